What follows belongs to an exercise in optimizing a design on an open flow for small area and a short achievable clock period; a production flow would make more cautious choices. At most, simulation tests tie the RTL to the original design; equivalence was not proved. Runs are listed by start time; runs that overlapped did not see each other's results, and the first one shown may already differ from the original design. The series may have gaps, and a smaller design here may also do less where the tests do not look. The RTL of run 2 was laid out without a check of its function. Power is estimated from default activity; no workload was simulated.

==> flow/config.mk <==
export PLATFORM = sky130hd
export DESIGN_NAME = ysyx_23060286_top
export DESIGN_NICKNAME = ysyx_23060286_top
export VERILOG_FILES = /design/flow/design.v
export SDC_FILE = /design/flow/constraint.sdc
export NUM_CORES = 4
export LEC_CHECK = 0
export CAP_MARGIN = 20
export CORE_MARGIN = 2
export CORE_UTILIZATION = 40
export SETUP_SLACK_MARGIN = 0.3
export SLEW_MARGIN = 20
==> flow/constraint.sdc <==
create_clock -name core_clock -period 14.0 [get_ports {clk}]
set_input_delay 2.8000 -clock core_clock [delete_from_list [all_inputs] [get_ports {clk}]]
set_output_delay 2.8000 -clock core_clock [all_outputs]
set_load 0.01 [all_outputs]
==> flow/design.v <==
module ysyx_23060286_Alu(
  input [31:0] srca,
  input [31:0] srcb,
  input [3:0] alucontrol,
  input [2:0] f3,
  output zero,
  output reg [31:0] aluresult
);
  assign zero = (aluresult == 32'd0 & f3==3'b000) |(aluresult != 32'd0 & f3==3'b001)|($signed(srca) >= $signed(srcb) & f3==3'b101)|(srca<srcb & f3==3'b110)|(($signed(srca) < $signed(srcb) & f3==3'b100))|(srca>=srcb & f3==3'b111);
  always @(*) begin
    case (alucontrol)
      4'b0000:aluresult=srca+srcb;
      4'b0001:aluresult=srca-srcb;
      4'b0010:aluresult=srca&srcb;
      4'b0011:aluresult=srca|srcb;
      4'b0100:aluresult=$signed(srca)>>>srcb[4:0];  
      4'b0101:aluresult=($signed(srca)<$signed(srcb) ? 32'd1:32'd0);
      4'b0110:aluresult=srca>>srcb[4:0];  
      4'b0111:aluresult=srca<<srcb[4:0];
      4'b1000:aluresult=srca^srcb;
      4'b1001:aluresult=srcb;
      default: aluresult={{32{1'b1}}};
    endcase
  end
endmodule
module ysyx_23060286_Alumux (
    input [31:0] rs2data,
    input [31:0] immext,
    input alusrc,
    output [31:0] srcb
);
    assign srcb=(alusrc ? immext:rs2data);
endmodule
module ysyx_23060286_Dnpc (
    input [31:0] pc,
    input [31:0] immext,
    input [31:0] rs1data,
    input jalr,
    output [31:0] dnpc
);
    assign dnpc= jalr? rs1data+immext:pc+immext;
endmodule
module ysyx_23060286_Idu (
    input [6:0] op,
    input [2:0] f3,
    input f7,
    input zero,
    output jalr,
    output pcsrc,
    output reg [1:0] resultsrc,
    output [3:0] memwrite,
    output reg [3:0] alucontrol,
    output reg alusrc,
    output reg [1:0] immsrc,
    output reg regwrite,
    output reg auipc
);
    reg branch;
    reg [1:0] aluop;
    reg jump;
    assign jalr=(immsrc==2'b00)&jump;
    assign pcsrc=(zero&branch)|jump;
    reg mw0;
    reg [2:0] mwhi;
    assign memwrite={mwhi,mw0};
  always @(*) begin
    /*verilator lint_off CASEINCOMPLETE*/
    case (op)
        7'd3:begin regwrite=1;immsrc=2'b00;alusrc=1;mw0=0;resultsrc=2'b01;branch=0;aluop=2'b00;jump=0;auipc=0; end  
        7'd35:begin regwrite=0;immsrc=2'b01;alusrc=1;mw0=1;resultsrc=2'b01;branch=0;aluop=2'b00;jump=0; auipc=0;end  
        7'd51:begin regwrite=1;immsrc=2'b00;alusrc=0;mw0=0;resultsrc=2'b00;branch=0;aluop=2'b10;jump=0; auipc=0;end  
        7'd99:begin regwrite=0;immsrc=2'b10;alusrc=0;mw0=0;resultsrc=2'b01;branch=1;aluop=2'b01;jump=0; auipc=0;end  
        7'd19:begin regwrite=1;immsrc=2'b00;alusrc=1;mw0=0;resultsrc=2'b00;branch=0;aluop=2'b10;jump=0; auipc=0;end  
        7'd111:begin regwrite=1;immsrc=2'b11;alusrc=1;mw0=0;resultsrc=2'b10;branch=0;aluop=2'b00;jump=1; auipc=0;end  
        7'd103:begin regwrite=1;immsrc=2'b00;alusrc=1;mw0=0;resultsrc=2'b10;branch=0;aluop=2'b00;jump=1; auipc=0;end  
        7'd23:begin regwrite=1;immsrc=2'b00;alusrc=1;mw0=0;resultsrc=2'b00;branch=0;aluop=2'b11;jump=0; auipc=1;end  
        7'd55:begin regwrite=1;immsrc=2'b00;alusrc=1;mw0=0;resultsrc=2'b00;branch=0;aluop=2'b11;jump=0; auipc=1;end  
        7'd115:begin regwrite=1;immsrc=2'b00;alusrc=1;mw0=0;resultsrc=2'b10;branch=0;aluop=2'b00;jump=1;auipc=1;end  
        default:begin regwrite=1;immsrc=2'b00;alusrc=1;mw0=0;resultsrc=2'b10;branch=0;aluop=2'b00;jump=1;auipc=1;end  
    endcase
    /*verilator lint_off CASEINCOMPLETE*/
  end
  always @(*) begin
    mwhi=3'b000;
    /*verilator lint_off CASEINCOMPLETE*/
    case (aluop)
        2'b00:begin
                alucontrol=4'b0000;  
                /*verilator lint_off CASEINCOMPLETE*/
                case(f3)
                    3'b010:mwhi=3'b000;  
                    3'b100:mwhi=3'b001;  
                    3'b001:mwhi=3'b010;  
                    3'b101:mwhi=3'b011;  
                    3'b000:mwhi=3'b011;  
                endcase
                 /*verilator lint_off CASEINCOMPLETE*/
            end
        2'b01:alucontrol=4'b0001;     
        2'b10:begin
            /*verilator lint_off CASEINCOMPLETE*/
            case (f3)
                3'b111:alucontrol=4'b0010;    
                3'b110:alucontrol=4'b0011;    
                3'b010:alucontrol=4'b0101;    
                3'b011:alucontrol=4'b0101;    
                3'b001:alucontrol=4'b0111;    
                3'b100:alucontrol=4'b1000;    
                3'b101:begin if(f7==1'b1) alucontrol=4'b0100; else alucontrol=4'b0110; end  
                3'b000:begin 
                        if ({op[5],f7}==2'b11)
                            alucontrol=4'b0001;   
                        else
                            alucontrol=4'b0000;   
                    end
            endcase
            /*verilator lint_off CASEINCOMPLETE*/
        end
        2'b11:begin if(op[5]==0) alucontrol=4'b0000; else alucontrol=4'b1001; end 
    endcase
    /*verilator lint_off CASEINCOMPLETE*/
  end
endmodule
module ysyx_23060286_Imm (
    input [31:7] imm,
    input auipc,
    input [1:0] immsrc,
    output reg [31:0] immext  
);
    always @(*) begin
        case ({immsrc,auipc})
            3'b000: immext = {{20{imm[31]}}, imm[31:20]};  
            3'b010: immext = {{20{imm[31]}}, imm[31:25], imm[11:7]};  
            3'b100: immext = {{19{imm[31]}}, imm[31], imm[7], imm[30:25], imm[11:8], 1'b0};  
            3'b110: immext = {{12{imm[31]}}, imm[19:12], imm[20], imm[30:21], 1'b0};  
            3'b001: immext = {{imm[31:12]},{12{1'b0}}};  
            default: immext = {32{1'b1}};
        endcase
    end
endmodule
module ysyx_23060286_Pc (
    input clk,
    input rst,
    input [31:0] next_pc,
    output reg [31:0] pc
);
    always @(posedge clk ) begin
        if(rst)
            pc<=32'h80000000;
        else
            pc<=next_pc;
    end
endmodule
module ysyx_23060286_Pcmux (
    input [31:0] snpc,
    input [31:0] dnpc,
    input pcsrc,
    output [31:0] next_pc
);
    assign next_pc=(pcsrc ? dnpc:snpc);
endmodule
module ysyx_23060286_RegisterFile(
  input clk,
  input [31:0] rddata,
  input [4:0] waddr,
  input [4:0] r1addr,
  input [4:0] r2addr,
  input wen,
  output [31:0] rs1data,
  output [31:0] rs2data
);
    reg [31:0] rf [31:0];
    assign rs1data=rf[r1addr];
    assign rs2data=rf[r2addr];
    always @(posedge clk) begin
        if (wen) rf[waddr] <= rddata;
        rf[0]<=32'd0;
    end
endmodule
module ysyx_23060286_Resultmux (
    input [31:0] aluresult,
    input [31:0] readdata,
    input [31:0] snpc,
    input [1:0] resultsrc,
    output [31:0] result
);
     assign result=(resultsrc[1] ? snpc:(resultsrc[0] ? readdata:aluresult));
endmodule
module ysyx_23060286_Snpc (
    input [31:0] pc,
    output [31:0] snpc
);
    assign snpc=pc+32'd4;
endmodule
module ysyx_23060286_Srcamux (
    input [31:0] rs1data,
    input [31:0] pc,
    input auipc,
    output [31:0] srca
);
    assign srca=auipc? pc:rs1data;
endmodule
module ysyx_23060286_top (
  input clk,
  input rst,
  /*verilator lint_off UNDRIVEN*/
  input [31:0] inst_wire,
  /*verilator lint_off UNDRIVEN*/
  input [31:0] readdata_wire,
  output [31:0] npc_wire,pc_wire,snpc_wire,rs1data_wire,rs2data_wire,immext_wire,srcb_wire,aluresult_wire,dnpc_wire,result_wire,srca_wire,
  output pcsrc,alusrc,regwrite,zero,jalr,auipc,
  output [1:0] resultsrc,immsrc,
  output [3:0] memwrite,
  output [3:0] alucontrol
);
	ysyx_23060286_Alu ALU(srca_wire,srcb_wire,alucontrol,inst_wire[14:12],zero,aluresult_wire);
  ysyx_23060286_Srcamux SRCA(rs1data_wire,pc_wire,auipc,srca_wire);
  ysyx_23060286_Alumux ALUMUX(rs2data_wire,immext_wire,alusrc,srcb_wire);
  ysyx_23060286_Dnpc DNPC(pc_wire,immext_wire,rs1data_wire,jalr,dnpc_wire);
  ysyx_23060286_Idu IDU(inst_wire[6:0],inst_wire[14:12],inst_wire[30],zero,jalr,pcsrc,resultsrc,memwrite,alucontrol,alusrc,immsrc,regwrite,auipc);
  ysyx_23060286_Imm Imm(inst_wire[31:7],auipc,immsrc,immext_wire);
  ysyx_23060286_Pc PC(clk,rst,npc_wire,pc_wire);
  ysyx_23060286_Pcmux PCMUX(snpc_wire,dnpc_wire,pcsrc,npc_wire);
  ysyx_23060286_RegisterFile GRP(clk,result_wire,inst_wire[11:7],inst_wire[19:15],inst_wire[24:20],regwrite,rs1data_wire,rs2data_wire);
  ysyx_23060286_Resultmux RESMUX(aluresult_wire,readdata_wire,snpc_wire,resultsrc,result_wire);
  ysyx_23060286_Snpc SNPC(pc_wire,snpc_wire);
endmodule
==> flow/run.sh <==
#!/bin/bash
# synth_recipe.tcl (not shown) runs the flow's synth.tcl, then flattens the netlist and writes it again
# the make line also repeats each setting of config.mk as NAME=value (left out here)
make -C /OpenROAD-flow-scripts/flow DESIGN_CONFIG=/design/flow/config.mk WORK_HOME=/design/flow/orfs CLKGATE_MAP_FILE= SYNTH_SCRIPT=/design/flow/synth_recipe.tcl finish
==> results of run 1 <==
## stage by stage
| step | cells | setup WS [ns] | hold slack, ns | TNS [ns] |
|---|---|---|---|---|
| after global placement | 7408 | -0.6542 | 0.6005 | -19.17 |
| after global routing | 7647 | 0.3049 | 0.6677 | 0 |
| after CTS | 7620 | 0.1577 | 0.6093 | 0 |
| after floorplan | 4727 | 0.3106 | 0.5512 | 0 |
| after detailed placement | 7408 | -0.6500 | 0.6027 | -19.46 |
| final | 7657 | 0.3471 | 0.6293 | 0 |
## power by group
group | total (mW) | internal [mW] | switching, mW | leakage (nW)
clock | 2.91 | 1.61 | 1.30 | 1.73
sequential | 3.69 | 3.61 | 0.0772 | 9.34
combinational | 3.36 | 1.32 | 2.04 | 17.1
total | 9.96 | 6.54 | 3.42 | 28.2
## state kept, by name (all words and copies together) (netlist names)
register	flops
GRP.rf	992
PC.pc	32
## cell type report
class | count | area, µm² | share of cell area
clock inverter | 77 | 775.7 | 0.01013
clock buffer | 122 | 2776 | 0.03625
sequential | 1024 | 30430 | 0.3973
inverter | 229 | 865.8 | 0.01130
tap | 2030 | 2540 | 0.03316
timing repair buffer | 1040 | 9654 | 0.1260
multi-input combinational | 3121 | 29510 | 0.3854
antenna | 14 | 35.03 | 0.0004574
## layout by cell type, fill, tap and decap left out, types with 125 or more instances in the layout
| cell | count |
|---|---|
| edfxtp_1 | 992 |
| buf_4 | 545 |
| mux4_2 | 406 |
| clkdlybuf4s50_1 | 387 |
| mux2i_1 | 353 |
| nand2_1 | 320 |
| nor2_1 | 274 |
| inv_1 | 216 |
| a21oi_1 | 175 |
| a22oi_1 | 126 |
| o21ai_0 | 125 |
## kinds of logic (layout without fill, tap and decap cells)
group	count (synthesis)	after routing	synth area share
AO/OA/AOI/OAI	979	979	0.1122
XOR/XNOR	83	83	0.01182
adder cells (fa/ha/maj)	133	133	0.02743
buffers and inverters	582	1468	0.04249
flip-flops	1024	1024	0.4949
multiplexers	913	913	0.2345
other	1	15	0.00006099
AND/OR/NAND/NOR	1012	1012	0.07663
## worst max-delay path: cells and delay by family
kind | cells | cell delay, ns
compound gates | 10 | 2.28
fa+ha+maj | 1 | 0.36
buf+inv | 9 | 2.06
mux | 3 | 0.92
simple gates | 9 | 2.40
## routing by layer
metal	wire [µm]	vias up	track usage
met5	64	-	0
met4	21650	10	0.2300
met3	31670	749	0.08532
met2	136900	3430	0.5868
met1	108300	25770	0.4635
li1	-	20300	-
## worst paths after layout
check,to,slack [ns],start,cells after the start
max reg2reg,PC.pc[10],5.71,GRP.rf[14][1],30
min reg2reg,PC.pc[0],0.63,PC.pc[0],2
min,PC.pc[0],0.63,PC.pc[0],2
max,npc_wire[0],0.35,inst_wire[19],32
## timing repair
item	4_1_cts	5_1_grt
setup endpoints to repair	34	34
hold buffers	0	0
cloned	5	5
pin swaps	6	11
gates resized for setup	100	88
setup buffers	8	17
==> flow_metrics.tcl, run 1 <==
set metrics [dict create \
    run_status "complete, no violations" \
    fillCellCount 13090 \
    synth_fp_nets 4926 \
    clk_pin_slew_ns 0.07 \
    setup_violations 0 \
    max_freq_ghz 0.07324 \
    synth_warnings 5 \
    hold_class "register to register" \
    vdd_drop_max_v 0.00009971 \
    endpoint_kind "primary output" \
    io_pins 436 \
    place_hpwl_mm 213.7 \
    synth.most_common_cell "edfxtp_1" \
    critical_path_required_ns 11.20 \
    p_total_mw 9.958 \
    initial_core_util 0.4038 \
    syn_area_um2 61490 \
    nNetsFinal 5724 \
    hold_viol_final 0 \
    crit_type "input port to primary output" \
    dieWidth_um 396.1 \
    cts_max_path_buffers 3 \
    synth_edf_count 992 \
    clkLatencyLatePin_ns 0.76 \
    synth_seq_area_share 0.4949 \
    drive_gt1_frac 0.2701 \
    slew_headroom 0.2228 \
    min_period_over_period 0.9752 \
    netlist.area_leader.share 0.4845 \
    power_density_nw_per_um2 130.0 \
    path_common_cell "buf_4" \
    dr.pass1.iters 8 \
    slowest_stage "clkdlybuf4s15_1" \
    via_per_inst 6.564 \
    async_reset_ff_frac 0 \
    ys_types 102 \
    leakage_nw 28.16 \
    rows 143 \
    fin_area_um2 76590 \
    synthTopCellsByArea "edfxtp_1, mux4_2, mux2i_1" \
    start_kind "input port" \
    gp_congestion 1.051 \
    grt_overflow_total 0 \
    final_util 0.5030 \
    area_growth_pct 24.56 \
    synth_common_cells "edfxtp_1, mux4_2, mux2i_1, nand2_1, nor2_1" \
    ys.flop_type "edfxtp_1" \
    cts_root_buf "clkbuf_16" \
    slowest_delay_ns 0.46 \
    ant_nets 0 \
    vias 50260 \
    cts_tree "done" \
    rsz0062_at_grt "no" \
    grt_pass1_vias 48440 \
    syn_inst 4727 \
    skew_ns 0.04828 \
    fp.dieArea_um2 156900 \
    clock_sinks 1024 \
    synth-seq-cells 1024 \
    core_region_area_um2 152300 \
    tightest_slew_ns 1.166 \
    drcViolationCount 0 \
    max_cap_violations 0 \
    maxSlewViolCount 0 \
    critPathArrivalTime_ns 10.85 \
    syn_area_per_cell_um2 13.01 \
    dpl_cell_area_um2 71870 \
    htree_num_levels 3 \
    grt_max_degree 74 \
    wl_mm 298.6 \
    routedWlPerCell_um 38.99 \
    io_buffer_count 434 \
    crit_fanout 11 \
    drt_iter0_markers 6223 \
    grtUsageTotal 0.3717 \
    yosysTopAreaCell "edfxtp_1" \
    cts_buffers 109 \
    grt_pass1_wl_mm 402.8 \
    antenna_found_initial 19 \
    period_minus_slack_ns 13.65 \
    die_h_um 396.1 \
]
==> run 2, diff against run 1 <==
==> flow/design.v (replaced) <==
module ysyx_23060286_Alu_unused;
endmodule
module ysyx_23060286_Alumux_unused;
endmodule
module ysyx_23060286_Dnpc_unused;
endmodule
module ysyx_23060286_Idu_unused;
endmodule
module ysyx_23060286_Imm_unused;
endmodule
module ysyx_23060286_Pc_unused;
endmodule
module ysyx_23060286_Pcmux_unused;
endmodule
module ysyx_23060286_rdport (
  input  [31:1] sel,
  input  [32*31-1:0] d,       
  output [31:0] q
);
  genvar b, j;
  generate for (b = 0; b < 32; b = b + 1) begin : bt
    wire [9:0] t;
    for (j = 0; j < 10; j = j + 1) begin : grp
      ysyx_23060286_aoi222 u (.a1(sel[3*j+1]), .a2(d[(3*j)*32+b]),
                              .b1(sel[3*j+2]), .b2(d[(3*j+1)*32+b]),
                              .c1(sel[3*j+3]), .c2(d[(3*j+2)*32+b]), .y(t[j]));
    end
    wire t31;
    ysyx_23060286_nand2 u31 (.a(sel[31]), .b(d[30*32+b]), .y(t31));
    wire [2:0] o;
    ysyx_23060286_nand4 n0 (.a(t[0]), .b(t[1]), .c(t[2]), .d(t[3]), .y(o[0]));
    ysyx_23060286_nand4 n1 (.a(t[4]), .b(t[5]), .c(t[6]), .d(t[7]), .y(o[1]));
    ysyx_23060286_nand3 n2 (.a(t[8]), .b(t[9]), .c(t31), .y(o[2]));
    ysyx_23060286_or3 r (.a(o[0]), .b(o[1]), .c(o[2]), .y(q[b]));
  end endgenerate
endmodule
module ysyx_23060286_aoi222 (input a1, a2, b1, b2, c1, c2, output y);
  assign y = ~((a1 & a2) | (b1 & b2) | (c1 & c2));
endmodule
module ysyx_23060286_nand2 (input a, b, output y);
  assign y = ~(a & b);
endmodule
module ysyx_23060286_nand3 (input a, b, c, output y);
  assign y = ~(a & b & c);
endmodule
module ysyx_23060286_nand4 (input a, b, c, d, output y);
  assign y = ~(a & b & c & d);
endmodule
module ysyx_23060286_or3 (input a, b, c, output y);
  assign y = a | b | c;
endmodule
module ysyx_23060286_Resultmux_unused;
endmodule
module ysyx_23060286_Snpc_unused;
endmodule
module ysyx_23060286_Srcamux_unused;
endmodule
module ysyx_23060286_top (
  input clk,
  input rst,
  input [31:0] inst_wire,
  input [31:0] readdata_wire,
  output [31:0] npc_wire,pc_wire,snpc_wire,rs1data_wire,rs2data_wire,immext_wire,srcb_wire,aluresult_wire,dnpc_wire,result_wire,srca_wire,
  output pcsrc,alusrc,regwrite,zero,jalr,auipc,
  output [1:0] resultsrc,immsrc,
  output [3:0] memwrite,
  output [3:0] alucontrol
);
  wire [6:0] op = inst_wire[6:0];
  wire [2:0] f3 = inst_wire[14:12];
  wire f7 = inst_wire[30];
  wire is_load  = op == 7'd3;
  wire is_store = op == 7'd35;
  wire is_r     = op == 7'd51;
  wire is_br    = op == 7'd99;
  wire is_i     = op == 7'd19;
  wire is_jal   = op == 7'd111;
  wire is_jalr  = op == 7'd103;
  wire is_u     = (op == 7'd23) | (op == 7'd55);    
  wire is_other = ~(is_load | is_store | is_r | is_br | is_i | is_jal | is_jalr | is_u);
  wire jump     = is_jal | is_jalr | is_other;
  wire is_ri    = is_r | is_i;                       
  wire aluop0   = ~(is_ri | is_br | is_u);           
  assign regwrite  = ~(is_store | is_br);
  assign immsrc    = {is_br | is_jal, is_store | is_jal};
  assign alusrc    = ~(is_r | is_br);
  assign resultsrc = {jump, is_load | is_store | is_br};
  assign auipc     = is_u | is_other;
  assign jalr      = is_jalr | is_other;
  wire sub_ri  = is_ri & (f3 == 3'b000) & op[5] & f7;
  wire op_add  = aluop0 | (is_ri & (f3 == 3'b000) & ~(op[5] & f7)) | (is_u & ~op[5]);
  wire op_sub  = is_br | sub_ri;
  wire op_and  = is_ri & (f3 == 3'b111);
  wire op_or   = is_ri & (f3 == 3'b110);
  wire op_slt  = is_ri & (f3[2:1] == 2'b01);
  wire op_sll  = is_ri & (f3 == 3'b001);
  wire op_xor  = is_ri & (f3 == 3'b100);
  wire op_sra  = is_ri & (f3 == 3'b101) & f7;
  wire op_srl  = is_ri & (f3 == 3'b101) & ~f7;
  wire op_pass = is_u & op[5];
  assign alucontrol = {op_xor | op_pass, op_sra | op_slt | op_srl | op_sll,
                       op_and | op_or | op_srl | op_sll,
                       op_sub | op_or | op_slt | op_sll | op_pass};
  wire [2:0] mwhi = ~aluop0 ? 3'b000 :
                    (f3 == 3'b100) ? 3'b001 :
                    (f3 == 3'b001) ? 3'b010 :
                    (f3 == 3'b101 || f3 == 3'b000) ? 3'b011 : 3'b000;
  assign memwrite = {mwhi, is_store};
  wire [31:0] i = inst_wire;
  wire [31:0] imm_i = {{20{i[31]}}, i[31:20]};
  wire [31:0] imm_s = {{20{i[31]}}, i[31:25], i[11:7]};
  wire [31:0] imm_b = {{19{i[31]}}, i[31], i[7], i[30:25], i[11:8], 1'b0};
  wire [31:0] imm_j = {{12{i[31]}}, i[19:12], i[20], i[30:21], 1'b0};
  wire [31:0] imm_u = {i[31:12], 12'b0};
  assign immext_wire = auipc ? imm_u : is_store ? imm_s : is_br ? imm_b : is_jal ? imm_j : imm_i;
  reg [31:0] rf [1:31];
  reg [31:0] pc;
  wire [4:0] ra1 = inst_wire[19:15];
  wire [4:0] ra2 = inst_wire[24:20];
  wire [4:0] wa  = inst_wire[11:7];
  wire [31:1] sel1, sel2;
  genvar g;
  generate for (g = 1; g < 32; g = g + 1) begin : dec
    assign sel1[g] = ra1 == g;
    assign sel2[g] = ra2 == g;
  end endgenerate
  wire [32*31-1:0] rfflat;
  generate for (g = 1; g < 32; g = g + 1) begin : fl
    assign rfflat[(g-1)*32 +: 32] = rf[g];
  end endgenerate
  wire [31:0] rd1, rd2;
  ysyx_23060286_rdport RP1 (.sel(sel1), .d(rfflat), .q(rd1));
  ysyx_23060286_rdport RP2 (.sel(sel2), .d(rfflat), .q(rd2));
  assign rs1data_wire = rd1;
  assign rs2data_wire = rd2;
  integer k;
  always @(posedge clk) begin
    for (k = 1; k < 32; k = k + 1)
      if (regwrite && wa == k) rf[k] <= result_wire;
  end
  always @(posedge clk) begin
    if (rst) pc <= 32'h80000000;
    else pc <= npc_wire;
  end
  assign pc_wire = pc;
  wire [31:0] a = auipc ? pc : rd1;
  wire [31:0] b = alusrc ? immext_wire : rd2;
  assign srca_wire = a;
  assign srcb_wire = b;
  wire [31:0] sum = a + (b ^ {32{op_sub}}) + {31'd0, op_sub};
  wire [32:0] cmp = {1'b0, a} + {1'b0, ~b} + 33'd1;
  wire ltu = ~cmp[32];
  wire lts = (a[31] ^ b[31]) ? a[31] : ltu;
  wire [4:0] sh = b[4:0];
  wire [31:0] a_rev;
  generate for (g = 0; g < 32; g = g + 1) begin : rv
    assign a_rev[g] = a[31 - g];
  end endgenerate
  wire [31:0] shin = op_sll ? a_rev : a;
  wire fill = op_sra & a[31];
  wire [31:0] shout = $signed({fill, shin}) >>> sh;
  wire [31:0] shout_rev;
  generate for (g = 0; g < 32; g = g + 1) begin : rv2
    assign shout_rev[g] = shout[31 - g];
  end endgenerate
  assign aluresult_wire =
      ({32{op_add | op_sub}} & sum) |
      ({32{op_and}} & (a & b)) |
      ({32{op_or}}  & (a | b)) |
      ({32{op_xor}} & (a ^ b)) |
      ({32{op_slt}} & {31'd0, lts}) |
      ({32{op_srl | op_sra}} & shout) |
      ({32{op_sll}} & shout_rev) |
      ({32{op_pass}} & b);
  wire z_add  = (a ^ b) == {(a[30:0] | b[30:0]), 1'b0};
  wire z_sub  = a == b;
  wire z_pass = b == 32'd0;
  wire z_sll  = (a & (32'hffffffff >> sh)) == 32'd0;
  wire alu_z  = op_add ? z_add : op_sub ? z_sub : op_pass ? z_pass : op_sll ? z_sll : (aluresult_wire == 32'd0);
  reg zr;
  always @(*) begin
    case (f3)
      3'b000: zr = alu_z;
      3'b001: zr = ~alu_z;
      3'b100: zr = lts;
      3'b101: zr = ~lts;
      3'b110: zr = ltu;
      3'b111: zr = ~ltu;
      default: zr = 1'b0;
    endcase
  end
  assign zero = zr;
  assign pcsrc = (zr & is_br) | jump;
  assign dnpc_wire = (jalr ? rd1 : pc) + immext_wire;
  assign snpc_wire = pc + 32'd4;
  assign npc_wire = pcsrc ? dnpc_wire : snpc_wire;
  assign result_wire = jump ? snpc_wire : (resultsrc[0] ? readdata_wire : aluresult_wire);
endmodule
--- a/flow/config.mk
+++ b/flow/config.mk
@@ -10,3 +10,5 @@
 export CORE_UTILIZATION = 40
 export SETUP_SLACK_MARGIN = 0.3
 export SLEW_MARGIN = 20
+export SYNTH_HIERARCHICAL = 1
+export SYNTH_MINIMUM_KEEP_SIZE = 0
==> flow_metrics.tcl, run 2 <==
set metrics [dict create \
    layout_commonest_cell "buf_4" \
    regMostFlops "rf" \
    cts_max_path_buffers 3 \
    endpoint_kind "primary output" \
    place_inst 7606 \
    htree_num_levels 3 \
    slowest_stage "nand4_1" \
    clkLatencyLatePin_ns 0.73 \
    clk_pin_slew_ns 0.05 \
    fp.dieArea_um2 138900 \
    grt_pass1_vias 52180 \
    ys_types 106 \
    rsz0062_at_grt "no" \
    max_cap_violations 0 \
    setup_violations 0 \
    die_h_um 372.7 \
    crit_type "input port to primary output" \
    grt_overflow_total 0 \
    area_growth_pct 38.07 \
    place_ws_ns -0.7197 \
    worst-path-buf-inv 12 \
    synth_warnings 8 \
    p_total_mw 10.47 \
    cts_tree "done" \
    rows 135 \
    cts_buffers 101 \
    min_period_over_period 0.9813 \
    syn_area_per_cell_um2 12.25 \
    fin_area_um2 75090 \
    crit_fanout 12 \
    syn_inst 4439 \
    place_hpwl_mm 250.5 \
    maxSlewViolCount 0 \
    path_common_cell "buf_12" \
    leakage_nw 28.44 \
    drt_iter0_markers 11870 \
    grtUsageTotal 0.4547 \
    synth_common_cells "edfxtp_1, a222oi_1, nor2_1, nand2_1, a21oi_1" \
    initial_core_util 0.4025 \
    largest_registers "rf x992, pc x32" \
    critPathArrivalTime_ns 10.94 \
    wl_mm 327.9 \
    critical_path_required_ns 11.20 \
    start_kind "input port" \
    nNetsFinal 6205 \
    min_from "pc[0]" \
    gp_congestion 1.129 \
    io_buffer_count 434 \
    cts_hold_buf 0 \
    slowest_delay_ns 0.56 \
    ant_nets 0 \
    skew_ns 0.04239 \
    power_density_nw_per_um2 139.5 \
    reg2reg_from "rf[4][3]" \
    final_cell_mix "buf_4, edfxtp_1, a222oi_1" \
    final_cells 7868 \
    timing.hold.ws_ns 0.7990 \
    netlist.area_leader.share 0.5477 \
    dpl_cell_area_um2 70520 \
    crit_path_start "inst_wire[19]" \
    critical_path.top_delay_family "simple AND/OR/NAND/NOR gates" \
    ys.flop_type "edfxtp_1" \
    via_per_inst 7.078 \
    synthTopCellsByArea "edfxtp_1, a222oi_1, ha_1" \
    synth-seq-cells 1024 \
    yosysTopAreaCell "edfxtp_1" \
    hold_class "register to register" \
    synth_fp_nets 4663 \
    routedWlPerCell_um 41.68 \
    finalWorstSetupSlack_ns 0.2623 \
    dieWidth_um 372.7 \
    io_pins 436 \
    drive_gt1_frac 0.2867 \
    max_freq_ghz 0.07279 \
    cts_root_buf "clkbuf_16" \
    synth.most_common_cell "edfxtp_1" \
    slew_headroom 0.1585 \
    async_reset_ff_frac 0 \
    syn_area_um2 54390 \
    tightest_slew_ns 1.230 \
    clock_sinks 1024 \
    tns_ns 0 \
    r2r_cells 33 \
    run_status "complete, no violations" \
    largest_register_ffs 992 \
    grt_pass1_wl_mm 438.3 \
    crit_cells 33 \
    vdd_drop_max_v 0.0001269 \
    synth_seq_area_share 0.5595 \
    synth_edf_count 992 \
    grt_max_degree 70 \
    drcViolationCount 0 \
    period_minus_slack_ns 13.74 \
    hold_depth 4 \
    dr.pass1.iters 13 \
    fillCellCount 11590 \
    antenna_found_initial 37 \
    core_region_area_um2 135100 \
    hold_viol_final 0 \
    vias 55690 \
    final_util 0.5557 \
]
## run 2: worst paths after layout
| path | to | slack (ns) |
|---|---|---|
| max | npc_wire[11] | 0.26 |
| min reg2reg | pc[0] | 0.80 |
| min | pc[0] | 0.80 |
| max reg2reg | pc[13] | 6.17 |
## run 2: layout make-up
cell class                 count  area, µm²  area share
sequential                  1024      30430      0.4052
tap                         1781       2228     0.02967
timing repair buffer        1606      14160      0.1886
multi-input combinational   3096      24340      0.3241
inverter                     152      570.5    0.007598
clock inverter                62      671.9    0.008947
clock buffer                 123       2631     0.03504
antenna                       24      60.06   0.0007998
## run 2: tightest hold or removal path, cell delays in order (launching register included)
cell	delay, ns
dfxtp_1	0.29
buf_4	0.19
nand3_1	0.11
buf_4	0.11
a21oi_1	0.05
## run 2: cells by family (layout without fill, tap and decap cells)
kind of cell,count (synthesis),count (layout),share of synthesized area
flops,1024,1024,0.5595
fa+ha+maj,159,159,0.03681
simple gates,1219,1222,0.1088
other cells,1,25,0.00006895
buf+inv,322,1943,0.02365
xor+xnor,138,138,0.02222
mux,199,199,0.03978
compound gates,1377,1377,0.2091
## run 2: per-module statistics from Yosys, one instance, submodules excluded, a selection
module | flops+latches | cell area [µm²] | times used | cells inside
ysyx_23060286_aoi222 | 0 | 10.01 | 640 | 1
ysyx_23060286_nand3 | 0 | 5.005 | 64 | 1
ysyx_23060286_nand2 | 0 | 3.754 | 64 | 1
ysyx_23060286_nand4 | 0 | 6.256 | 128 | 1
ysyx_23060286_or3 | 0 | 6.256 | 64 | 1
ysyx_23060286_top | 1024 | 46220 | 1 | 3479
## run 2: power breakdown
part	total, mW	switching (mW)	internal, mW
clock	2.78	1.22	1.56
combinational	3.94	2.43	1.52
sequential	3.75	0.123	3.63
## run 2: what timing repair did
action,4_1_cts,5_1_grt
setup buffers,17,31
pin swaps,52,97
gates cloned,2,3
gates resized for setup,127,118
endpoints found under the setup margin,34,35
## run 2: per-layer routing
layer / vias up / track usage / wire, µm
met5: - / 0 / 257
met4: 30 / 0.3636 / 32880
met3: 1178 / 0.1294 / 42570
met2: 5111 / 0.6773 / 138300
met1: 27290 / 0.5519 / 114000
li1: 22080 / - / -
==> run 3, diff against run 2 <==
--- a/flow/design.v
+++ b/flow/design.v
@@ -1,4 +1,28 @@
-module ysyx_23060286_Alu_unused;
+module ysyx_23060286_shifter (
+  input  [31:0] a,
+  input  [4:0]  sh,
+  input         left,     
+  input         arith,    
+  output [31:0] y
+);
+  wire fill = arith & a[31];
+  wire [31:0] s0;   
+  genvar i;
+  generate for (i = 0; i < 32; i = i + 1) begin : rv
+    ysyx_23060286_mux2i m (.s(left), .a0(a[i]), .a1(a[31-i]), .y(s0[i]));
+  end endgenerate
+  wire [31:0] s1, s2, s3, s4, s5;
+  generate for (i = 0; i < 32; i = i + 1) begin : st
+    ysyx_23060286_mux2i m0 (.s(sh[0]), .a0(s0[i]), .a1((i + 1  < 32) ? s0[(i + 1)  % 32] : ~fill), .y(s1[i]));
+    ysyx_23060286_mux2i m1 (.s(sh[1]), .a0(s1[i]), .a1((i + 2  < 32) ? s1[(i + 2)  % 32] :  fill), .y(s2[i]));
+    ysyx_23060286_mux2i m2 (.s(sh[2]), .a0(s2[i]), .a1((i + 4  < 32) ? s2[(i + 4)  % 32] : ~fill), .y(s3[i]));
+    ysyx_23060286_mux2i m3 (.s(sh[3]), .a0(s3[i]), .a1((i + 8  < 32) ? s3[(i + 8)  % 32] :  fill), .y(s4[i]));
+    ysyx_23060286_mux2i m4 (.s(sh[4]), .a0(s4[i]), .a1((i + 16 < 32) ? s4[(i + 16) % 32] : ~fill), .y(s5[i]));
+  end endgenerate
+  assign y = s5;
+endmodule
+module ysyx_23060286_mux2i (input s, a0, a1, output y);
+  assign y = ~(s ? a1 : a0);
 endmodule
 module ysyx_23060286_Alumux_unused;
 endmodule
@@ -10,7 +34,45 @@
 endmodule
 module ysyx_23060286_Pc_unused;
 endmodule
-module ysyx_23060286_Pcmux_unused;
+module ysyx_23060286_cmp (
+  input  [31:0] a,
+  input  [31:0] b,
+  output ltu,      
+  output lts,      
+  output eq        
+);
+  wire [31:0] g0 = ~a & b;
+  wire [31:0] e0 = ~(a ^ b);
+  wire [31:0] gp = {1'b0, g0[30:0]};
+  wire [31:0] ep = {1'b1, e0[30:0]};
+  wire [15:0] g1, e1;
+  wire [7:0]  g2, e2;
+  wire [3:0]  g3, e3;
+  wire [1:0]  g4, e4;
+  genvar i;
+  generate
+    for (i = 0; i < 16; i = i + 1) begin : l1
+      assign g1[i] = gp[2*i+1] | (ep[2*i+1] & gp[2*i]);
+      assign e1[i] = ep[2*i+1] & ep[2*i];
+    end
+    for (i = 0; i < 8; i = i + 1) begin : l2
+      assign g2[i] = g1[2*i+1] | (e1[2*i+1] & g1[2*i]);
+      assign e2[i] = e1[2*i+1] & e1[2*i];
+    end
+    for (i = 0; i < 4; i = i + 1) begin : l3
+      assign g3[i] = g2[2*i+1] | (e2[2*i+1] & g2[2*i]);
+      assign e3[i] = e2[2*i+1] & e2[2*i];
+    end
+    for (i = 0; i < 2; i = i + 1) begin : l4
+      assign g4[i] = g3[2*i+1] | (e3[2*i+1] & g3[2*i]);
+      assign e4[i] = e3[2*i+1] & e3[2*i];
+    end
+  endgenerate
+  wire glo = g4[1] | (e4[1] & g4[0]);    
+  wire elo = e4[1] & e4[0];              
+  assign ltu = g0[31] | (e0[31] & glo);
+  assign lts = (a[31] & ~b[31]) | (e0[31] & glo);
+  assign eq  = e0[31] & elo;
 endmodule
 module ysyx_23060286_rdport (
   input  [31:1] sel,
@@ -148,35 +210,29 @@
   assign srca_wire = a;
   assign srcb_wire = b;
   wire [31:0] sum = a + (b ^ {32{op_sub}}) + {31'd0, op_sub};
-  wire [32:0] cmp = {1'b0, a} + {1'b0, ~b} + 33'd1;
-  wire ltu = ~cmp[32];
-  wire lts = (a[31] ^ b[31]) ? a[31] : ltu;
+  wire ltu, lts, eq;
+  ysyx_23060286_cmp CMP (.a(a), .b(b), .ltu(ltu), .lts(lts), .eq(eq));
   wire [4:0] sh = b[4:0];
-  wire [31:0] a_rev;
-  generate for (g = 0; g < 32; g = g + 1) begin : rv
-    assign a_rev[g] = a[31 - g];
-  end endgenerate
-  wire [31:0] shin = op_sll ? a_rev : a;
-  wire fill = op_sra & a[31];
-  wire [31:0] shout = $signed({fill, shin}) >>> sh;
+  wire [31:0] shout;
+  ysyx_23060286_shifter SHF (.a(rd1), .sh(sh), .left(op_sll), .arith(op_sra), .y(shout));
   wire [31:0] shout_rev;
   generate for (g = 0; g < 32; g = g + 1) begin : rv2
     assign shout_rev[g] = shout[31 - g];
   end endgenerate
   assign aluresult_wire =
       ({32{op_add | op_sub}} & sum) |
-      ({32{op_and}} & (a & b)) |
-      ({32{op_or}}  & (a | b)) |
-      ({32{op_xor}} & (a ^ b)) |
+      ({32{op_and}} & (rd1 & b)) |
+      ({32{op_or}}  & (rd1 | b)) |
+      ({32{op_xor}} & (rd1 ^ b)) |
       ({32{op_slt}} & {31'd0, lts}) |
       ({32{op_srl | op_sra}} & shout) |
       ({32{op_sll}} & shout_rev) |
       ({32{op_pass}} & b);
   wire z_add  = (a ^ b) == {(a[30:0] | b[30:0]), 1'b0};
-  wire z_sub  = a == b;
+  wire z_sub  = eq;
   wire z_pass = b == 32'd0;
-  wire z_sll  = (a & (32'hffffffff >> sh)) == 32'd0;
-  wire alu_z  = op_add ? z_add : op_sub ? z_sub : op_pass ? z_pass : op_sll ? z_sll : (aluresult_wire == 32'd0);
+  wire z_sll  = (rd1 & (32'hffffffff >> sh)) == 32'd0;
+  wire alu_z  = op_add ? z_add : op_sub ? z_sub : op_pass ? z_pass : op_sll & z_sll;
   reg zr;
   always @(*) begin
     case (f3)
@@ -190,7 +246,19 @@
     endcase
   end
   assign zero = zr;
-  assign pcsrc = (zr & is_br) | jump;
+  reg brc;
+  always @(*) begin
+    case (f3)
+      3'b000: brc = eq;
+      3'b001: brc = ~eq;
+      3'b100: brc = lts;
+      3'b101: brc = ~lts;
+      3'b110: brc = ltu;
+      3'b111: brc = ~ltu;
+      default: brc = 1'b0;
+    endcase
+  end
+  assign pcsrc = (brc & is_br) | jump;
   assign dnpc_wire = (jalr ? rd1 : pc) + immext_wire;
   assign snpc_wire = pc + 32'd4;
   assign npc_wire = pcsrc ? dnpc_wire : snpc_wire;
==> flow/flow/run.sh (new file) <==
#!/bin/bash
# Standard ORFS layout (standard.sh), with the port buffers made from
# sky130_fd_sc_hd__buf_2 instead of the flow's default pick (a delay buffer).
set -euo pipefail
export BUFFER_PORTS_ARGS="-buffer_cell sky130_fd_sc_hd__buf_2"
bash standard.sh BUFFER_PORTS_ARGS="$BUFFER_PORTS_ARGS" finish > standard_flow.log 2>&1
==> flow/standard.sh (new file) <==
#!/bin/bash
# synth_recipe.tcl (not shown) runs the flow's synth.tcl, then flattens the netlist and writes it again
# the make line also repeats each setting of config.mk as NAME=value (left out here)
make -C /OpenROAD-flow-scripts/flow DESIGN_CONFIG=/design/flow/config.mk WORK_HOME=/design/flow/orfs CLKGATE_MAP_FILE= SYNTH_SCRIPT=/design/flow/synth_recipe.tcl "${@:-finish}"
--- a/flow/config.mk
+++ b/flow/config.mk
@@ -7,8 +7,8 @@
 export LEC_CHECK = 0
 export CAP_MARGIN = 20
 export CORE_MARGIN = 2
-export CORE_UTILIZATION = 40
-export SETUP_SLACK_MARGIN = 0.3
+export CORE_UTILIZATION = 35
+export SETUP_SLACK_MARGIN = 2.0
 export SLEW_MARGIN = 20
 export SYNTH_HIERARCHICAL = 1
 export SYNTH_MINIMUM_KEEP_SIZE = 0
removed: flow/run.sh
==> flow_metrics.tcl, run 3 <==
set metrics [dict create \
    syn_inst 4049 \
    antenna_found_initial 44 \
    grt_pass1_wl_mm 365.7 \
    setup_violations 0 \
    cts_max_path_buffers 3 \
    initial_core_util 0.3516 \
    worst-path-buf-inv 3 \
    synth_edf_count 992 \
    gp_congestion 1.074 \
    start_kind "input port" \
    r2r_cells 18 \
    yosysTopAreaCell "edfxtp_1" \
    area_growth_pct 22.38 \
    io_pins 436 \
    min_from "pc[1]" \
    synthTopCellsByArea "edfxtp_1, a222oi_1, ha_1" \
    synth_fp_nets 4307 \
    synth.most_common_cell "edfxtp_1" \
    layout_commonest_cell "edfxtp_1" \
    power_density_nw_per_um2 141.4 \
    critPathArrivalTime_ns 9.25 \
    slowest_delay_ns 0.62 \
    wl_mm 275.3 \
    netlist.area_leader.share 0.5664 \
    run_status "complete, no violations" \
    grt_max_degree 43 \
    place_ws_ns 0.5977 \
    ant_nets 0 \
    max_cap_violations 0 \
    clkLatencyLatePin_ns 0.77 \
    vdd_drop_max_v 0.0001108 \
    async_reset_ff_frac 0 \
    syn_area_um2 52590 \
    synth_warnings 8 \
    min_period_over_period 0.8610 \
    syn_area_per_cell_um2 12.99 \
    hold_class "register to register" \
    cts_buffers 108 \
    endpoint_kind "primary output" \
    slew_headroom 0.1500 \
    cts_hold_buf 0 \
    core_region_area_um2 149600 \
    synth_seq_area_share 0.5786 \
    skew_ns 0.06860 \
    regMostFlops "rf" \
    reg2reg_from "rf[7][10]" \
    nNetsFinal 5077 \
    io_buffer_count 434 \
    grt_pass1_vias 44240 \
    vias 48020 \
    place_hpwl_mm 199.1 \
    tns_ns 0 \
    drcViolationCount 0 \
    fp.dieArea_um2 153400 \
    cts_root_buf "clkbuf_16" \
    max_freq_ghz 0.08296 \
    hold_path_end "pc[1]" \
    cts_tree "done" \
    drt_iter0_markers 11160 \
    leakage_nw 23.07 \
    slowest_stage "nor2_4" \
    via_per_inst 6.903 \
    finalWorstSetupSlack_ns 1.946 \
    final_cell_mix "edfxtp_1, a222oi_1, buf_2" \
    ys.flop_type "edfxtp_1" \
    synth_common_cells "edfxtp_1, a222oi_1, nand2_1, mux2i_1, nor2_1" \
    critical_path_required_ns 11.20 \
    dpl_cell_area_um2 59900 \
    largest_register_ffs 992 \
    r2r_slack_ns 7.65 \
    rsz0062_at_grt "no" \
    crit_fanout 20 \
    synth-seq-cells 1024 \
    fin_area_um2 64360 \
    dieWidth_um 391.6 \
    routedWlPerCell_um 39.58 \
    period_minus_slack_ns 12.05 \
    grtUsageTotal 0.3436 \
    rows 142 \
    drive_gt1_frac 0.2400 \
    hold_depth 3 \
    largest_registers "rf x992, pc x32" \
    maxSlewViolCount 0 \
    critical_path.top_delay_family "compound AO/OA/AOI/OAI gates" \
    htree_num_levels 3 \
    hold_viol_final 0 \
    grt_overflow_total 0 \
    clock_sinks 1024 \
    ys_types 89 \
    worstPathCellList "clkbuf_4 -> nor2_1 -> nand2_2 -> nor2_4 -> buf_4 -> a222oi_1 -> nand4_1 -> or3_1 -> nor2_1 -> a31oi_2 -> ha_1 -> nand3_2 -> o211ai_1 -> a211oi_1 -> a21bo_1 -> nand3b_1 -> nand3b_1 -> o21ai_0 -> a222oi_1 -> o2111ai_1 -> mux2i_1 -> o21ai_2 -> buf_2" \
    tightest_slew_ns 1.274 \
    timing.hold.ws_ns 0.7768 \
    crit_type "input port to primary output" \
    r2r_end "rf[30][19]" \
    die_h_um 391.6 \
    dr.pass1.iters 14 \
    clk_pin_slew_ns 0.06 \
]
[run 3: cell count changes after synthesis, sizes merged, moves of 28 or more]
cell / change
o31ai: -28
clkbuf: -28
buf: -35
mux2: -45
ha: +34
mux2i: +113
a222oi: +28
o21ai: -28
o221ai: -30
inv: +31
nor2: -163
xnor2: +34
a211oi: -37
a21oi: -38
[run 3: worst max path at each step]
stage | start | endpoint | slack (ns) | cells after the start
detailed placement | inst_wire[18] | result_wire[25] | 0.60 | 23
CTS | inst_wire[19] | result_wire[27] | 2.00 | 21
global route | inst_wire[21] | result_wire[21] | 1.97 | 23
global placement | inst_wire[18] | result_wire[25] | 0.53 | 23
finish | inst_wire[20] | result_wire[0] | 1.95 | 23
floorplan | inst_wire[20] | result_wire[26] | 2.09 | 23
[run 3: cell type report]
cell class,count,area (µm²)
antenna,28,70.07
clock buffer,124,2763
clock inverter,79,676.9
fill,13990,85230
inverter,183,691.9
multi-input combinational,2745,22420
sequential,1024,30430
tap,2016,2522
timing repair buffer,757,4787
[run 3: worst register-to-register path, stage by stage, from the launching register on]
cell and delay (ns):
edfxtp_1 0.41, a222oi_1 0.47, nand4_1 0.53, or3_1 0.66, inv_1 0.15, o21ai_0 0.09, buf_4 0.17, ha_1 0.36
a21oi_1 0.34, o21ai_0 0.19, buf_4 0.18, o21a_1 0.18, a311o_1 0.39, a311oi_1 0.36, xnor2_1 0.20, a221o_1 0.32
nor2_1 0.11, a311oi_4 0.42, buf_4 0.50
[run 3: per-layer routing]
layer	share of wire	track usage	up-vias
met3	0.15	0.1085	902
met1	0.34	0.4210	23630
li1	-	-	19060
met5	0.00052	0	-
met4	0.083	0.2324	22
met2	0.43	0.5176	4403
[run 3: metrics by stage]
stage	util	cells	power [mW]
6_report	0.4302	6956	9.102
5_1_grt	0.4299	6934	9.309
4_1_cts	0.4267	6898	8.993
3_5_place_dp	0.4004	6661	6.175
3_3_place_gp	0.4003	6660	6.165
2_1_floorplan	-	4049	4.885
[run 3: cells by family (layout without fill, tap and decap cells)]
logic type | count (synthesis) | count (layout) | share of synthesized area
AOI/OAI and AO/OA | 1133 | 1134 | 0.1841
xor gates and xnor gates | 150 | 150 | 0.02524
adders and majority gates | 194 | 194 | 0.04634
buffers and inverters | 290 | 1143 | 0.02162
DFF | 1024 | 1024 | 0.5786
muxes | 262 | 262 | 0.05065
other | 1 | 29 | 0.00007130
and+or+nand+nor | 995 | 1004 | 0.09342
[run 3: Yosys stat by module (local to each module, per instance), excerpt]
module,copies in the design,cells inside,flip-flops and latches
ysyx_23060286_aoi222,640,1,0
ysyx_23060286_nand2,64,1,0
ysyx_23060286_cmp,1,121,0
ysyx_23060286_or3,64,1,0
ysyx_23060286_top,1,2774,1024
ysyx_23060286_mux2i,192,1,0
ysyx_23060286_shifter,1,2,0
ysyx_23060286_nand3,64,1,0
ysyx_23060286_nand4,128,1,0
[run 3: report_power, final]
group	switching, mW	total [mW]	internal [mW]	leakage, nW
combinational	1.81	2.58	0.771	12.1
sequential	0.0788	3.70	3.62	9.35
clock	1.29	2.83	1.54	1.67
[run 3: repair_timing]
item / 4_1_cts / 5_1_grt
hold endpoints to repair: 0 / 0
setup endpoints to repair: 90 / 60
pin swaps: 28 / 29
gates cloned: 5 / 5
setup buffers: 29 / 25
resized for setup: 53 / 49
==> run 4, diff against run 3 <==
--- a/flow/config.mk
+++ b/flow/config.mk
@@ -8,6 +8,8 @@
 export CAP_MARGIN = 20
 export CORE_MARGIN = 2
 export CORE_UTILIZATION = 35
+export CTS_CLUSTER_DIAMETER = 100
+export CTS_CLUSTER_SIZE = 20
 export SETUP_SLACK_MARGIN = 2.0
 export SLEW_MARGIN = 20
 export SYNTH_HIERARCHICAL = 1
==> flow_metrics.tcl, run 4 <==
set metrics [dict create \
    largest_registers "rf x992, pc x32" \
    syn_area_per_cell_um2 12.99 \
    layout_commonest_cell "edfxtp_1" \
    hold_class "register to register" \
    grt_pass1_wl_mm 363.0 \
    drt_iter0_markers 11060 \
    cts_root_buf "clkbuf_16" \
    synthTopCellsByArea "edfxtp_1, a222oi_1, ha_1" \
    routedWlPerCell_um 40.18 \
    nNetsFinal 5051 \
    antenna_found_initial 31 \
    syn_inst 4049 \
    min_period_over_period 0.8677 \
    ys_types 89 \
    power_density_nw_per_um2 131.3 \
    netlist.area_leader.share 0.5664 \
    hold_path_end "pc[1]" \
    r2r_slack_ns 7.53 \
    yosysTopAreaCell "edfxtp_1" \
    drcViolationCount 0 \
    ant_nets 0 \
    cts_hold_buf 0 \
    io_buffer_count 434 \
    synth_common_cells "edfxtp_1, a222oi_1, nand2_1, mux2i_1, nor2_1" \
    place_ws_ns 0.5977 \
    maxSlewViolCount 0 \
    final_util 0.4213 \
    synth_fp_nets 4307 \
    synth_edf_count 992 \
    drive_gt1_frac 0.2359 \
    vias 47820 \
    fp.dieArea_um2 153400 \
    htree_num_levels 3 \
    min_from "pc[1]" \
    hold_depth 3 \
    max_cap_violations 0 \
    slowest_stage "or3_1" \
    run_status "complete, no violations" \
    dieWidth_um 391.6 \
    crit_type "input port to primary output" \
    skew_ns 0.06636 \
    synth_warnings 8 \
    cts_max_path_buffers 3 \
    leakage_nw 22.44 \
    die_h_um 391.6 \
    finalWorstSetupSlack_ns 1.852 \
    synth-seq-cells 1024 \
    core_region_area_um2 149600 \
    slew_headroom 0.1239 \
    via_per_inst 6.983 \
    place_hpwl_mm 199.1 \
    cts_buffers 66 \
    slowest_delay_ns 0.71 \
    gp_congestion 1.074 \
    grt_max_degree 43 \
    syn_area_um2 52590 \
    grt_overflow_total 0 \
    crit_fanout 9 \
    area_growth_pct 19.84 \
    r2r_end "rf[20][25]" \
    io_pins 436 \
    dr.pass1.iters 13 \
    final_cells 6848 \
    vdd_drop_max_v 0.00009729 \
    regMostFlops "rf" \
    tightest_slew_ns 1.309 \
    place_inst 6661 \
    hold_viol_final 0 \
    tns_ns 0 \
    worstPathCellList "clkbuf_4 -> nand2b_4 -> buf_4 -> nor2_4 -> buf_4 -> a222oi_1 -> nand4_1 -> or3_1 -> mux2i_1 -> inv_1 -> ha_1 -> nand4_1 -> nor2_1 -> a221oi_1 -> a31o_1 -> nand3b_1 -> nand3b_1 -> o21ai_0 -> a222oi_1 -> o2111ai_1 -> mux2i_1 -> o21ai_2 -> buf_2" \
    clkLatencyLatePin_ns 0.73 \
    r2r_cells 16 \
    clock_sinks 1024 \
    reg2reg_from "rf[1][10]" \
    synth.most_common_cell "edfxtp_1" \
    async_reset_ff_frac 0 \
    initial_core_util 0.3516 \
    rsz0062_at_grt "yes" \
    max_freq_ghz 0.08232 \
    start_kind "input port" \
    wl_mm 275.2 \
    endpoint_kind "primary output" \
    critical_path_required_ns 11.20 \
    largest_register_ffs 992 \
    final_cell_mix "edfxtp_1, a222oi_1, buf_2" \
    rows 142 \
    grtUsageTotal 0.3418 \
    clk_pin_slew_ns 0.09 \
    grt_pass1_vias 43790 \
    synth_seq_area_share 0.5786 \
    ys.flop_type "edfxtp_1" \
    setup_violations 0 \
    period_minus_slack_ns 12.15 \
    cts_tree "done" \
    critPathArrivalTime_ns 9.35 \
]
-- run 4: worst max path at each step --
stage / start / to / slack [ns] / depth (start not counted)
floorplan: inst_wire[20] / result_wire[26] / 2.09 / 23
global placement: inst_wire[18] / result_wire[25] / 0.53 / 23
detailed placement: inst_wire[18] / result_wire[25] / 0.60 / 23
CTS: inst_wire[19] / result_wire[0] / 1.99 / 23
global route: inst_wire[20] / result_wire[28] / 1.84 / 23
finish: inst_wire[23] / result_wire[0] / 1.85 / 23
-- run 4: through the flow --
step	hold WS [ns]	power [mW]	cell area [µm²]
detailed placement	0.7829	6.175	59900
global placement	0.7887	6.165	59890
finish	0.7661	8.274	63030
global route	0.8044	8.467	62990
floorplan	0.6934	4.885	52710
CTS	0.7957	8.157	62310
-- run 4: cell families (layout without fill, tap and decap cells) --
group / after synthesis / in the layout / synth area share
AO/OA/AOI/OAI: 1133 / 1134 / 0.1841
XOR/XNOR: 150 / 150 / 0.02524
adder cells (fa/ha/maj): 194 / 194 / 0.04634
buffers and inverters: 290 / 1041 / 0.02162
flip-flops: 1024 / 1024 / 0.5786
multiplexers: 262 / 262 / 0.05065
other: 1 / 21 / 0.00007130
AND/OR/NAND/NOR: 995 / 1006 / 0.09342
-- run 4: layout make-up --
cell class	instances	area, µm²
Antenna cell	20	50.05
Clock buffer	71	1670
Clock inverter	16	304.0
Fill cell	14060	86570
Inverter	183	694.4
Multi-Input combinational cell	2747	22510
Sequential cell	1024	30430
Tap cell	2016	2522
Timing Repair Buffer	771	4847
-- run 4: layer usage --
layer  vias to the layer above  GRT usage  wire length [µm]
li1                      18900          -                 -
met1                     23650     0.4196             94580
met2                      4354     0.5142            117100
met3                       884     0.1117             40530
met4                        28     0.2243             22610
met5                         -          0               334
-- run 4: critical path, delay by kind of cell --
family / cells / cell delay [ns]
AO/OA/AOI/OAI: 7 / 2.14
adder cells (fa/ha/maj): 1 / 0.38
AND/OR/NAND/NOR: 8 / 2.08
multiplexers: 2 / 0.72
buffers and inverters: 5 / 1.19
-- run 4: timing repair --
item	CTS	global route
buffers inserted	26	42
gates cloned	4	8
pin swaps	24	45
resized for setup	51	75
endpoints found under the setup margin	90	63
-- run 4: per-module statistics from Yosys, one instance, submodules excluded, excerpt --
module / cells inside / flops+latches / copies in the design / cell area, µm²
ysyx_23060286_aoi222: 1 / 0 / 640 / 10.01
ysyx_23060286_nand4: 1 / 0 / 128 / 6.256
ysyx_23060286_nand3: 1 / 0 / 64 / 5.005
ysyx_23060286_shifter: 2 / 0 / 1 / 10.01
ysyx_23060286_top: 2774 / 1024 / 1 / 41640
ysyx_23060286_or3: 1 / 0 / 64 / 6.256
ysyx_23060286_mux2i: 1 / 0 / 192 / 10.01
ysyx_23060286_nand2: 1 / 0 / 64 / 3.754
ysyx_23060286_cmp: 121 / 0 / 1 / 855.8
-- run 4: power by group --
group / internal, mW / total, mW / switching [mW]
Combinational: 0.769 / 2.57 / 1.80
Clock: 0.893 / 2.01 / 1.12
Sequential: 3.62 / 3.69 / 0.0782
==> run 5, diff against run 4 <==
--- a/flow/config.mk
+++ b/flow/config.mk
@@ -10,7 +10,7 @@
 export CORE_UTILIZATION = 35
 export CTS_CLUSTER_DIAMETER = 100
 export CTS_CLUSTER_SIZE = 20
-export SETUP_SLACK_MARGIN = 2.0
+export SETUP_SLACK_MARGIN = 2.6
 export SLEW_MARGIN = 20
 export SYNTH_HIERARCHICAL = 1
 export SYNTH_MINIMUM_KEEP_SIZE = 0
==> flow_metrics.tcl, run 5 <==
set metrics [dict create \
    run_status "complete, no violations" \
    grtUsageTotal 0.3426 \
    place_ws_ns 1.113 \
    synth.area.mux_share 0.05065 \
    cts_tree "done" \
    hold_class "register to register" \
    path_common_cell "mux2i_1" \
    r2r_cells 17 \
    slowest_delay_ns 1.08 \
    via_per_inst 6.935 \
    setup_violations 0 \
    routedWlPerCell_um 39.74 \
    largest_register_ffs 992 \
    nNetsFinal 5151 \
    register_area_um2 30430 \
    final_cells 6934 \
    netlist.area_leader.share 0.5664 \
    power_density_nw_per_um2 128.1 \
    grt_pass1_vias 43900 \
    final_util 0.4319 \
    ys_types 89 \
    period_minus_slack_ns 11.55 \
    synth_warnings 8 \
    drt_iter0_markers 11140 \
    slowest_stage "a222oi_1" \
    fillCellCount 13890 \
    synth_edf_count 992 \
    place_inst 6654 \
    grt_overflow_total 0 \
    start_kind "input port" \
    synth_top_family_by_area "compound AO/OA/AOI/OAI gates" \
    tightest_slew_ns 1.206 \
    min_period_over_period 0.8248 \
    worst-path-buf-inv 5 \
    io_pins 436 \
    synth.most_common_cell "edfxtp_1" \
    multi_input_area_um2 23220 \
    synthXorXnorAreaFrac 0.02524 \
    synth_common_cells "edfxtp_1, a222oi_1, nand2_1, mux2i_1, nor2_1" \
    syn_inst 4049 \
    dr.pass1.iters 17 \
    regMostFlops "rf" \
    skew_ns 0.04084 \
    synth_compound_area_frac 0.1841 \
    wl_mm 275.6 \
    worstPathCellList "buf_4 -> nand2b_4 -> buf_4 -> nor3_4 -> buf_6 -> a222oi_1 -> nand4_1 -> or3_4 -> buf_6 -> mux2i_2 -> mux2i_1 -> mux2i_2 -> mux2i_1 -> mux2i_1 -> mux2i_1 -> a222oi_1 -> o211ai_1 -> a21oi_2 -> o21ai_2 -> nor2_2 -> o21ai_4 -> buf_6" \
    syn_area_um2 52590 \
    ys.flop_type "edfxtp_1" \
    clk_pin_slew_ns 0.07 \
    max_freq_ghz 0.08660 \
    synthTopCellsByArea "edfxtp_1, a222oi_1, ha_1" \
    gp_congestion 1.064 \
    largest_registers "rf x992, pc x32" \
    synth_fa_ha_area_frac 0.04634 \
    hold_viol_final 0 \
    slew_headroom 0.1957 \
    clock_sinks 1024 \
    synth-simple-area-share 0.09342 \
    finalWorstSetupSlack_ns 2.453 \
    cts_root_buf "clkbuf_16" \
    rsz0062_at_grt "yes" \
    place_hpwl_mm 193.7 \
    endpoint_kind "primary output" \
    die_h_um 391.6 \
    max_cap_violations 0 \
    critical_path_required_ns 11.20 \
    core_region_area_um2 149600 \
    cts_buffers 61 \
    dieWidth_um 391.6 \
    tns_ns 0 \
    cts_max_path_buffers 3 \
    crit_type "input port to primary output" \
    vdd_drop_max_v 0.0001033 \
    antenna_found_initial 27 \
    grt_max_degree 44 \
    leakage_nw 22.98 \
    async_reset_ff_frac 0 \
    synth-seq-cells 1024 \
    synth_seq_area_share 0.5786 \
    area_growth_pct 22.85 \
    final_cell_mix "edfxtp_1, a222oi_1, buf_2" \
    yosysTopAreaCell "edfxtp_1" \
    hold_depth 3 \
    layout_commonest_cell "edfxtp_1" \
    drive_gt1_frac 0.2716 \
    clkLatencyLatePin_ns 0.76 \
    vias 48090 \
    syn_area_per_cell_um2 12.99 \
    cts_hold_buf 0 \
    synth_fp_nets 4307 \
    critical_path.top_delay_family "compound AO/OA/AOI/OAI gates" \
    io_buffer_count 434 \
    fp.dieArea_um2 153400 \
    initial_core_util 0.3516 \
    critPathArrivalTime_ns 8.75 \
    crit_cells 22 \
    ant_nets 0 \
    grt_pass1_wl_mm 364.7 \
    maxSlewViolCount 0 \
    crit_fanout 10 \
    drcViolationCount 0 \
    htree_num_levels 2 \
    rows 142 \
]
## run 5: cell count changes in the layout (fill, tap and decap cells not counted), moves of 8 or more
cell	change
o21ai_2	+8
buf_6	+24
clkinvlp_4	+8
inv_1	-9
or3_1	-23
mux2i_4	+13
or3_4	+23
mux2i_1	-29
mux2i_2	+16
buf_4	+59
nor2_4	+12
buf_12	+16
## run 5: where the power goes
group          internal (mW)  leakage, nW  total (mW)  switching [mW]
Combinational          0.865         12.8        2.70            1.83
Sequential              3.62         9.35        3.70          0.0824
Clock                  0.818        0.853        1.88            1.06
Total                   5.30         23.0        8.28            2.98
## run 5: per-module statistics from Yosys (local to each module, per instance), a selection
module                 times used  cells  area, µm²
ysyx_23060286_aoi222          640      1      10.01
ysyx_23060286_nand2            64      1      3.754
ysyx_23060286_or3              64      1      6.256
ysyx_23060286_mux2i           192      1      10.01
ysyx_23060286_shifter           1      2      10.01
ysyx_23060286_cmp               1    121      855.8
ysyx_23060286_nand3            64      1      5.005
ysyx_23060286_top               1   2774      41640
ysyx_23060286_nand4           128      1      6.256
## run 5: cell type report
cell class	count	share of cell area
multi-input combinational	2754	0.3594
clock buffer	61	0.02363
antenna	14	0.0005422
timing repair inverter	2	0.0002324
inverter	183	0.01110
clock inverter	13	0.003428
timing repair buffer	867	0.09166
sequential	1024	0.4710
tap	2016	0.03904
## run 5: kinds of logic after synthesis
logic type	Yosys count
AO/OA/AOI/OAI	1133
XOR/XNOR	150
adder cells (fa/ha/maj)	194
buffers and inverters	290
flip-flops	1024
multiplexers	262
other	1
AND/OR/NAND/NOR	995
## run 5: repair_timing
item,CTS,global route
gates resized for setup,185,140
endpoints found under the setup margin,103,60
buffers inserted,85,85
pin swaps,110,130
gates cloned,18,4
## run 5: stage by stage
stage          instance area (µm²)  total power [mW]  hold slack [ns]
6_report                     64610             8.279           0.7277
5_1_grt                      64580             8.468           0.7497
4_1_cts                      63260             8.078           0.7176
3_3_place_gp                 59840             6.143           0.7050
2_1_floorplan                52820             4.889           0.6934
3_5_place_dp                 59880             6.152           0.7104
## run 5: worst register-to-register path, delay by kind of cell (launching register included)
family / cells / cell delay [ns]
muxes: 6 / 1.11
AOI/OAI and AO/OA: 6 / 2.49
buffers and inverters: 2 / 0.53
DFF: 1 / 0.41
and+or+nand+nor: 3 / 1.24
## run 5: worst paths after layout
path | end | start | slack (ns)
worst max register to register | rf[19][27] | rf[1][8] | 7.88
worst min-delay path | pc[0] | pc[0] | 0.73
worst max-delay path | result_wire[27] | inst_wire[18] | 2.45
worst min register to register | pc[0] | pc[0] | 0.73
## run 5: metal layers
layer	global-route usage	vias to the layer above	wire [µm]
li1	-	19090	-
met1	0.4156	23620	93940
met2	0.5121	4423	116700
met3	0.1147	929	40450
met4	0.2405	16	24330
met5	0	-	107
==> run 6, diff against run 5 <==
--- a/flow/config.mk
+++ b/flow/config.mk
@@ -10,7 +10,7 @@
 export CORE_UTILIZATION = 35
 export CTS_CLUSTER_DIAMETER = 100
 export CTS_CLUSTER_SIZE = 20
-export SETUP_SLACK_MARGIN = 2.6
+export SETUP_SLACK_MARGIN = 1.4
 export SLEW_MARGIN = 20
 export SYNTH_HIERARCHICAL = 1
 export SYNTH_MINIMUM_KEEP_SIZE = 0
==> flow_metrics.tcl, run 6 <==
set metrics [dict create \
    run_status "complete, no violations" \
    slew_headroom 0.2433 \
    routedWlPerCell_um 39.96 \
    r2r_slack_ns 7.17 \
    synthTopCellsByArea "edfxtp_1, a222oi_1, ha_1" \
    vias 47270 \
    fillCellCount 14050 \
    seqPwrFrac 0.448 \
    grt_pass1_vias 43720 \
    endpoint_kind "primary output" \
    io_pins 436 \
    core_region_area_um2 149600 \
    cts_root_buf "clkbuf_16" \
    clock_sinks 1024 \
    hold_depth 3 \
    fp.dieArea_um2 153400 \
    syn_area_um2 52590 \
    synth.most_common_cell "edfxtp_1" \
    netlist.area_leader.share 0.5664 \
    synth_seq_area_share 0.5786 \
    hold_class "register to register" \
    layout_commonest_cell "edfxtp_1" \
    regMostFlops "rf" \
    gp_congestion 1.068 \
    register_area_um2 30430 \
    drt_iter0_markers 10610 \
    pwr-share-clk 0.250 \
    via_per_inst 6.970 \
    die_h_um 391.6 \
    largest_registers "rf x992, pc x32" \
    max_cap_violations 0 \
    leakage_nw 22.03 \
    max_freq_ghz 0.07939 \
    area_growth_pct 18.25 \
    antenna_found_initial 38 \
    grt_pass1_wl_mm 361.8 \
    dieWidth_um 391.6 \
    yosysTopAreaCell "edfxtp_1" \
    critical_path_required_ns 11.20 \
    grt_max_degree 41 \
    crit_fanout 12 \
    multi_input_area_um2 22200 \
    largest_register_ffs 992 \
    initial_core_util 0.3516 \
    p_switching_mw 2.977 \
    crit_type "input port to primary output" \
    maxSlewViolCount 0 \
    period_minus_slack_ns 12.60 \
    cts_max_path_buffers 3 \
    rsz0062_at_grt "no" \
    synth_fp_nets 4307 \
    hold_path_end "pc[1]" \
    r2r_cells 22 \
    p_int_mw 5.278 \
    sw_frac_of_total 0.3606 \
    cts_tree "done" \
    skew_ns 0.06158 \
    htree_num_levels 3 \
    syn_area_per_cell_um2 12.99 \
    synth_common_cells "edfxtp_1, a222oi_1, nand2_1, mux2i_1, nor2_1" \
    start_kind "input port" \
    synth-seq-cells 1024 \
    clk_pin_slew_ns 0.08 \
    dr.pass1.iters 10 \
    setup_violations 0 \
    io_buffer_count 434 \
    nNetsFinal 4977 \
    comb_power_share 0.302 \
    drcViolationCount 0 \
    cts_buffers 68 \
    dpl_cell_area_um2 59700 \
    vdd_drop_max_v 0.00009099 \
    final_cell_mix "edfxtp_1, a222oi_1, buf_2" \
    reg2reg_from "rf[16][1]" \
    fin_area_um2 62190 \
    wl_mm 271.0 \
    drive_gt1_frac 0.2145 \
    power_density_nw_per_um2 132.7 \
    grtUsageTotal 0.3405 \
    place_inst 6633 \
    tns_ns 0 \
    ys_types 89 \
    place_hpwl_mm 196.2 \
    rows 142 \
    final_cells 6782 \
    synth_edf_count 992 \
    tightest_slew_ns 1.125 \
    r2r_end "rf[16][14]" \
    ys.flop_type "edfxtp_1" \
    p_total_mw 8.255 \
    grt_overflow_total 0 \
    min_from "pc[1]" \
    ant_nets 0 \
    syn_inst 4049 \
    async_reset_ff_frac 0 \
    hold_viol_final 0 \
    synth_warnings 8 \
    timing.hold.ws_ns 0.7149 \
    clkLatencyLatePin_ns 0.74 \
    critPathArrivalTime_ns 9.80 \
    min_period_over_period 0.8998 \
]
## run 6: cell count changes in the layout (fill, tap and decap cells not counted), sizes merged
cell      change
buf         -164
a21oi         -2
diode        +16
clkbuf        +5
clkinvlp      -6
clkinv        -4
nor2         -11
inv          +14
## run 6: routing by layer
layer / share of wire / global-route usage
met5: 0.00044 / 0
met2: 0.44 / 0.5205
met3: 0.13 / 0.09893
met1: 0.34 / 0.4109
met4: 0.087 / 0.2444
## run 6: area by class of cell
class / count / area share
well taps: 2016 / 0.04056
repair buffers: 701 / 0.06794
clock buffers: 68 / 0.02736
multi-input cells: 2741 / 0.3570
diodes: 30 / 0.001207
clock inverters: 19 / 0.005512
inverters: 183 / 0.01115
flip-flops and latches: 1024 / 0.4893
## run 6: kinds of logic (layout without fill, tap and decap cells)
| logic type | after synthesis | count (layout) | synth area share |
|---|---|---|---|
| AND/OR/NAND/NOR | 995 | 1001 | 0.09342 |
| XOR/XNOR | 150 | 150 | 0.02524 |
| multiplexers | 262 | 262 | 0.05065 |
| buffers and inverters | 290 | 971 | 0.02162 |
| flip-flops | 1024 | 1024 | 0.5786 |
| other | 1 | 31 | 0.00007130 |
| AO/OA/AOI/OAI | 1133 | 1133 | 0.1841 |
| adder cells (fa/ha/maj) | 194 | 194 | 0.04634 |
## run 6: modules after synthesis, one instance, submodules excluded, a selection
| module | flops+latches | copies in the design |
|---|---|---|
| ysyx_23060286_or3 | 0 | 64 |
| ysyx_23060286_top | 1024 | 1 |
| ysyx_23060286_aoi222 | 0 | 640 |
| ysyx_23060286_nand3 | 0 | 64 |
| ysyx_23060286_nand4 | 0 | 128 |
| ysyx_23060286_mux2i | 0 | 192 |
| ysyx_23060286_shifter | 0 | 1 |
| ysyx_23060286_nand2 | 0 | 64 |
| ysyx_23060286_cmp | 0 | 1 |
## run 6: worst max path at each step
stage,depth (start not counted),slack (ns),start,end
global placement,22,0.96,inst_wire[17],npc_wire[6]
detailed placement,23,0.93,inst_wire[19],npc_wire[17]
finish,23,1.40,inst_wire[20],result_wire[23]
CTS,23,1.39,inst_wire[19],npc_wire[17]
floorplan,19,1.43,inst_wire[19],result_wire[19]
global route,27,1.41,inst_wire[18],npc_wire[6]
## run 6: through the flow
step           setup slack, ns    util
5_1_grt                  1.407  0.4153
4_1_cts                  1.392  0.4138
3_5_place_dp            0.9252  0.3991
2_1_floorplan            1.435       -
6_report                 1.403  0.4157
3_3_place_gp            0.9565  0.3989
## run 6: worst max-delay path, stage by stage
cell,delay [ns]
buf_2,0.36
nand2b_2,0.38
nor2_4,0.15
buf_4,0.24
a222oi_1,0.92
nand4_1,0.31
or3_1,0.59
nand2b_1,0.20
o31ai_1,0.28
xnor2_1,0.14
ha_1,0.29
a21o_1,0.24
a21oi_1,0.18
nor2b_1,0.06
o31a_1,0.30
a221oi_1,0.46
a21oi_1,0.17
or2_2,0.33
xnor2_1,0.14
o21ai_0,0.49
o211a_1,0.22
a21o_2,0.30
buf_2,0.20
## run 6: power by group through the flow
stage               clock, mW  sequential, mW  combinational, mW
finish                   2.06            3.70               2.50
global route             2.17            3.70               2.58
CTS                      2.07            3.70               2.41
detailed placement          0            3.77               2.39
global placement            0            3.76               2.39
floorplan                   0            3.75               1.14
## run 6: timing repair
action / in CTS / in global routing
hold buffers: 0 / 0
resized for setup: 17 / 30
gates cloned: 4 / 2
hold endpoints to repair: 0 / 0
pin swaps: 8 / 10
endpoints found under the setup margin: 48 / 49
buffers inserted: 12 / 14
==> run 7, diff against run 6 <==
--- a/flow/config.mk
+++ b/flow/config.mk
@@ -10,7 +10,7 @@
 export CORE_UTILIZATION = 35
 export CTS_CLUSTER_DIAMETER = 100
 export CTS_CLUSTER_SIZE = 20
-export SETUP_SLACK_MARGIN = 1.4
+export SETUP_SLACK_MARGIN = 3.2
 export SLEW_MARGIN = 20
 export SYNTH_HIERARCHICAL = 1
 export SYNTH_MINIMUM_KEEP_SIZE = 0
==> flow_metrics.tcl, run 7 <==
set metrics [dict create \
    finalWorstSetupSlack_ns 2.681 \
    min_period_over_period 0.8085 \
    synth_common_cells "edfxtp_1, a222oi_1, nand2_1, mux2i_1, nor2_1" \
    initial_core_util 0.3516 \
    area_growth_pct 31.15 \
    synth_fp_nets 4307 \
    cts_root_buf "clkbuf_16" \
    io_pins 436 \
    core_region_area_um2 149600 \
    via_per_inst 6.911 \
    pwr-share-clk 0.212 \
    vdd_drop_max_v 0.0001265 \
    wl_mm 290.5 \
    ys_types 89 \
    dr.pass1.iters 13 \
    crit_type "input port to primary output" \
    register_area_um2 30430 \
    gp_congestion 1.085 \
    endpoint_kind "primary output" \
    hold_class "register to register" \
    crit_path_start "inst_wire[17]" \
    synth.most_common_cell "edfxtp_1" \
    syn_area_per_cell_um2 12.99 \
    largest_register_ffs 992 \
    tightest_slew_ns 1.136 \
    clkLatencyLatePin_ns 0.74 \
    r2r_end "rf[11][20]" \
    synthTopCellsByArea "edfxtp_1, a222oi_1, ha_1" \
    grt_max_degree 42 \
    nNetsFinal 5375 \
    final_util 0.4611 \
    drcViolationCount 0 \
    drt_iter0_markers 10910 \
    reg2reg_from "rf[7][7]" \
    tns_ns 0 \
    cts_max_path_buffers 3 \
    maxSlewViolCount 0 \
    start_kind "input port" \
    r2r_slack_ns 7.88 \
    grtUsageTotal 0.3604 \
    clock_sinks 1024 \
    ys.flop_type "edfxtp_1" \
    run_status "complete, no violations" \
    critPathArrivalTime_ns 8.52 \
    grt_overflow_total 0 \
    io_buffer_count 434 \
    yosysTopAreaCell "edfxtp_1" \
    synth_seq_area_share 0.5786 \
    drive_gt1_frac 0.3353 \
    synth-seq-cells 1024 \
    antenna_found_initial 28 \
    dieWidth_um 391.6 \
    cts_tree "done" \
    synth_edf_count 992 \
    ant_nets 0 \
    p_total_mw 8.631 \
    r2r_cells 19 \
    regMostFlops "rf" \
    routedWlPerCell_um 40.54 \
    grt_pass1_wl_mm 382.2 \
    power_density_nw_per_um2 125.1 \
    multi_input_area_um2 24430 \
    p_switching_mw 3.115 \
    cts_hold_buf 0 \
    rsz0062_at_grt "yes" \
    grt_pass1_vias 46070 \
    syn_inst 4049 \
    critical_path.endpoint "result_wire[24]" \
    critical_path_required_ns 11.20 \
    crit_fanout 7 \
    place_inst 6632 \
    async_reset_ff_frac 0 \
    cts_buffers 59 \
    max_cap_violations 0 \
    syn_area_um2 52590 \
    skew_ns 0.06779 \
    final_cells 7167 \
    die_h_um 391.6 \
    sw_frac_of_total 0.3609 \
    fillCellCount 13470 \
    final_cell_mix "edfxtp_1, a222oi_1, buf_4" \
    hold_depth 3 \
    place_ws_ns 0.9501 \
    leakage_nw 24.80 \
    netlist.area_leader.share 0.5664 \
    largest_registers "rf x992, pc x32" \
    max_freq_ghz 0.08835 \
    hold_viol_final 0 \
    slew_headroom 0.2407 \
    layout_commonest_cell "edfxtp_1" \
    rows 142 \
    synth_warnings 8 \
    period_minus_slack_ns 11.32 \
    p_int_mw 5.516 \
    setup_violations 0 \
    vias 49530 \
    seqPwrFrac 0.429 \
    clk_pin_slew_ns 0.09 \
    place_hpwl_mm 197.8 \
    htree_num_levels 2 \
    fp.dieArea_um2 153400 \
    comb_power_share 0.359 \
]
## run 7: cell count changes in the layout (fill, tap and decap cells not counted), sizes merged
cell      before   now
a21oi        135   136
buf          700  1072
and3          22    23
nor2         208   223
clkbuf        69    77
clkinvlp       2     9
diode         30    16
bufbuf         0     7
o21a           8     9
inv          194   180
nand2b        27    28
## run 7: power groups by stage
stage / Clock [mW] / Combinational (mW) / Sequential, mW
floorplan: 0 / 1.16 / 3.74
global placement: 0 / 2.43 / 3.76
detailed placement: 0 / 2.42 / 3.77
CTS: 1.82 / 2.80 / 3.70
global route: 1.92 / 3.20 / 3.70
finish: 1.83 / 3.10 / 3.70
## run 7: kinds of logic after synthesis
logic type               after synthesis  share of synthesized area
buffers and inverters                290                    0.02162
AO/OA/AOI/OAI                       1133                     0.1841
AND/OR/NAND/NOR                      995                    0.09342
other                                  1                 0.00007130
XOR/XNOR                             150                    0.02524
multiplexers                         262                    0.05065
adder cells (fa/ha/maj)              194                    0.04634
flip-flops                          1024                     0.5786
## run 7: critical path, cell delays in order
cell and delay [ns]:
buf_12 0.12, nand2b_4 0.17, buf_12 0.13, nor3_4 0.07
buf_6 0.13, a222oi_1 0.36, nand4_1 0.78, or3_4 0.73
buf_12 0.16, mux2i_4 0.19, mux2i_2 0.13, mux2i_2 0.23
mux2i_2 0.14, mux2i_2 0.20, mux2i_1 0.14, a222oi_1 0.96
o2111ai_2 0.21, buf_4 0.22, mux2i_4 0.23, a21oi_4 0.10
buf_12 0.17, buf_6 0.11
## run 7: worst min path at each step
stage / start / slack, ns / endpoint
after CTS: pc[1] / 0.77 / pc[1]
after floorplan: pc[0] / 0.69 / pc[0]
final: pc[1] / 0.77 / pc[1]
after detailed placement: pc[1] / 0.76 / pc[1]
after global placement: pc[1] / 0.76 / pc[1]
after global routing: pc[1] / 0.79 / pc[1]
## run 7: layer usage
metal	GRT usage	vias up	share of wire
li1	-	19590	-
met1	0.4315	24370	0.34
met2	0.5491	4471	0.43
met3	0.1166	1078	0.15
met4	0.2519	24	0.092
met5	0	-	0.00051
## run 7: stage by stage
stage	instance area, µm²	hold slack, ns
2_1_floorplan	53220	0.6934
3_3_place_gp	59810	0.7569
3_5_place_dp	59900	0.7596
5_1_grt	68940	0.7902
4_1_cts	67050	0.7694
6_report	68980	0.7682
## run 7: area by class of cell
class / instances / share of cell area
Timing Repair Buffer: 1086 / 0.1323
Multi-Input combinational cell: 2760 / 0.3542
Sequential cell: 1024 / 0.4411
Clock inverter: 9 / 0.002195
Timing Repair inverter: 3 / 0.0004535
Clock buffer: 70 / 0.02200
Tap cell: 2016 / 0.03657
Inverter: 183 / 0.01054
Antenna cell: 16 / 0.0005805
## run 7: timing repair
action / 4_1_cts / 5_1_grt
buffers inserted: 300 / 91
endpoints found under the setup margin: 122 / 99
pin swaps: 340 / 146
resized for setup: 522 / 223
gates cloned: 38 / 9
## run 7: per-module statistics from Yosys (local to each module, per instance), a selection
module                 cells inside  flip-flops and latches  times used
ysyx_23060286_nand3               1                       0          64
ysyx_23060286_or3                 1                       0          64
ysyx_23060286_nand2               1                       0          64
ysyx_23060286_nand4               1                       0         128
ysyx_23060286_mux2i               1                       0         192
ysyx_23060286_top              2774                    1024           1
ysyx_23060286_cmp               121                       0           1
ysyx_23060286_aoi222              1                       0         640
ysyx_23060286_shifter             2                       0           1
==> run 8, diff against run 7 <==
--- a/flow/config.mk
+++ b/flow/config.mk
@@ -10,7 +10,7 @@
 export CORE_UTILIZATION = 35
 export CTS_CLUSTER_DIAMETER = 100
 export CTS_CLUSTER_SIZE = 20
-export SETUP_SLACK_MARGIN = 3.2
+export SETUP_SLACK_MARGIN = 3.8
 export SLEW_MARGIN = 20
 export SYNTH_HIERARCHICAL = 1
 export SYNTH_MINIMUM_KEEP_SIZE = 0
==> flow_metrics.tcl, run 8 <==
set metrics [dict create \
    cts_max_path_buffers 3 \
    period_minus_slack_ns 11.84 \
    grt_pass1_vias 47870 \
    tightest_slew_ns 1.274 \
    largest_registers "rf x992, pc x32" \
    io_buffer_count 434 \
    gp_congestion 1.063 \
    worst-path-buf-inv 5 \
    synth_seq_area_share 0.5786 \
    rows 142 \
    slowest_delay_ns 0.95 \
    largest_register_ffs 992 \
    antenna_found_initial 27 \
    run_status "complete, no violations" \
    grt_overflow_total 0 \
    fp.dieArea_um2 153400 \
    netlist.area_leader.share 0.5664 \
    vdd_drop_max_v 0.0001086 \
    syn_area_um2 52590 \
    yosysTopAreaCell "edfxtp_1" \
    wl_met3_mm 46.34 \
    final_cell_mix "edfxtp_1, a222oi_1, buf_4" \
    via_per_inst 6.972 \
    setup_violations 0 \
    hold_class "register to register" \
    fillCellCount 13200 \
    cts_root_buf "clkbuf_16" \
    core_region_area_um2 149600 \
    clock_sinks 1024 \
    wl_met2_mm 126.1 \
    routedWlPerCell_um 41.17 \
    initial_core_util 0.3516 \
    synth-seq-cells 1024 \
    ant_nets 0 \
    final_util 0.4808 \
    drcViolationCount 0 \
    critPathArrivalTime_ns 9.04 \
    wl_met1_mm 100.6 \
    skew_ns 0.03693 \
    endpoint_kind "primary output" \
    slew_headroom 0.1508 \
    rsz0062_at_grt "yes" \
    crit_type "input port to primary output" \
    grt_pass1_wl_mm 401.2 \
    drt_iter0_markers 11440 \
    synthTopCellsByArea "edfxtp_1, a222oi_1, ha_1" \
    synth_fp_nets 4307 \
    power_density_nw_per_um2 127.2 \
    io_pins 436 \
    wl_mm 302.9 \
    crit_fanout 5 \
    synth.most_common_cell "edfxtp_1" \
    leakage_nw 26.12 \
    clk_pin_slew_ns 0.09 \
    cts_buffers 66 \
    grt_max_degree 52 \
    top_layer_used "met5" \
    hold_viol_final 0 \
    vias 51290 \
    synth_common_cells "edfxtp_1, a222oi_1, nand2_1, mux2i_1, nor2_1" \
    cts_tree "done" \
    htree_num_levels 3 \
    timing.hold.ws_ns 0.7858 \
    place_hpwl_mm 200.6 \
    die_h_um 391.6 \
    synth_edf_count 992 \
    clkLatencyLatePin_ns 0.72 \
    regMostFlops "rf" \
    nNetsFinal 5562 \
    min_period_over_period 0.8457 \
    drive_gt1_frac 0.3792 \
    grtUsageTotal 0.3807 \
    area_growth_pct 36.77 \
    max_cap_violations 0 \
    syn_area_per_cell_um2 12.99 \
    ys_types 89 \
    async_reset_ff_frac 0 \
    worstPathCellList "buf_12 -> buf_4 -> or3_4 -> nor2_4 -> buf_12 -> a222oi_1 -> nand4_1 -> or3_4 -> buf_12 -> mux2i_4 -> mux2i_1 -> mux2i_1 -> mux2i_1 -> mux2i_2 -> mux2i_1 -> a222oi_1 -> o211ai_1 -> a221oi_2 -> nand2_1 -> a21oi_2 -> nor2_4 -> buf_6" \
    syn_inst 4049 \
    p_total_mw 9.151 \
    layout_commonest_cell "edfxtp_1" \
    synth_warnings 8 \
    dr.pass1.iters 13 \
    max_freq_ghz 0.08446 \
    tns_ns 0 \
    cts_hold_buf 0 \
    dieWidth_um 391.6 \
    path_common_cell "mux2i_1" \
    maxSlewViolCount 0 \
    ys.flop_type "edfxtp_1" \
    critical_path.top_delay_family "simple AND/OR/NAND/NOR gates" \
    start_kind "input port" \
    critical_path_required_ns 11.20 \
    slowest_stage "a222oi_1" \
]
run 8: cell types whose count changed in the layout (fill, tap and decap cells not counted), moves of 16 or more:
cell / delta
a21oi_1: -22
buf_2: -33
buf_4: +160
buf_6: +58
mux2i_1: +19
mux2i_2: -25
nand2_1: -24
xnor2_1: -16
run 8: per-module statistics from Yosys (local to each module, per instance), a selection:
| module | copies in the design | cells inside |
|---|---|---|
| ysyx_23060286_shifter | 1 | 2 |
| ysyx_23060286_nand4 | 128 | 1 |
| ysyx_23060286_top | 1 | 2774 |
| ysyx_23060286_nand2 | 64 | 1 |
| ysyx_23060286_cmp | 1 | 121 |
| ysyx_23060286_nand3 | 64 | 1 |
| ysyx_23060286_aoi222 | 640 | 1 |
| ysyx_23060286_or3 | 64 | 1 |
| ysyx_23060286_mux2i | 192 | 1 |
run 8: worst paths after layout:
check	startpoint	cells past startpoint	end	slack (ns)
setup / recovery	inst_wire[18]	22	result_wire[30]	2.16
hold / removal	pc[2]	3	pc[2]	0.79
setup reg to reg	rf[1][17]	56	pc[0]	4.58
hold reg to reg	pc[2]	3	pc[2]	0.79
run 8: logic make-up (layout without fill, tap and decap cells):
group | after synthesis | after routing | share of synthesized area
AO/OA/AOI/OAI | 1133 | 1136 | 0.1841
flip-flops | 1024 | 1024 | 0.5786
AND/OR/NAND/NOR | 995 | 1011 | 0.09342
buffers and inverters | 290 | 1546 | 0.02162
multiplexers | 262 | 262 | 0.05065
adder cells (fa/ha/maj) | 194 | 194 | 0.04634
XOR/XNOR | 150 | 150 | 0.02524
other | 1 | 17 | 0.00007130
run 8: stage by stage:
step                cell area, µm²  std cells  setup slack [ns]
detailed placement           60310       6649            0.9697
global route                 71910       7347             2.108
finish                       71930       7356             2.160
CTS                          70600       7262             2.963
global placement             60290       6648            0.9113
floorplan                    53870       4049             3.619
run 8: layer usage:
| metal | up-vias | track usage |
|---|---|---|
| met3 | 1169 | 0.1314 |
| met5 | - | 0 |
| met2 | 4869 | 0.5606 |
| met4 | 20 | 0.2905 |
| met1 | 25270 | 0.4572 |
| li1 | 19960 | - |
run 8: layout make-up:
type,count,area (µm²),share of cell area
Antenna cell,16,40.04,0.0005566
Clock buffer,72,1674,0.02327
Clock inverter,16,257.7,0.003583
Inverter,183,797.0,0.01108
Multi-Input combinational cell,2754,25380,0.3528
Sequential cell,1024,30430,0.4230
Tap cell,2016,2522,0.03507
Timing Repair Buffer,1273,10820,0.1504
Timing Repair inverter,2,16.27,0.0002261
run 8: report_power, final:
part / total (mW) / leakage (nW) / switching [mW] / internal (mW)
registers: 3.70 / 9.35 / 0.0832 / 3.62
logic: 3.43 / 15.8 / 2.13 / 1.30
clock network: 2.02 / 0.936 / 1.13 / 0.890
total: 9.15 / 26.1 / 3.34 / 5.81
run 8: worst reg2reg max path: cells and delay by family (launching register included):
| kind | cells | cell delay [ns] |
|---|---|---|
| buffers and inverters | 39 | 4.75 |
| and+or+nand+nor | 7 | 2.21 |
| AOI/OAI and AO/OA | 7 | 1.37 |
| DFF | 1 | 0.42 |
| muxes | 1 | 0.22 |
| adders and majority gates | 1 | 0.20 |
| xor gates and xnor gates | 1 | 0.13 |
run 8: timing repair:
item / in CTS / in global routing
endpoints found under the setup margin: 126 / 122
buffers inserted: 490 / 75
cloned: 35 / 1
resized for setup: 773 / 134
pin swaps: 412 / 127
==> run 9, diff against run 8 <==
--- a/flow/config.mk
+++ b/flow/config.mk
@@ -10,7 +10,7 @@
 export CORE_UTILIZATION = 35
 export CTS_CLUSTER_DIAMETER = 100
 export CTS_CLUSTER_SIZE = 20
-export SETUP_SLACK_MARGIN = 3.8
+export SETUP_SLACK_MARGIN = 2.8
 export SLEW_MARGIN = 20
 export SYNTH_HIERARCHICAL = 1
 export SYNTH_MINIMUM_KEEP_SIZE = 0
==> flow_metrics.tcl, run 9 <==
set metrics [dict create \
    run_status "complete, no violations" \
    wl_met2_mm 120.4 \
    synth_fp_nets 4307 \
    r2r_end "rf[18][19]" \
    syn_inst 4049 \
    p_int_mw 5.320 \
    sw_frac_of_total 0.3619 \
    ys_types 89 \
    comb_power_share 0.332 \
    dieWidth_um 391.6 \
    rows 142 \
    pwr-share-clk 0.225 \
    io_buffer_count 434 \
    drcViolationCount 0 \
    die_h_um 391.6 \
    crit_type "input port to primary output" \
    area_growth_pct 24.14 \
    initial_core_util 0.3516 \
    r2r_cells 18 \
    skew_ns 0.04816 \
    critical_path_required_ns 11.20 \
    finalWorstSetupSlack_ns 2.615 \
    regMostFlops "rf" \
    yosysTopAreaCell "edfxtp_1" \
    fillCellCount 14010 \
    grt_pass1_vias 44160 \
    cts_buffers 61 \
    maxSlewViolCount 0 \
    hold_depth 4 \
    synth_edf_count 992 \
    synth.most_common_cell "edfxtp_1" \
    crit_fanout 17 \
    synth_seq_area_share 0.5786 \
    r2r_slack_ns 8.03 \
    largest_register_ffs 992 \
    wl_met3_mm 40.20 \
    synth-seq-cells 1024 \
    tightest_slew_ns 1.113 \
    grtUsageTotal 0.3487 \
    antenna_found_initial 24 \
    min_from "pc[1]" \
    synth_common_cells "edfxtp_1, a222oi_1, nand2_1, mux2i_1, nor2_1" \
    rsz0062_at_grt "yes" \
    wl_met1_mm 95.42 \
    clkLatencyLatePin_ns 0.75 \
    grt_pass1_wl_mm 370.3 \
    start_kind "input port" \
    hold_class "register to register" \
    hold_path_end "pc[1]" \
    gp_congestion 1.066 \
    ys.flop_type "edfxtp_1" \
    tns_ns 0 \
    htree_num_levels 2 \
    routedWlPerCell_um 40.28 \
    period_minus_slack_ns 11.38 \
    setup_violations 0 \
    place_ws_ns 0.8308 \
    vias 48380 \
    drive_gt1_frac 0.2847 \
    critPathArrivalTime_ns 8.58 \
    seqPwrFrac 0.443 \
    clk_pin_slew_ns 0.10 \
    final_util 0.4364 \
    max_cap_violations 0 \
    synth_warnings 8 \
    fp.dieArea_um2 153400 \
    grt_overflow_total 0 \
    layout_commonest_cell "edfxtp_1" \
    slew_headroom 0.2476 \
    p_switching_mw 3.017 \
    via_per_inst 6.946 \
    nNetsFinal 5173 \
    power_density_nw_per_um2 127.7 \
    core_region_area_um2 149600 \
    async_reset_ff_frac 0 \
    grt_max_degree 40 \
    drt_iter0_markers 10870 \
    cts_max_path_buffers 3 \
    min_period_over_period 0.8132 \
    cts_tree "done" \
    place_inst 6649 \
    vdd_drop_max_v 0.0001085 \
    leakage_nw 23.24 \
    syn_area_um2 52590 \
    clock_sinks 1024 \
    max_freq_ghz 0.08784 \
    hold_viol_final 0 \
    netlist.area_leader.share 0.5664 \
    largest_registers "rf x992, pc x32" \
    syn_area_per_cell_um2 12.99 \
    final_cell_mix "edfxtp_1, a222oi_1, buf_2" \
    wl_mm 280.6 \
    final_cells 6965 \
    ant_nets 0 \
    reg2reg_from "rf[10][16]" \
    synthTopCellsByArea "edfxtp_1, a222oi_1, ha_1" \
    dr.pass1.iters 15 \
    io_pins 436 \
    place_hpwl_mm 197.8 \
    cts_root_buf "clkbuf_16" \
    endpoint_kind "primary output" \
    crit_path_start "inst_wire[17]" \
    top_layer_used "met5" \
]
==> run 9: cell counts after synthesis <==
No cell type changed its count.
==> run 9: kinds of logic (layout without fill, tap and decap cells) <==
kind of cell,Yosys count,count (layout),synth area share
AND/OR/NAND/NOR,995,1004,0.09342
AO/OA/AOI/OAI,1133,1134,0.1841
buffers and inverters,290,1163,0.02162
XOR/XNOR,150,150,0.02524
adder cells (fa/ha/maj),194,194,0.04634
multiplexers,262,262,0.05065
flip-flops,1024,1024,0.5786
other,1,18,0.00007130
==> run 9: repair_timing <==
action / CTS / global route
buffers inserted: 126 / 75
resized for setup: 232 / 185
hold buffers: 0 / 0
endpoints found under the setup margin: 114 / 72
cloned: 12 / 6
pin swaps: 117 / 145
==> run 9: area by class of cell <==
class / instances / area [µm²] / share of cell area
tap: 2016 / 2522 / 0.03863
multi-input combinational: 2745 / 23460 / 0.3593
timing repair buffer: 897 / 6342 / 0.09714
clock inverter: 11 / 188.9 / 0.002894
sequential: 1024 / 30430 / 0.4661
inverter: 183 / 726.9 / 0.01113
antenna: 17 / 42.54 / 0.0006516
timing repair inverter: 3 / 22.52 / 0.0003449
clock buffer: 69 / 1556 / 0.02384
==> run 9: how the worst max path moves through the flow <==
stage | end | slack, ns | cells after the start
final | result_wire[5] | 2.62 | 20
after global routing | npc_wire[16] | 2.69 | 28
after CTS | result_wire[17] | 2.75 | 23
after detailed placement | result_wire[13] | 0.83 | 22
after global placement | result_wire[13] | 0.93 | 22
after floorplan | result_wire[28] | 2.77 | 23
==> run 9: Yosys stat by module, one instance, submodules excluded, excerpt <==
| module | cells | times used | flip-flops and latches | area (µm²) |
|---|---|---|---|---|
| ysyx_23060286_nand2 | 1 | 64 | 0 | 3.754 |
| ysyx_23060286_nand3 | 1 | 64 | 0 | 5.005 |
| ysyx_23060286_top | 2774 | 1 | 1024 | 41640 |
| ysyx_23060286_nand4 | 1 | 128 | 0 | 6.256 |
| ysyx_23060286_cmp | 121 | 1 | 0 | 855.8 |
| ysyx_23060286_aoi222 | 1 | 640 | 0 | 10.01 |
| ysyx_23060286_shifter | 2 | 1 | 0 | 10.01 |
| ysyx_23060286_mux2i | 1 | 192 | 0 | 10.01 |
==> run 9: power groups by stage <==
stage	combinational (mW)	sequential (mW)	clock, mW
after floorplan	1.15	3.74	0
after global placement	2.40	3.76	0
after detailed placement	2.41	3.76	0
after CTS	2.56	3.69	1.87
after global routing	2.86	3.70	1.98
final	2.77	3.69	1.87
==> run 9: through the flow <==
stage          hold WS, ns  area, µm²  total power [mW]
2_1_floorplan       0.6934      52960             4.894
3_3_place_gp        0.7617      59900             6.161
3_5_place_dp        0.7757      59900             6.173
4_1_cts             0.7893      63690             8.127
5_1_grt             0.8201      65260             8.542
6_report            0.7982      65290             8.337
==> run 9: critical path, stage by stage <==
cell      delay [ns]
buf_12          0.12
nand2b_4        0.21
buf_6           0.14
nor3_4          0.06
buf_12          0.17
a222oi_1        0.46
nand4_1         0.58
or3_4           0.68
buf_4           0.22
mux2i_1         0.19
mux2i_1         0.14
mux2i_1         0.28
mux2i_1         0.16
mux2i_1         0.22
mux2i_1         0.17
a222oi_1        0.78
o211ai_1        0.43
nor2_1          0.29
o21ai_4         0.23
buf_2           0.23
==> run 9: routing by layer <==
layer / vias to the layer above / GRT usage
met5: - / 0
met4: 18 / 0.2346
met3: 956 / 0.1067
met2: 4379 / 0.5312
met1: 23900 / 0.4248
li1: 19130 / -

re-timing with driven ports:
The results above use ideal ports. As a check the final layouts listed here were re-extracted and re-timed, cells and wires unchanged.
Step 1: set_driving_cell puts a clkbuf_16 on clk and a buf_2 on each other input, an assumption about the parent block.
Step 2 adds t to the input delays and takes it off the output delays; t is the mean of the earliest and latest rising clock arrival at the registers after step 1. Input paths then give back, and output paths get back, about the clock's delay inside the block.
Slacks: no drivers / after step 1 / after step 2; pairs: no drivers / after step 1.
run | t, ns | setup slack, ns | latest minus earliest clock arrival (ns) | worst slew at a driven data input, ns | cell pins on the clock port's net
run 1 | 0.818 | 0.347 / 0.247 / 0.247 | 0.049 / 0.048 | 0.20 | 1
run 2 | 0.792 | 0.262 / 0.089 / 0.089 | 0.042 / 0.042 | 0.22 | 1
run 3 | 0.816 | 1.946 / 1.796 / 1.796 | 0.068 / 0.068 | 0.18 | 1
run 4 | 0.782 | 1.852 / 1.733 / 1.733 | 0.066 / 0.067 | 0.20 | 1
run 5 | 0.814 | 2.453 / 2.302 / 2.302 | 0.041 / 0.040 | 0.25 | 1
run 6 | 0.793 | 1.403 / 1.373 / 1.373 | 0.062 / 0.061 | 0.16 | 1
run 7 | 0.786 | 2.681 / 2.493 / 2.493 | 0.067 / 0.068 | 0.27 | 1
run 8 | 0.782 | 2.160 / 2.026 / 1.522 | 0.037 / 0.037 | 0.34 | 1
run 9 | 0.804 | 2.615 / 2.405 / 2.405 | 0.048 / 0.048 | 0.27 | 1
After both steps every run listed still meets setup and hold. For run 8, which loses most, drivers alone change the setup slack by -0.134 ns; drivers and shift together by -0.638 ns.
